Source: an optimization exercise on an open RTL-to-GDS flow (aim: small area). Production flows keep margins and buffers that such runs may drop.
Where RTL was checked, it was by simulation tests only, not by an equivalence proof against the original.
Runs are listed by start time; runs that overlapped did not see each other's results, and the first one shown may already differ from the original design.
The series may have gaps, and a smaller design here may also do less where the tests do not look.
Only the layout flow was run in runs 1 and 2; the RTL was not checked for function there.
The clock port is modelled as an ideal driver; clocking choices that lean on that would not hold on a real chip.
No activity file was given, so power comes from the tool's default toggle rates.

==> flow/run.sh <==
#!/bin/bash
# Standard ORFS layout, with the port buffers made from the smallest buffer
# cell and a clock tree of small clock buffers without dummy loads.
bash standard.sh "BUFFER_PORTS_ARGS=-buffer_cell sky130_fd_sc_hd__buf_1" \
  "CTS_ARGS=-sink_clustering_enable -repair_clock_nets -root_buf sky130_fd_sc_hd__clkbuf_8 -buf_list sky130_fd_sc_hd__clkbuf_4 -dont_use_dummy_load" \
  finish > flow_make.log 2>&1
==> standard.sh <==
#!/bin/bash
# synth_recipe.tcl (not shown) runs the flow's synth.tcl, then flattens the netlist and writes it again
# the make line also repeats each setting of config.mk as NAME=value (left out here)
make -C /OpenROAD-flow-scripts/flow DESIGN_CONFIG=/design/flow/config.mk WORK_HOME=/design/flow/orfs CLKGATE_MAP_FILE= SYNTH_SCRIPT=/design/flow/synth_recipe.tcl "${@:-finish}"
==> config.mk <==
export PLATFORM = sky130hd
export DESIGN_NAME = spi_verilog
export DESIGN_NICKNAME = spi_verilog
export VERILOG_FILES = /design/flow/design.v
export SDC_FILE = /design/flow/constraint.sdc
export NUM_CORES = 4
export LEC_CHECK = 0
export CAP_MARGIN = 20
export CORE_MARGIN = 2
export CORE_UTILIZATION = 40
export PLACE_DENSITY = 0.6
export SLEW_MARGIN = 20
export SYNTH_HIERARCHICAL = 1
export SYNTH_MINIMUM_KEEP_SIZE = 0
==> constraint.sdc <==
create_clock -name core_clock -period 10.0 [get_ports {clk}]
set_input_delay 2.0000 -clock core_clock [delete_from_list [all_inputs] [get_ports {clk}]]
set_output_delay 2.0000 -clock core_clock [all_outputs]
set_load 0.01 [all_outputs]
==> design.v <==
module spi_verilog
#( parameter CLK_FREQ    = 100000000,
   parameter WORD_LENGTH =        32,
   parameter SPICLK_FREQ =  25000000
)
( input wire clk,
  input wire reset,
  output wire cs,
  output reg  mosi_1,
  input  wire miso_1,
  output reg  mosi_2,
  input  wire miso_2,
  output wire sclk,
  input  wire data_in_v,
  output wire ready_out,
  output wire data_out_v,
  input  wire [WORD_LENGTH-1:0] data_in_1,
  input  wire [WORD_LENGTH-1:0] data_in_2,
  output wire [WORD_LENGTH-1:0] data_out_1,
  output wire [WORD_LENGTH-1:0] data_out_2
);
localparam [5:0] ST_WAIT = 6'd63, ST_LAST = 6'd32, ST_END = 6'd34, ST_IDLE = 6'd35;
reg [1:0] ph;
reg [5:0] st;
wire step   = (ph == 2'd3);
wire st_end = (st == ST_END);
wire ready  = (st_end && ph != 2'd0) || (st == ST_IDLE);
wire bits   = !st[5];                                    
wire load   = ready;                                     
wire shift  = step && (bits || st == ST_WAIT);
wire hold   = !(load || shift);
always @(posedge clk) begin
    if (reset) begin
        ph <= 2'd2;
        st <= ST_END;
    end else begin
        ph <= ph + 2'd1;
        if (ready)
            st <= data_in_v ? ST_WAIT : ST_IDLE;
        else if (step)
            st <= st + 6'd1;
        if (shift && st != 6'd31) begin
            mosi_1 <= sr_1[WORD_LENGTH-1];
            mosi_2 <= sr_2[WORD_LENGTH-1];
        end
    end
end
reg  [WORD_LENGTH-1:0] srn_1, srn_2;
wire [WORD_LENGTH-1:0] sr_1 = ~srn_1;
wire [WORD_LENGTH-1:0] sr_2 = ~srn_2;
wire [WORD_LENGTH-1:0] nxt_1, nxt_2;
spi_lane_sel #(.W(WORD_LENGTH)) u_sel_1 (.load(load), .shift(shift), .hold(hold),
    .d(data_in_1), .p({sr_1[WORD_LENGTH-2:0], miso_1}), .o(sr_1), .yn(nxt_1));
spi_lane_sel #(.W(WORD_LENGTH)) u_sel_2 (.load(load), .shift(shift), .hold(hold),
    .d(data_in_2), .p({sr_2[WORD_LENGTH-2:0], miso_2}), .o(sr_2), .yn(nxt_2));
always @(posedge clk) begin
    srn_1 <= nxt_1;
    srn_2 <= nxt_2;
end
wire cs_low = bits || (st == ST_LAST && !ph[1]);
assign cs         = !cs_low;
assign sclk       = cs_low && ph[1];
assign ready_out  = ready;
assign data_out_v = st_end && (ph[0] ^ ph[1]);
assign data_out_1 = sr_1;
assign data_out_2 = sr_2;
endmodule
module spi_lane_sel #(parameter W = 32)
( input  wire load, shift, hold,
  input  wire [W-1:0] d, p, o,
  output wire [W-1:0] yn
);
assign yn = ~(({W{load}} & d) | ({W{shift}} & p) | ({W{hold}} & o));
endmodule
==> results.txt, run 1 <==
The first-pass GRT wire length came out at 10200 um. In the routed layout, each cell is associated on average with a via count of 5.26. The cts-stage hold buffer count is 0. The cell area that synthesis handed to floorplanning was 0.00290 mm2. For the worst setup path, the data arrival time is 2380 ps. The multiplexer fraction of the synthesized cell area came out at 0%.

The starting density of the core came out at 40.6%. The clock skew after layout is 18.3 ps. Counting every net in the synthesized netlist gives 344. For this run, the number of Yosys warnings is 7. The count of filler cells inserted in the layout is 729. The power per cell area is 371 mW/mm2. Clock tree synthesis selected as its root buffer the cell sky130_fd_sc_hd__clkbuf_8. The smallest clock period supported by the final layout is computed as 4380 ps. The synthesized netlist devotes 4.14% of its cell area to simple gates. The synthesized-area fraction occupied by ao, oa, aoi and oai cells is 24.8%.

After Yosys synthesis, full adders, half adders and majority gates account for 2.16% of the synthesized area. The die extent in y came out at 89.1 um. The cell count after synthesis is 270.

The area used by multi-input combinational logic is 958 um2. In this run, post-CTS repair resized a total of 0 instances. The final max-slew violation count is 0.

The worst setup path category is flop to output pin. The share of the Yosys chip area taken by registers is 51.8%. The level count of the clock H-tree is 3. The floorplan die width is 89.1 um. Setup repair after global routing left no endpoint under its margin. The number of different library cells used by synthesis comes to 29.

The routed design has 7040 um of wire. For the pin with the worst max-slew slack, the measured transition is 1070 ps. Counting along the longest clock path gives a buffer depth of 2.

The global-route usage over all layers is 16.5%. The XOR/XNOR share of the synthesized area came out at 1.51%. The total instance count after detailed placement is 489. In this run the post-CTS setup repair buffer count came out at 0. The repair_antennas step left the layout with diodes totalling 0. The maximum VDD drop is 0.163 mV. The detailed router finished its first iteration with 363 violations. The worst path required time is 8000 ps.

The initial antenna violation count is 0. The leakage power came out at 1.65 nW. In this run the tool buffered the top-level ports with 138 buffer cells. Counting flops and latches in the post-synthesis netlist gives 74.

The number of placement rows came out at 31. The global route total overflow is 0. Dividing the detail-routed wire length by the instance count gives 14.1 um. The number of hold-slack violations in the final timing report was 0. The number of global-route vias before repair is 2266. The via count is 2619. The startpoint type of the worst setup path is a flop. The filler-free cell count of the finished design came out at 498. The core outline area is 0.00714 mm2. The run finished with no timing, DRC or antenna violations. The detail route stage leaves a number of antenna-violating nets equal to 0. The sort of element at the end of the critical path is an output pin. The number of ports placed on the die boundary is 139. The final net count came out at 475. The clock insertion delay at the later pin of the skew report came out at 340 ps. The clock buffer count from CTS is 9. The final critical-path share of the clock period is 43.8%.

The wire-length estimate of the detail-placed layout is 4810 um. The most common cell after layout, fill and taps aside is sky130_fd_sc_hd__buf_1. The layout-stage area growth over the synthesis result came out at 21.8%. The number of detailed-routing iterations run before antenna repair came out at 6. The minimum setup slack among reg-to-reg paths is 7430 ps. The top cell types in the final layout, fill and taps aside, are sky130_fd_sc_hd__buf_1, sky130_fd_sc_hd__dfxtp_1, sky130_fd_sc_hd__inv_1. The setup violation total in the final timing report came out at 0. The maximum number of pins on one net before global-route repair came out at 66. After synthesis, the largest family of logic cells by area is compound AO/OA/AOI/OAI gates. Across the whole layout, storage elements account for 0.00150 mm2.

The class of the tightest hold or removal check is flop to flop. The floorplan step defined a die boundary enclosing 0.00794 mm2. For this run, design rule violations remaining after detail routing come to 0.

The setup total negative slack is 0 ps. The remaining max-slew budget at the tightest pin is 28.9%. The clock tree from TritonCTS is built. The clock net sink count came out at 74. The clock-pin transition on the worst setup and hold timing paths came out at 60 ps. Static timing analysis puts the maximum clock frequency at 228 MHz.

In this run the worst path has a maximum fanout of 65. The layout cell share with drive strength beyond 1 came out at 4.26%. The final weighted congestion of routability-driven global placement came out at 0.815. The number of max-cap violations came out at 0. The average instance in the mapped netlist occupies 10.7 um2.
metrics by stage:
stage | worst slack [ps] | hold slack, ps | instance area, um2 | utilization, % | total power, mW
global placement | 6040 | 435 | 3380 | 47.4 | 1.14
global route | 5380 | 477 | 3530 | 49.5 | 1.42
finish | 5620 | 454 | 3530 | 49.5 | 1.31
detailed placement | 5990 | 444 | 3410 | 47.7 | 1.15
floorplan | 6770 | 415 | 2900 | - | 0.991
CTS | 5620 | 454 | 3530 | 49.5 | 1.32
cells by family after synthesis:
family,after synthesis
flip-flops,74
XOR/XNOR,5
adder cells (fa/ha/maj),5
AND/OR/NAND/NOR,19
AO/OA/AOI/OAI,75
buffers and inverters,92
layer usage:
| layer | vias up | GRT usage (%) | wire, um |
|---|---|---|---|
| li1 | 1276 | - | - |
| met2 | 104 | 26.3 | 3370 |
| met3 | 5 | 5.91 | 522 |
| met1 | 1234 | 20.6 | 3080 |
| met4 | 0 | 6.11 | 70 |
| met5 | - | 0 | 0 |
registers in the layout, summed over array words and instances (netlist names):
signal,cells
srn_1,32
srn_2,32
st,6
ph,2
mosi_1,1
mosi_2,1
synth_stat cells (all sizes together):
library cell | count | area [um2]
o211a | 1 | 10.0
o21ai | 2 | 13.8
ha | 5 | 62.6
and3 | 2 | 12.5
and2 | 1 | 6.26
buf | 20 | 181
a21oi | 2 | 10.0
nor2b | 1 | 6.26
a21boi | 1 | 7.51
nand2 | 3 | 11.3
o211ai | 1 | 7.51
dfxtp | 72 | 1440
nand4 | 4 | 25.0
edfxtp | 2 | 60.1
nor3 | 1 | 5.00
nand3 | 2 | 10.0
a222oi | 64 | 641
xnor2 | 2 | 17.5
a211oi | 2 | 15.0
or3 | 1 | 6.26
or2 | 1 | 6.26
xor2 | 3 | 26.3
o2111ai | 1 | 8.76
nor4b | 1 | 23.8
a31oi | 1 | 6.26
inv | 72 | 270
nor2 | 2 | 7.51
worst max-delay path: stages, from the launching register on:
cell	delay, ps
sky130_fd_sc_hd__dfxtp_1	350
sky130_fd_sc_hd__inv_1	100
sky130_fd_sc_hd__ha_1	160
sky130_fd_sc_hd__nor2b_1	240
sky130_fd_sc_hd__o21ai_2	160
sky130_fd_sc_hd__inv_2	790
sky130_fd_sc_hd__buf_1	220
final timing paths:
check,cells past startpoint,endpoint,from
worst max register to register,7,srn_2[30],st[0]
worst min register to register,1,ph[0],ph[0]
worst max-delay path,6,ready_out,st[0]
worst min-delay path,1,ph[0],ph[0]
power by group:
group	switching, mW	total (mW)	internal, mW
Combinational	0.417	0.652	0.235
Clock	0.0892	0.169	0.0802
Sequential	0.0438	0.490	0.446
Total	0.550	1.31	0.761
layout make-up:
| class | instances | share of cell area (%) |
|---|---|---|
| clock buffers | 9 | 3.51 |
| well taps | 99 | 3.51 |
| multi-input cells | 104 | 27.1 |
| flip-flops and latches | 74 | 42.5 |
| repair buffers | 140 | 15.7 |
| inverters | 72 | 7.65 |
==> run 2, diff against run 1 <==
--- a/config.mk
+++ b/config.mk
@@ -10,5 +10,3 @@
 export CORE_UTILIZATION = 40
 export PLACE_DENSITY = 0.6
 export SLEW_MARGIN = 20
-export SYNTH_HIERARCHICAL = 1
-export SYNTH_MINIMUM_KEEP_SIZE = 0
==> run 2 against run 1 <==
  * Still clean
  * Sequential cell count is the same
  * Via count grew 59%
  * Cell area grew 43%
  * Wire length grew 76%
  * Final cell count grew 49%
  * Non-clock buffer count grew 6
  * Clock skew grew 2.3 ps
  * Highest routed layer unchanged
==> results.txt, run 2 <==
The via density per instance came out at 5.63 (was 5.26). The sequential group share of total power came out at 31.0% (was 37.4%). The via count came to 4166 (was 2619).

The sum of buffers and inverters on the critical path is 2 (was 3). The post-synthesis area per instance came out at 8.81 um2 (was 10.7 um2). Top library cells by usage in the layout, fill and taps aside: sky130_fd_sc_hd__buf_1, sky130_fd_sc_hd__inv_1, sky130_fd_sc_hd__dfxtp_1 (was sky130_fd_sc_hd__buf_1, sky130_fd_sc_hd__dfxtp_1, sky130_fd_sc_hd__inv_1). The post-layout minimum cycle time is 4260 ps (was 4380 ps). The initial antenna violation count was 0 (unchanged). The finished layout cell area came out at 0.00506 mm2 (was 0.00353 mm2). The maximum VDD drop came out at 0.214 mV (was 0.163 mV). The level count of the clock H-tree came to 3 (unchanged). The final max-slew violation count is 0 (unchanged). The flip-flop and latch count after synthesis is 74 (unchanged). The number of synthesized flops with an enable pin is 2 (unchanged). The worst setup slack after layout came out at 5740 ps (was 5620 ps).

The leakage power came out at 3.08 nW (was 1.65 nW). The number of remaining DRC errors came to 0 (unchanged). The synthesized-area fraction occupied by ao, oa, aoi and oai cells came out at 43.6% (was 24.8%). The worst setup path category is flop to output pin (unchanged). The share of the yosys chip area belonging to registers was 33.9% (was 51.8%). The maximum fanout encountered on the critical timing path is 22 (was 65). The clock tree from TritonCTS is built (unchanged). The layout cell share with drive strength beyond 1 came out at 9.50% (was 4.26%). The floorplan die area was 0.0119 mm2 (was 0.00794 mm2). The number of setup buffers added after CTS was 0 (unchanged).

The post-layout total power was 1.57 mW (was 1.31 mW). The number of max-cap violations is 0 (unchanged). The most common cell after layout, fill and taps aside is sky130_fd_sc_hd__buf_1 (unchanged). The clock insertion delay at the later pin of the skew report is 350 ps (was 340 ps). The final weighted congestion of routability-driven global placement came out at 0.803 (was 0.815). Result of the run: finished clean (unchanged). The number of ports placed on the die boundary came out at 139 (unchanged).

The dominant combinational cell family by area after synthesis is compound AO/OA/AOI/OAI gates (unchanged). The power per cell area is 310 mW/mm2 (was 371 mW/mm2). The cell area reported after detailed placement came out at 0.00494 mm2 (was 0.00341 mm2).

The residual antenna-violating net count after detailed routing is 0 (unchanged). The final critical-path share of the clock period came out at 42.6% (was 43.8%). The highest attainable clock frequency came out at 235 MHz (was 228 MHz).

The filler-free cell count of the finished design came out at 740 (was 498). Yosys instantiated no cell more often than sky130_fd_sc_hd__inv_1. The worst path required time was 8000 ps (about the same).

The area share of fa/ha/maj cells after synthesis is 1.41% (was 2.16%). The root buffer cell was sky130_fd_sc_hd__clkbuf_8 (unchanged). Commonest cells in the netlist: sky130_fd_sc_hd__inv_1, sky130_fd_sc_hd__dfxtp_1, sky130_fd_sc_hd__a211oi_1 (was sky130_fd_sc_hd__dfxtp_1, sky130_fd_sc_hd__inv_1, sky130_fd_sc_hd__a222oi_1). The clock buffer count from CTS is 9 (unchanged). The data arrival time at the worst-slack endpoint is 2260 ps (was 2380 ps). The top cell type's share of synthesized area came out at 32.5% (was 49.7%). The async set-or-reset flop fraction in the synthesized netlist came out at 0% (unchanged). The count of synthesis-stage warnings from yosys was 1 (was 7). The final wirelength is 12400 um (was 7040 um).

The most used flip-flop cell after synthesis is sky130_fd_sc_hd__dfxtp_1 (unchanged). The simple-gate share of the synthesized area came out at 2.63% (was 4.14%). The sort of element at the end of the critical path is an output pin (unchanged). The final net count came to 676 (was 475). The number of input and output port buffers inserted is 138 (unchanged). The actual slew at the worst max-slew pin was 1090 ps (was 1070 ps). The starting density of the core came out at 40.9% (was 40.6%). The cell count after synthesis is 503 (was 270). The final routed wire length divided by cell count is 16.8 um (was 14.1 um). The XOR/XNOR share of the synthesized area came out at 0.988% (was 1.51%). The clock skew after layout was 20.7 ps (was 18.3 ps). The multiplexer fraction of the synthesized cell area is 0% (unchanged). The total nets after synthesis is 577 (was 344). The startpoint type of the worst setup path is a flop (unchanged).

The number of detailed-routing iterations run before antenna repair is 6 (unchanged). The total instance count after detailed placement was 731 (was 489). The post-synthesis cell type count is 33 (was 29). The number of violations reported at the end of detailed-routing iteration 0 is 302 (was 363). The global-route usage over all layers came out at 20.5% (was 16.5%). The largest stage delay on the critical path came out at 910 ps (was 790 ps).

The design internal power came out at 0.826 mW (was 0.761 mW). The biggest area consumer among synthesized cells is sky130_fd_sc_hd__dfxtp_1 (unchanged). The start of the worst register-to-register path is st[5] (was st[0]). The number of inserted diodes came out at 0 (unchanged).

The critical-path cell with the highest stage delay is sky130_fd_sc_hd__or4b_2 (was sky130_fd_sc_hd__inv_2). The critical path startpoint is st[5] (was st[0]). Leading registers by flop count: srn_1 (32), srn_2 (32), st (6) (unchanged).

The pre-CTS worst setup slack is 6060 ps (was 5990 ps). The layout-stage area growth over the synthesis result is 14.3% (was 21.8%). The post-cts sizing count came out at 0 (unchanged). The floorplan die width is 109 um (was 89.1 um).

The switching power share of the total came out at 47.5% (was 41.9%). The number of placement rows came out at 38 (was 31). The net switching power is 0.746 mW (was 0.550 mW). The sum of net half-perimeters after detailed placement came out at 7200 um (was 4810 um). The remaining max-slew budget at the tightest pin is 27.2% (was 28.9%). The class of the tightest hold or removal check is flop to flop (unchanged).

The maximum buffer depth of the clock tree came out at 2 (unchanged). The start point of the worst min-delay path is ph[0] (unchanged). The post-synth design cell area came to 0.00443 mm2 (was 0.00290 mm2). The setup violation total in the final timing report came out at 0 (unchanged). The maximum number of pins on one net before global-route repair is 74 (was 66).

The core outline area came out at 0.0108 mm2 (was 0.00714 mm2). Leading post-synthesis cells by cell area: sky130_fd_sc_hd__dfxtp_1, sky130_fd_sc_hd__o211a_1, sky130_fd_sc_hd__inv_1 (was sky130_fd_sc_hd__dfxtp_1, sky130_fd_sc_hd__a222oi_1, sky130_fd_sc_hd__inv_1). The clock-pin transition on the worst setup and hold timing paths is 60 ps (about the same). The number of global-route vias before repair was 3924 (was 2266).

Sequence of cells on the critical path: or4b_2, a21o_2, inv_1, buf_1 (was inv_1, ha_1, nor2b_1, o21ai_2, inv_2, buf_1). The cts-stage hold buffer count is 0 (unchanged). The number of hold-slack violations in the final timing report was 0 (unchanged). The global route total overflow is 0 (unchanged). The combinational group share of total power was 57.4% (was 49.7%). RSZ-0062 raised after global routing: false (unchanged). The die extent in y is 109 um (was 89.1 um). The clock net sink count is 74 (unchanged). The clock share of power came out at 11.6% (was 12.9%). The setup total negative slack is 0 ps (unchanged). The cell type group with the largest total delay on the critical path is simple AND/OR/NAND/NOR gates (was buffers and inverters).

The first-pass GRT wire length came to 19500 um (was 10200 um).
run 2: path summary, 6_finish.rpt:
check,end,depth (start not counted),slack (ps)
setup / recovery,ready_out,4,5740
setup reg to reg,srn_1[8],5,7250
hold / removal,ph[0],1,450
hold reg to reg,ph[0],1,450
run 2: stage by stage:
stage                     util [%]  hold WS [ps]
after floorplan                  -           415
after global placement        45.6           434
after detailed placement      45.6           446
after CTS                     46.7           454
after global routing          46.7           471
final                         46.7           452
run 2: power by group through the flow:
stage | Combinational (mW) | Clock, mW | Sequential, mW
finish | 0.903 | 0.182 | 0.488
global route | 0.985 | 0.197 | 0.503
CTS | 0.901 | 0.188 | 0.487
detailed placement | 0.899 | 0 | 0.494
global placement | 0.886 | 0 | 0.490
floorplan | 0.687 | 0 | 0.482
run 2: layout make-up:
| cell class | instances | area [um2] |
|---|---|---|
| fillers | 1110 | 5780 |
| multi-input cells | 234 | 2170 |
| flip-flops and latches | 74 | 1500 |
| repair buffers | 146 | 578 |
| inverters | 137 | 514 |
| well taps | 140 | 175 |
| clock buffers | 9 | 124 |
run 2: cells by family (layout without fill, tap and decap cells):
group / count (synthesis) / in the layout
simple gates: 21 / 21
compound gates: 203 / 203
flops: 74 / 74
fa+ha+maj: 5 / 5
xor+xnor: 5 / 5
buf+inv: 195 / 292
run 2: layer usage:
layer  track usage (%)  wire length (um)  up-vias
met3              6.10               899        9
met4              4.52               126        0
li1                  -                 -     2006
met5                 0                 0        -
met2              32.9              5630      144
met1              27.1              5770     2007
==> run 3, diff against run 2 <==
--- a/design.v
+++ b/design.v
@@ -22,19 +22,20 @@
 localparam [5:0] ST_WAIT = 6'd63, ST_LAST = 6'd32, ST_END = 6'd34, ST_IDLE = 6'd35;
 reg [1:0] ph;
 reg [5:0] st;
-wire step   = (ph == 2'd3);
-wire st_end = (st == ST_END);
-wire ready  = (st_end && ph != 2'd0) || (st == ST_IDLE);
+wire step   = !ph[1] && ph[0];
+wire tail   = (st[5:1] == 5'b10001);                     
+wire ready  = tail && (st[0] || !ph[0]);
 wire bits   = !st[5];                                    
+wire wait_s = (st == ST_WAIT);
 wire load   = ready;                                     
-wire shift  = step && (bits || st == ST_WAIT);
+wire shift  = step && (bits || wait_s);
 wire hold   = !(load || shift);
 always @(posedge clk) begin
     if (reset) begin
-        ph <= 2'd2;
+        ph <= 2'b00;
         st <= ST_END;
     end else begin
-        ph <= ph + 2'd1;
+        ph <= {ph[0], !ph[1]};
         if (ready)
             st <= data_in_v ? ST_WAIT : ST_IDLE;
         else if (step)
@@ -57,11 +58,11 @@
     srn_1 <= nxt_1;
     srn_2 <= nxt_2;
 end
-wire cs_low = bits || (st == ST_LAST && !ph[1]);
+wire cs_low = bits || (st == ST_LAST && ph[1]);
 assign cs         = !cs_low;
-assign sclk       = cs_low && ph[1];
+assign sclk       = bits && !ph[1];
 assign ready_out  = ready;
-assign data_out_v = st_end && (ph[0] ^ ph[1]);
+assign data_out_v = tail && !st[0] && !ph[0];
 assign data_out_1 = sr_1;
 assign data_out_2 = sr_2;
 endmodule
--- a/config.mk
+++ b/config.mk
@@ -10,3 +10,5 @@
 export CORE_UTILIZATION = 40
 export PLACE_DENSITY = 0.6
 export SLEW_MARGIN = 20
+export SYNTH_HIERARCHICAL = 1
+export SYNTH_MINIMUM_KEEP_SIZE = 0
==> run 3 against run 2 <==
  * Utilization up 4.0 points
  * Fmax increased by 22%
  * Clock skew decreased by 6.8 ps
  * Area after synthesis fell by 36%
  * Still clean
  * Combinational power decreased by 42%
  * Clock power down 7%
  * Cell area is 31% lower
==> results.txt, run 3 <==
The post-cts sizing count is 0 (unchanged). The final routed wire length divided by cell count came out at 14.2 um (was 16.8 um). The clock insertion delay at the later pin of the skew report came out at 330 ps (was 350 ps).

The count of synthesis-stage warnings from yosys came out at 7 (was 1). The worst setup path category is flop to output pin (unchanged). The finished layout cell area was 0.00348 mm2 (was 0.00506 mm2).

The logic depth of the worst register-to-register path is 6 (was 5). The post-synth design cell area is 0.00286 mm2 (was 0.00443 mm2). The maximum buffer depth of the clock tree came out at 2 (unchanged). The die extent in y is 88.5 um (was 109 um). The setup violation total in the final timing report is 0 (unchanged). The storage element area came out at 0.00150 mm2 (unchanged). The flip-flop and latch count after synthesis is 74 (unchanged). The initial antenna violation count is 0 (unchanged). The most common cell after layout, fill and taps aside was sky130_fd_sc_hd__buf_1 (unchanged).

The final wirelength came to 7030 um (was 12400 um). The minimum setup slack among reg-to-reg paths is 7420 ps (was 7250 ps). The post-layout minimum cycle time is 3490 ps (was 4260 ps).

The level count of the clock H-tree came to 3 (unchanged). The starting density of the core came out at 41.6% (was 40.9%). The clock buffer count from CTS is 9 (unchanged). The core utilization of the finished layout was 50.7% (was 46.7%). The final net count was 471 (was 676). The area used by multi-input combinational logic was 932 um2 (was 0.00217 mm2). The global route total overflow came to 0 (unchanged). The most used flip-flop cell after synthesis was sky130_fd_sc_hd__dfxtp_1 (unchanged). The number of ports placed on the die boundary came out at 139 (unchanged).

The final critical-path share of the clock period is 34.9% (was 42.6%). The sink of the worst hold path is mosi_1 (was ph[0]). The number of synthesized flops with an enable pin came out at 2 (unchanged). The core outline area came to 0.00687 mm2 (was 0.0108 mm2). The count of filler cells inserted in the layout came to 706 (was 1110). The maximum VDD drop came out at 0.124 mV (was 0.214 mV).

The maximum number of pins on one net before global-route repair is 69 (was 74). The post-synthesis area per instance came out at 10.7 um2 (was 8.81 um2). The start of the worst register-to-register path is st[2] (was st[5]). The actual slew at the worst max-slew pin came out at 717 ps (was 1090 ps). The maximum fanout encountered on the critical timing path was 6 (was 22). The number of inserted diodes is 0 (unchanged). The number of placement rows came out at 30 (was 38). The clock net sink count came out at 74 (unchanged). The cell count after synthesis is 268 (was 503). The top cell type's share of synthesized area came to 50.5% (was 32.5%). The biggest area consumer among synthesized cells is sky130_fd_sc_hd__dfxtp_1 (unchanged). The startpoint type of the worst setup path is a flop (unchanged). The total instance count after detailed placement came out at 485 (was 731).

The number of setup buffers added after CTS came out at 0 (unchanged). The first-pass GRT wire length came out at 10400 um (was 19500 um). The post-synthesis cell type count came to 30 (was 33). Leading post-synthesis cells by cell area: sky130_fd_sc_hd__dfxtp_1, sky130_fd_sc_hd__a222oi_1, sky130_fd_sc_hd__inv_1 (was sky130_fd_sc_hd__dfxtp_1, sky130_fd_sc_hd__o211a_1, sky130_fd_sc_hd__inv_1).

The global-route usage over all layers came out at 17.0% (was 20.5%). Commonest cells in the netlist: sky130_fd_sc_hd__dfxtp_1, sky130_fd_sc_hd__inv_1, sky130_fd_sc_hd__a222oi_1 (was sky130_fd_sc_hd__inv_1, sky130_fd_sc_hd__dfxtp_1, sky130_fd_sc_hd__a211oi_1). Top library cells by usage in the layout, fill and taps aside: sky130_fd_sc_hd__buf_1, sky130_fd_sc_hd__dfxtp_1, sky130_fd_sc_hd__inv_1 (was sky130_fd_sc_hd__buf_1, sky130_fd_sc_hd__inv_1, sky130_fd_sc_hd__dfxtp_1).

The number of max-cap violations is 0 (unchanged). The sum of net half-perimeters after detailed placement came out at 4760 um (was 7200 um). Result of the run: finished clean (unchanged). The floorplan die width came out at 88.5 um (was 109 um). The floorplan die area is 0.00783 mm2 (was 0.0119 mm2). The clock tree from TritonCTS is built (unchanged). The leakage power is 1.57 nW (was 3.08 nW). The via count is 2619 (was 4166).

The async set-or-reset flop fraction in the synthesized netlist came to 0% (unchanged). The number of detailed-routing iterations run before antenna repair was 8 (was 6). The number of remaining DRC errors came to 0 (unchanged).

The data arrival time at the worst-slack endpoint was 1490 ps (was 2260 ps). The number of hold-slack violations in the final timing report came out at 0 (unchanged). The number of instances on the worst hold path came to 1 (unchanged). The final weighted congestion of routability-driven global placement was 0.772 (was 0.803). The sort of element at the end of the critical path is an output pin (unchanged).

The number of input and output port buffers inserted came out at 138 (unchanged). The number of global-route vias before repair came out at 2220 (was 3924). The root buffer cell was sky130_fd_sc_hd__clkbuf_8 (unchanged). The via density per instance came out at 5.30 (was 5.63).

The power per cell area is 334 mW/mm2 (was 310 mW/mm2). The cts-stage hold buffer count came to 0 (unchanged). The start point of the worst min-delay path is srn_1[31] (was ph[0]). The cell area reported after detailed placement came out at 0.00336 mm2 (was 0.00494 mm2). The remaining max-slew budget at the tightest pin is 52.2% (was 27.2%). The highest attainable clock frequency came out at 286 MHz (was 235 MHz).

The total nets after synthesis is 339 (was 577). The clock skew after layout came out at 13.9 ps (was 20.7 ps). The layout cell share with drive strength beyond 1 came out at 4.52% (was 9.50%). The filler-free cell count of the finished design is 494 (was 740).

The residual antenna-violating net count after detailed routing is 0 (unchanged). RSZ-0062 raised after global routing: false (unchanged). Leading registers by flop count: srn_1 (32), srn_2 (32), st (6) (unchanged).

The clock-pin transition on the worst setup and hold timing paths came out at 70 ps (was 60 ps). The final max-slew violation count came to 0 (unchanged). The dominant cell by count in the synthesized netlist is sky130_fd_sc_hd__dfxtp_1 (was sky130_fd_sc_hd__inv_1). The number of violations reported at the end of detailed-routing iteration 0 was 318 (was 302). The share of the yosys chip area belonging to registers came out at 52.6% (was 33.9%).

The layout-stage area growth over the synthesis result came out at 21.9% (was 14.3%). The worst path required time came out at 8000 ps (about the same). The capturing point of the worst reg2reg path is srn_1[7] (was srn_1[8]). The class of the tightest hold or removal check is flop to flop (unchanged). The setup total negative slack was 0 ps (unchanged).
==> run 3: kinds of logic (layout without fill, tap and decap cells) <==
logic type	count (synthesis)	after routing	share of synthesized area (%)
flip-flops	74	74	52.6
XOR/XNOR	2	2	0.613
buffers and inverters	90	220	15.5
AND/OR/NAND/NOR	24	24	5.08
AO/OA/AOI/OAI	76	76	25.4
adder cells (fa/ha/maj)	2	2	0.876
==> run 3: cell type report <==
type | count | share of cell area, %
Inverter | 70 | 7.55
Timing Repair Buffer | 141 | 15.5
Clock buffer | 9 | 3.56
Sequential cell | 74 | 43.1
Tap cell | 96 | 3.45
Multi-Input combinational cell | 104 | 26.8
==> run 3: how the worst max path moves through the flow <==
stage                       to  slack [ps]  start
floorplan           data_out_v        6990  st[2]
detailed placement  data_out_v        6840  st[2]
global route        data_out_v        6330  st[2]
CTS                 data_out_v        6470  st[2]
global placement    data_out_v        6880  st[2]
finish              data_out_v        6510  st[2]
==> run 3: power breakdown <==
part	total, mW	leakage (nW)	switching, mW	internal, mW
clock network	0.169	0.0647	0.0890	0.0803
registers	0.472	0.623	0.0357	0.436
logic	0.522	0.884	0.342	0.180
total	1.16	1.57	0.467	0.696
==> run 3: worst max-delay path: stages (launching register included) <==
cell	delay, ps
sky130_fd_sc_hd__dfxtp_1	360
sky130_fd_sc_hd__nor3_2	380
sky130_fd_sc_hd__nand2_1	120
sky130_fd_sc_hd__nor3_1	150
sky130_fd_sc_hd__buf_1	170
==> run 3: per-layer routing <==
metal | vias up | share of wire [%] | routed length (um) | GRT usage [%]
met4 | 0 | 0.58 | 41 | 5.79
met5 | - | 0 | 0 | 0
li1 | 1277 | - | - | -
met3 | 5 | 9.5 | 670 | 4.94
met2 | 129 | 45 | 3190 | 26.9
met1 | 1208 | 44 | 3130 | 22.3
==> run 3: stage by stage <==
| step | hold slack (ps) | worst slack (ps) | total power, mW |
|---|---|---|---|
| 2_1_floorplan | 447 | 6990 | 0.853 |
| 3_3_place_gp | 467 | 6880 | 0.994 |
| 3_5_place_dp | 477 | 6840 | 1.00 |
| 4_1_cts | 493 | 6470 | 1.17 |
| 5_1_grt | 511 | 6330 | 1.26 |
| 6_report | 492 | 6510 | 1.16 |
==> run 4, diff against run 3 <==
--- a/config.mk
+++ b/config.mk
@@ -5,10 +5,10 @@
 export SDC_FILE = /design/flow/constraint.sdc
 export NUM_CORES = 4
 export LEC_CHECK = 0
-export CAP_MARGIN = 20
+export CAP_MARGIN = 0
 export CORE_MARGIN = 2
 export CORE_UTILIZATION = 40
 export PLACE_DENSITY = 0.6
-export SLEW_MARGIN = 20
+export SLEW_MARGIN = 0
 export SYNTH_HIERARCHICAL = 1
 export SYNTH_MINIMUM_KEEP_SIZE = 0
==> run 4 against run 3 <==
  * Utilization stayed put
  * Clock-buffer cell count did not move
  * Fmax unchanged
  * First-iteration DRC count did not move
  * Final cell count unchanged
  * Global-route usage unchanged
  * Clock skew unchanged
  * Combinational power about the same
==> results.txt, run 4 <==
Result of the run: finished clean (unchanged). The dominant cell by count in the synthesized netlist is sky130_fd_sc_hd__dfxtp_1 (unchanged). The clock tree from TritonCTS is built (unchanged). The biggest area consumer among synthesized cells is sky130_fd_sc_hd__dfxtp_1 (unchanged).

Commonest cells in the netlist: sky130_fd_sc_hd__dfxtp_1, sky130_fd_sc_hd__inv_1, sky130_fd_sc_hd__a222oi_1 (unchanged). The via count came out at 2619 (unchanged). The post-synthesis area per instance was 10.7 um2 (unchanged). The clock insertion delay at the later pin of the skew report came out at 330 ps (about the same).

The dominant combinational cell family by area after synthesis is compound AO/OA/AOI/OAI gates (unchanged). The number of violations reported at the end of detailed-routing iteration 0 is 318 (unchanged). The cts-stage hold buffer count is 0 (unchanged).

The number of input and output port buffers inserted is 138 (unchanged). The worst path required time is 8000 ps (about the same). The final max-slew violation count is 0 (unchanged).

The setup violation total in the final timing report came out at 0 (unchanged). The number of hold-slack violations in the final timing report is 0 (unchanged). The most used flip-flop cell after synthesis is sky130_fd_sc_hd__dfxtp_1 (unchanged).

The number of inserted diodes came to 0 (unchanged). The final net count came out at 471 (unchanged). The final routed wire length divided by cell count is 14.2 um (unchanged). The post-layout minimum cycle time came out at 3490 ps (unchanged).

The cell count after synthesis came out at 268 (unchanged). The maximum VDD drop came to 0.124 mV (unchanged). The final hold slack is 492 ps (unchanged). The top cell type's share of synthesized area came to 50.5% (unchanged). The floorplan die width came out at 88.5 um (unchanged). The post-layout total power is 1.16 mW (unchanged). The leakage power came out at 1.57 nW (unchanged). The global-route usage over all layers came to 17.0% (unchanged). The finished layout cell area came out at 0.00348 mm2 (unchanged).

RSZ-0062 raised after global routing: false (unchanged). The data arrival time at the worst-slack endpoint was 1490 ps (about the same). The synthesized-area fraction occupied by ao, oa, aoi and oai cells was 25.4% (unchanged). The initial antenna violation count came out at 0 (unchanged). The critical-path cell with the highest stage delay was sky130_fd_sc_hd__nor3_2 (unchanged). The maximum buffer depth of the clock tree is 2 (unchanged). The worst setup slack after layout came to 6510 ps (unchanged). The multiplexer fraction of the synthesized cell area came to 0% (unchanged).

The number of ports placed on the die boundary came out at 139 (unchanged). The post-synth design cell area came out at 0.00286 mm2 (unchanged). The layout-stage area growth over the synthesis result came to 21.9% (unchanged).

The global route total overflow is 0 (unchanged). The cell area reported after detailed placement was 0.00336 mm2 (unchanged). The filler-free cell count of the finished design came out at 494 (unchanged). The post-cts sizing count came out at 0 (unchanged). The core utilization of the finished layout is 50.7% (unchanged). The number of global-route vias before repair was 2220 (unchanged). The number of synthesized flops with an enable pin came to 2 (unchanged).

The setup total negative slack came out at 0 ps (unchanged). The via density per instance is 5.30 (unchanged). The XOR/XNOR share of the synthesized area was 0.613% (unchanged). The clock skew after layout came to 13.9 ps (unchanged). Leading registers by flop count: srn_1 (32), srn_2 (32), st (6) (unchanged). The total instance count after detailed placement is 485 (unchanged). Leading post-synthesis cells by cell area: sky130_fd_sc_hd__dfxtp_1, sky130_fd_sc_hd__a222oi_1, sky130_fd_sc_hd__inv_1 (unchanged).

The actual slew at the worst max-slew pin is 717 ps (unchanged). The number of remaining DRC errors came out at 0 (unchanged). The most common cell after layout, fill and taps aside is sky130_fd_sc_hd__buf_1 (unchanged). The sort of element at the end of the critical path is an output pin (unchanged).

The worst setup path category was flop to output pin (unchanged). The maximum number of pins on one net before global-route repair is 69 (unchanged). The layout cell share with drive strength beyond 1 is 4.52% (unchanged). The final weighted congestion of routability-driven global placement came out at 0.772 (unchanged). The area share of fa/ha/maj cells after synthesis came out at 0.876% (unchanged). The startpoint type of the worst setup path is a flop (unchanged).

The core outline area came out at 0.00687 mm2 (unchanged). The remaining max-slew budget at the tightest pin came to 52.2% (unchanged). The final critical-path share of the clock period was 34.9% (unchanged). The largest stage delay on the critical path is 380 ps (about the same).

The async set-or-reset flop fraction in the synthesized netlist is 0% (unchanged). The first-pass GRT wire length came out at 10400 um (unchanged). The pre-CTS worst setup slack was 6840 ps (unchanged).

The post-synthesis cell type count came out at 30 (unchanged). The final wirelength came to 7030 um (unchanged). The highest attainable clock frequency was 286 MHz (unchanged). The simple-gate share of the synthesized area is 5.08% (unchanged). The die extent in y is 88.5 um (unchanged). The level count of the clock H-tree is 3 (unchanged). The number of detailed-routing iterations run before antenna repair was 8 (unchanged). The power per cell area is 334 mW/mm2 (unchanged). The floorplan die area is 0.00783 mm2 (unchanged). Top library cells by usage in the layout, fill and taps aside: sky130_fd_sc_hd__buf_1, sky130_fd_sc_hd__dfxtp_1, sky130_fd_sc_hd__inv_1 (unchanged). Sequence of cells on the critical path: nor3_2, nand2_1, nor3_1, buf_1 (unchanged). The flip-flop and latch count after synthesis is 74 (unchanged). The number of placement rows came out at 30 (unchanged). The count of synthesis-stage warnings from yosys came out at 7 (unchanged). The root buffer cell is sky130_fd_sc_hd__clkbuf_8 (unchanged). The class of the tightest hold or removal check is flop to flop (unchanged). The maximum fanout encountered on the critical timing path is 6 (unchanged). The clock buffer count from CTS came out at 9 (unchanged). The number of max-cap violations is 0 (unchanged). The starting density of the core is 41.6% (unchanged). The share of the yosys chip area belonging to registers came to 52.6% (unchanged). The clock net sink count was 74 (unchanged).

The clock-pin transition on the worst setup and hold timing paths was 70 ps (about the same). The total nets after synthesis came out at 339 (unchanged). The sum of net half-perimeters after detailed placement is 4760 um (unchanged). The residual antenna-violating net count after detailed routing came to 0 (unchanged). The number of setup buffers added after CTS came to 0 (unchanged).
==> run 4: layout make-up <==
| cell class | count | area [um2] |
|---|---|---|
| well taps | 96 | 120 |
| multi-input cells | 104 | 932 |
| repair buffers | 141 | 541 |
| clock buffers | 9 | 124 |
| fillers | 706 | 3390 |
| inverters | 70 | 263 |
| flip-flops and latches | 74 | 1500 |
==> run 4: worst max-delay path, delay by kind of cell (launching register included) <==
| family | cells | cell delay (ps) |
|---|---|---|
| and+or+nand+nor | 3 | 650 |
| DFF | 1 | 360 |
| buffers and inverters | 1 | 170 |
==> run 4: kinds of logic after synthesis <==
logic type      Yosys count
compound gates           76
xor+xnor                  2
buf+inv                  90
simple gates             24
fa+ha+maj                 2
flops                    74
==> run 4: path summary, 6_finish.rpt <==
kind	slack, ps	to	cells after the start	from
setup / recovery	6510	data_out_v	4	st[2]
hold / removal	490	mosi_1	1	srn_1[31]
setup reg to reg	7420	srn_1[7]	6	st[2]
hold reg to reg	490	mosi_1	1	srn_1[31]
==> run 4: report_power, final <==
group          switching (mW)  internal [mW]  total [mW]
clock                  0.0890         0.0803       0.169
combinational           0.342          0.180       0.522
sequential             0.0357          0.436       0.472
==> run 4: layer usage <==
layer / track usage [%] / share of wire (%) / vias up
met5: 0 / 0 / -
met4: 5.79 / 0.58 / 0
met3: 4.94 / 9.5 / 5
met2: 26.9 / 45 / 129
met1: 22.3 / 44 / 1208
li1: - / - / 1277
==> run 5, diff against run 4 <==
==> flow/run.sh (replaced) <==
#!/bin/bash
# Layout flow: the standard ORFS flow (standard.sh, unchanged synthesis),
# with two placement/CTS choices passed to make:
#  - port buffers use the smallest buffer cell (buf_1) instead of the default;
#  - the clock tree uses clkbuf_8 at the root, clkbuf_4 below, no dummy loads.
# make's full output goes to flow_make.log; ORFS writes each step's own log
# under orfs/logs/.
set -euo pipefail
bash standard.sh \
  "BUFFER_PORTS_ARGS=-buffer_cell sky130_fd_sc_hd__buf_1" \
  "CTS_ARGS=-sink_clustering_enable -repair_clock_nets -root_buf sky130_fd_sc_hd__clkbuf_8 -buf_list sky130_fd_sc_hd__clkbuf_4 -dont_use_dummy_load" \
  finish > flow_make.log 2>&1
--- a/config.mk
+++ b/config.mk
@@ -5,10 +5,10 @@
 export SDC_FILE = /design/flow/constraint.sdc
 export NUM_CORES = 4
 export LEC_CHECK = 0
-export CAP_MARGIN = 0
+export CAP_MARGIN = 20
 export CORE_MARGIN = 2
 export CORE_UTILIZATION = 40
 export PLACE_DENSITY = 0.6
-export SLEW_MARGIN = 0
+export SLEW_MARGIN = 20
 export SYNTH_HIERARCHICAL = 1
 export SYNTH_MINIMUM_KEEP_SIZE = 0
==> run 5 against run 4 <==
  * Hold slack did not move
  * Global-route usage did not move
  * Critical path type unchanged
  * Cell area did not move
  * Total power did not move
  * Area after synthesis did not move
  * Wire length did not move
  * Clock skew did not move
  * Highest routed layer unchanged
  * Sequential share of layout area did not move
  * Sequential cell count did not move
==> results.txt, run 5 <==
Result of the run: finished clean (unchanged). The root buffer cell is sky130_fd_sc_hd__clkbuf_8 (unchanged). The level count of the clock H-tree came out at 3 (unchanged).

The simple-gate share of the synthesized area is 5.08% (unchanged). The most common cell after layout, fill and taps aside was sky130_fd_sc_hd__buf_1 (unchanged). The number of detailed-routing iterations run before antenna repair came out at 8 (unchanged). The core outline area is 0.00687 mm2 (unchanged). The actual slew at the worst max-slew pin is 717 ps (unchanged). The XOR/XNOR share of the synthesized area came to 0.613% (unchanged). The maximum fanout encountered on the critical timing path is 6 (unchanged). The number of input and output port buffers inserted was 138 (unchanged). The maximum VDD drop is 0.124 mV (unchanged). Sequence of cells on the critical path: nor3_2, nand2_1, nor3_1, buf_1 (unchanged).

The floorplan die area came out at 0.00783 mm2 (unchanged). RSZ-0062 raised after global routing: false (unchanged). The async set-or-reset flop fraction in the synthesized netlist was 0% (unchanged). The final max-slew violation count came out at 0 (unchanged). The final weighted congestion of routability-driven global placement came out at 0.772 (unchanged). The final net count is 471 (unchanged).

The highest attainable clock frequency was 286 MHz (unchanged). The total instance count after detailed placement is 485 (unchanged). The area share of fa/ha/maj cells after synthesis is 0.876% (unchanged).

The worst path required time was 8000 ps (about the same). The number of setup buffers added after CTS came out at 0 (unchanged). The critical-path cell with the highest stage delay is sky130_fd_sc_hd__nor3_2 (unchanged). The number of violations reported at the end of detailed-routing iteration 0 is 318 (unchanged). The largest stage delay on the critical path came out at 380 ps (about the same). The post-cts sizing count came to 0 (unchanged). The cts-stage hold buffer count came out at 0 (unchanged). The number of ports placed on the die boundary is 139 (unchanged). The number of hold-slack violations in the final timing report came to 0 (unchanged).

The layout-stage area growth over the synthesis result came out at 21.9% (unchanged). The multiplexer fraction of the synthesized cell area was 0% (unchanged). The post-synth design cell area is 0.00286 mm2 (unchanged). The worst setup path category is flop to output pin (unchanged). The logic depth of the worst register-to-register path was 6 (unchanged). The startpoint type of the worst setup path is a flop (unchanged). The clock skew after layout came out at 13.9 ps (unchanged). The clock net sink count was 74 (unchanged).

The sum of net half-perimeters after detailed placement was 4760 um (unchanged). The number of max-cap violations is 0 (unchanged). The clock buffer count from CTS is 9 (unchanged).

The top cell type's share of synthesized area came out at 50.5% (unchanged). The total nets after synthesis was 339 (unchanged). The layout cell share with drive strength beyond 1 is 4.52% (unchanged). The setup violation total in the final timing report is 0 (unchanged). The global-route usage over all layers came out at 17.0% (unchanged).

The starting density of the core was 41.6% (unchanged). The remaining max-slew budget at the tightest pin came to 52.2% (unchanged). The setup total negative slack is 0 ps (unchanged). The post-synthesis cell type count came out at 30 (unchanged). The clock-pin transition on the worst setup and hold timing paths is 70 ps (about the same).

The die extent in y came to 88.5 um (unchanged). The number of instances on the worst hold path is 1 (unchanged). The power per cell area came out at 334 mW/mm2 (unchanged). The count of synthesis-stage warnings from yosys came out at 7 (unchanged). The biggest area consumer among synthesized cells is sky130_fd_sc_hd__dfxtp_1 (unchanged).

The filler-free cell count of the finished design came to 494 (unchanged). The final wirelength is 7030 um (unchanged). The class of the tightest hold or removal check is flop to flop (unchanged).

The residual antenna-violating net count after detailed routing is 0 (unchanged). The number of placement rows is 30 (unchanged). The worst setup slack after layout is 6510 ps (unchanged). The clock insertion delay at the later pin of the skew report is 330 ps (about the same). Top library cells by usage in the layout, fill and taps aside: sky130_fd_sc_hd__buf_1, sky130_fd_sc_hd__dfxtp_1, sky130_fd_sc_hd__inv_1 (unchanged). The cell count after synthesis came to 268 (unchanged).

The share of the yosys chip area belonging to registers was 52.6% (unchanged). The global route total overflow is 0 (unchanged). Commonest cells in the netlist: sky130_fd_sc_hd__dfxtp_1, sky130_fd_sc_hd__inv_1, sky130_fd_sc_hd__a222oi_1 (unchanged). The leakage power is 1.57 nW (unchanged). The synthesized-area fraction occupied by ao, oa, aoi and oai cells is 25.4% (unchanged). The final critical-path share of the clock period is 34.9% (unchanged). The most used flip-flop cell after synthesis was sky130_fd_sc_hd__dfxtp_1 (unchanged). The sort of element at the end of the critical path is an output pin (unchanged). The via density per instance came out at 5.30 (unchanged). The first-pass GRT wire length came out at 10400 um (unchanged). The clock tree from TritonCTS is built (unchanged). The dominant combinational cell family by area after synthesis is compound AO/OA/AOI/OAI gates (unchanged). The post-synthesis area per instance came to 10.7 um2 (unchanged). The number of global-route vias before repair came out at 2220 (unchanged). The post-layout minimum cycle time came out at 3490 ps (unchanged). Leading post-synthesis cells by cell area: sky130_fd_sc_hd__dfxtp_1, sky130_fd_sc_hd__a222oi_1, sky130_fd_sc_hd__inv_1 (unchanged). The pre-CTS worst setup slack was 6840 ps (unchanged). The final routed wire length divided by cell count is 14.2 um (unchanged). The flip-flop and latch count after synthesis is 74 (unchanged). The count of filler cells inserted in the layout came out at 706 (unchanged). The floorplan die width is 88.5 um (unchanged). The number of inserted diodes was 0 (unchanged). The maximum number of pins on one net before global-route repair came out at 69 (unchanged). The number of synthesized flops with an enable pin is 2 (unchanged). Leading registers by flop count: srn_1 (32), srn_2 (32), st (6) (unchanged). The maximum buffer depth of the clock tree was 2 (unchanged). The initial antenna violation count is 0 (unchanged).

The data arrival time at the worst-slack endpoint was 1490 ps (about the same). The dominant cell by count in the synthesized netlist is sky130_fd_sc_hd__dfxtp_1 (unchanged). The via count came out at 2619 (unchanged).

The number of remaining DRC errors is 0 (unchanged).
==> run 5: path summary, 6_finish.rpt <==
path              slack, ps      start    endpoint
setup reg to reg       7420      st[2]    srn_1[7]
setup / recovery       6510      st[2]  data_out_v
hold / removal          490  srn_1[31]      mosi_1
hold reg to reg         490  srn_1[31]      mosi_1
==> run 5: through the flow <==
| step | utilization [%] | hold WS (ps) | instance area, um2 | total power [mW] |
|---|---|---|---|---|
| final | 50.7 | 492 | 3480 | 1.16 |
| after global routing | 50.7 | 511 | 3480 | 1.26 |
| after CTS | 50.7 | 493 | 3480 | 1.17 |
| after detailed placement | 48.9 | 477 | 3360 | 1.00 |
| after global placement | 48.9 | 467 | 3360 | 0.994 |
| after floorplan | - | 447 | 2860 | 0.853 |
==> run 5: kinds of logic (layout without fill, tap and decap cells) <==
logic type | count (synthesis) | count (layout)
buf+inv | 90 | 220
compound gates | 76 | 76
fa+ha+maj | 2 | 2
simple gates | 24 | 24
xor+xnor | 2 | 2
flops | 74 | 74
==> run 5: layout make-up <==
cell class / instances / area, um2 / share of cell area, %
Clock buffer: 9 / 124 / 3.56
Sequential cell: 74 / 1500 / 43.1
Timing Repair Buffer: 141 / 541 / 15.5
Tap cell: 96 / 120 / 3.45
Multi-Input combinational cell: 104 / 932 / 26.8
Inverter: 70 / 263 / 7.55
==> run 5: power breakdown <==
| group | internal (mW) | total [mW] | leakage [nW] | switching, mW |
|---|---|---|---|---|
| Combinational | 0.180 | 0.522 | 0.884 | 0.342 |
| Sequential | 0.436 | 0.472 | 0.623 | 0.0357 |
| Clock | 0.0803 | 0.169 | 0.0647 | 0.0890 |
==> run 5: worst max-delay path: cells and delay by family (launching register included) <==
family | cells | cell delay (ps)
and+or+nand+nor | 3 | 650
buffers and inverters | 1 | 170
DFF | 1 | 360
==> run 5: per-layer routing <==
metal	wire [um]	vias to the layer above	global-route usage, %
li1	-	1277	-
met1	3130	1208	22.3
met2	3190	129	26.9
met3	670	5	4.94
met4	41	0	5.79
met5	0	-	0
==> run 6, diff against run 5 <==
--- a/flow/run.sh
+++ b/flow/run.sh
@@ -8,5 +8,5 @@
 set -euo pipefail
 bash standard.sh \
   "BUFFER_PORTS_ARGS=-buffer_cell sky130_fd_sc_hd__buf_1" \
-  "CTS_ARGS=-sink_clustering_enable -repair_clock_nets -root_buf sky130_fd_sc_hd__clkbuf_8 -buf_list sky130_fd_sc_hd__clkbuf_4 -dont_use_dummy_load" \
+  "CTS_ARGS=-sink_clustering_enable -repair_clock_nets -root_buf sky130_fd_sc_hd__clkbuf_4 -buf_list sky130_fd_sc_hd__clkbuf_4 -dont_use_dummy_load -sink_clustering_size 8 -sink_clustering_max_diameter 60" \
   finish > flow_make.log 2>&1
==> run 6 against run 5 <==
  * Fmax down 1.8%
  * Non-clock buffer count unchanged
  * Wire length up 1.4%
  * Largest cell class unchanged
  * Area after synthesis unchanged
==> results.txt, run 6 <==
The cell area reported after detailed placement is 0.00336 mm2 (unchanged). The async set-or-reset flop fraction in the synthesized netlist is 0% (unchanged). The most common cell after layout, fill and taps aside is sky130_fd_sc_hd__buf_1 (unchanged). The highest metal layer with signal wires was met4 (unchanged). The final routed wire length divided by cell count came out at 14.4 um (was 14.2 um). The maximum VDD drop came out at 0.127 mV (was 0.124 mV).

The clock skew after layout came out at 30.1 ps (was 13.9 ps). The floorplan die area was 0.00783 mm2 (unchanged). The level count of the clock H-tree is 3 (unchanged).

The final hold slack is 484 ps (was 492 ps). The number of hold-slack violations in the final timing report was 0 (unchanged). The sum of net half-perimeters after detailed placement is 4760 um (unchanged). The number of ports placed on the die boundary is 139 (unchanged). The sum of routed wire segments on met1 came out at 3210 um (was 3130 um).

The number of violations reported at the end of detailed-routing iteration 0 was 367 (was 318). The wire length on met3 was 603 um (was 670 um). The final max-slew violation count came out at 0 (unchanged). The pre-CTS worst setup slack came out at 6840 ps (unchanged).

The worst setup slack after layout is 6440 ps (was 6510 ps). The cts-stage hold buffer count came out at 0 (unchanged). The minimum setup slack among reg-to-reg paths came out at 7400 ps (was 7420 ps). The number of max-cap violations is 0 (unchanged). The starting density of the core came to 41.6% (unchanged).

The clock tree from TritonCTS is built (unchanged). The sort of element at the end of the critical path is an output pin (unchanged). The clock-pin transition on the worst setup and hold timing paths came out at 120 ps (was 70 ps). The via count came out at 2656 (was 2619). The startpoint type of the worst setup path is a flop (unchanged). The count of synthesis-stage warnings from yosys is 7 (unchanged). The floorplan die width came to 88.5 um (unchanged). Result of the run: finished clean (unchanged). The number of remaining DRC errors was 0 (unchanged).

The root buffer cell is sky130_fd_sc_hd__clkbuf_4 (was sky130_fd_sc_hd__clkbuf_8). The worst path required time is 8000 ps (about the same). The post-synthesis cell type count is 30 (unchanged). The initial antenna violation count is 0 (unchanged). The biggest area consumer among synthesized cells is sky130_fd_sc_hd__dfxtp_1 (unchanged).

The dominant cell by count in the synthesized netlist is sky130_fd_sc_hd__dfxtp_1 (unchanged). Leading post-synthesis cells by cell area: sky130_fd_sc_hd__dfxtp_1, sky130_fd_sc_hd__a222oi_1, sky130_fd_sc_hd__inv_1 (unchanged). The critical-path cell with the highest stage delay is sky130_fd_sc_hd__nor3_2 (unchanged). The number of detailed-routing iterations run before antenna repair came out at 9 (was 8). The final net count came out at 471 (unchanged). The number of inserted diodes came out at 0 (unchanged).

The highest attainable clock frequency is 281 MHz (was 286 MHz). Top library cells by usage in the layout, fill and taps aside: sky130_fd_sc_hd__buf_1, sky130_fd_sc_hd__dfxtp_1, sky130_fd_sc_hd__inv_1 (unchanged). Sequence of cells on the critical path: nor3_2, nand2_1, nor3_1, buf_1 (unchanged). The most used flip-flop cell after synthesis was sky130_fd_sc_hd__dfxtp_1 (unchanged). The layout-stage area growth over the synthesis result came out at 19.9% (was 21.9%). The number of input and output port buffers inserted was 138 (unchanged). The post-synth design cell area is 0.00286 mm2 (unchanged). The number of placement rows is 30 (unchanged). The final critical-path share of the clock period came out at 35.6% (was 34.9%). The clock insertion delay at the later pin of the skew report came out at 400 ps (was 330 ps). The final wirelength is 7130 um (was 7030 um). The finished layout cell area is 0.00342 mm2 (was 0.00348 mm2). The largest stage delay on the critical path is 380 ps (about the same). The maximum fanout encountered on the critical timing path came out at 6 (unchanged). The setup violation total in the final timing report is 0 (unchanged).

The number of global-route vias before repair came out at 2239 (was 2220). The first-pass GRT wire length is 10400 um (about the same). The maximum number of pins on one net before global-route repair is 69 (unchanged).

The post-layout minimum cycle time came to 3560 ps (was 3490 ps). The flip-flop and latch count after synthesis is 74 (unchanged). The clock buffer count from CTS came out at 9 (unchanged). The core outline area is 0.00687 mm2 (unchanged). Commonest cells in the netlist: sky130_fd_sc_hd__dfxtp_1, sky130_fd_sc_hd__inv_1, sky130_fd_sc_hd__a222oi_1 (unchanged). The cell count after synthesis came to 268 (unchanged). The clock net sink count came out at 74 (unchanged).

The top cell type's share of synthesized area came out at 50.5% (unchanged). The post-cts sizing count is 0 (unchanged). The die extent in y is 88.5 um (unchanged). The maximum buffer depth of the clock tree came out at 2 (unchanged).

The worst setup path category is flop to output pin (unchanged). The global route total overflow is 0 (unchanged). The post-synthesis area per instance is 10.7 um2 (unchanged). The cell type group with the largest total delay on the critical path is simple AND/OR/NAND/NOR gates (unchanged). The via density per instance came out at 5.38 (was 5.30). The leakage power was 1.55 nW (was 1.57 nW). The global-route usage over all layers came out at 16.9% (was 17.0%).

The power per cell area is 328 mW/mm2 (was 334 mW/mm2). The class of the tightest hold or removal check is flop to flop (unchanged). The actual slew at the worst max-slew pin came out at 734 ps (was 717 ps).

The setup total negative slack is 0 ps (unchanged). The final weighted congestion of routability-driven global placement is 0.772 (unchanged). The data arrival time at the worst-slack endpoint is 1560 ps (was 1490 ps). Leading registers by flop count: srn_1 (32), srn_2 (32), st (6) (unchanged). The number of setup buffers added after CTS came out at 0 (unchanged). The number of synthesized flops with an enable pin is 2 (unchanged). RSZ-0062 raised after global routing: false (unchanged). The detailed route wirelength on metal2 is 3210 um (was 3190 um). The total nets after synthesis came out at 339 (unchanged). The layout cell share with drive strength beyond 1 is 4.52% (unchanged). The share of the yosys chip area belonging to registers came out at 52.6% (unchanged). The sum of buffers and inverters on the critical path is 1 (unchanged). The remaining max-slew budget at the tightest pin came out at 51.1% (was 52.2%).

The residual antenna-violating net count after detailed routing is 0 (unchanged).
==> run 6: path summary, 6_finish.rpt <==
| check | from | depth (start not counted) | endpoint |
|---|---|---|---|
| max | st[2] | 4 | data_out_v |
| min | srn_1[12] | 2 | srn_1[13] |
| max reg2reg | st[2] | 6 | srn_1[9] |
| min reg2reg | srn_1[12] | 2 | srn_1[13] |
==> run 6: routing by layer <==
metal	track usage, %	vias to the layer above
li1	-	1283
met1	22.4	1244
met2	26.8	119
met3	3.82	10
met4	7.02	0
met5	0	-
==> run 6: through the flow <==
step                utilization [%]  power, mW  instances
detailed placement             48.9       1.00        485
global route                   49.9       1.22        494
CTS                            49.9       1.13        494
finish                         49.9       1.12        494
global placement               48.9      0.994        485
floorplan                         -      0.853        268
==> run 6: where the power goes <==
part	switching (mW)	internal [mW]	leakage, nW
clock	0.0860	0.0419	0.0414
combinational	0.345	0.180	0.884
sequential	0.0357	0.435	0.623
==> run 6: worst reg2reg max path, cell delays in order (launching register included) <==
cell                       delay [ps]
sky130_fd_sc_hd__dfxtp_1          370
sky130_fd_sc_hd__nor3_2           380
sky130_fd_sc_hd__and3_2           260
sky130_fd_sc_hd__buf_4            560
sky130_fd_sc_hd__nor2_4           240
sky130_fd_sc_hd__buf_4            340
sky130_fd_sc_hd__a222oi_1         340
==> run 6: final cells by class <==
cell class / count / area (um2)
fillers: 712 / 3440
flip-flops and latches: 74 / 1500
multi-input cells: 104 / 932
repair buffers: 141 / 541
inverters: 70 / 263
well taps: 96 / 120
clock buffers: 9 / 67.6
==> run 6: cells by family (layout without fill, tap and decap cells) <==
group	after synthesis	count (layout)	synth area share, %
AO/OA/AOI/OAI	76	76	25.4
XOR/XNOR	2	2	0.613
adder cells (fa/ha/maj)	2	2	0.876
buffers and inverters	90	220	15.5
flip-flops	74	74	52.6
AND/OR/NAND/NOR	24	24	5.08
==> run 7, diff against run 6 <==
--- a/design.v
+++ b/design.v
@@ -23,23 +23,23 @@
 reg [1:0] ph;
 reg [5:0] st;
 wire step   = !ph[1] && ph[0];
-wire tail   = (st[5:1] == 5'b10001);                     
+wire tail   = st[5] && !st[4] && st[1];                  
 wire ready  = tail && (st[0] || !ph[0]);
 wire bits   = !st[5];                                    
-wire wait_s = (st == ST_WAIT);
+wire wait_s = st[5] && st[4];                           
 wire load   = ready;                                     
 wire shift  = step && (bits || wait_s);
 wire hold   = !(load || shift);
+wire       capture = ready && data_in_v;
+wire       st_inc  = (step && !ready) || (tail && !st[0] && !ph[0]);
+wire [5:0] st_nxt  = (st + {5'd0, st_inc}) | {6{capture}};
 always @(posedge clk) begin
     if (reset) begin
         ph <= 2'b00;
         st <= ST_END;
     end else begin
         ph <= {ph[0], !ph[1]};
-        if (ready)
-            st <= data_in_v ? ST_WAIT : ST_IDLE;
-        else if (step)
-            st <= st + 6'd1;
+        st <= st_nxt;
         if (shift && st != 6'd31) begin
             mosi_1 <= sr_1[WORD_LENGTH-1];
             mosi_2 <= sr_2[WORD_LENGTH-1];
@@ -58,7 +58,8 @@
     srn_1 <= nxt_1;
     srn_2 <= nxt_2;
 end
-wire cs_low = bits || (st == ST_LAST && ph[1]);
+wire last   = st[5] && !st[1] && !st[0];                 
+wire cs_low = bits || (last && ph[1]);
 assign cs         = !cs_low;
 assign sclk       = bits && !ph[1];
 assign ready_out  = ready;
--- a/flow/run.sh
+++ b/flow/run.sh
@@ -8,5 +8,5 @@
 set -euo pipefail
 bash standard.sh \
   "BUFFER_PORTS_ARGS=-buffer_cell sky130_fd_sc_hd__buf_1" \
-  "CTS_ARGS=-sink_clustering_enable -repair_clock_nets -root_buf sky130_fd_sc_hd__clkbuf_4 -buf_list sky130_fd_sc_hd__clkbuf_4 -dont_use_dummy_load -sink_clustering_size 8 -sink_clustering_max_diameter 60" \
+  "CTS_ARGS=-sink_clustering_enable -repair_clock_nets -root_buf sky130_fd_sc_hd__clkbuf_8 -buf_list sky130_fd_sc_hd__clkbuf_4 -dont_use_dummy_load" \
   finish > flow_make.log 2>&1
==> run 7 against run 6 <==
  * Non-clock buffer count unchanged
  * Sequential cell count unchanged
  * Fmax down 11%
  * Synthesized cell count down 4.1%
  * Hold slack better by 5.8 ps
  * Critical path type unchanged
  * Largest cell class unchanged
==> results.txt, run 7 <==
The maximum fanout encountered on the critical timing path came to 67 (was 6). The total nets after synthesis came out at 328 (was 339). The filler-free cell count of the finished design came to 484 (was 494). The power per cell area came out at 322 mW/mm2 (was 328 mW/mm2). The clock tree from TritonCTS is built (unchanged). The flip-flop and latch count after synthesis is 74 (unchanged). Result of the run: finished clean (unchanged). The final wirelength was 6710 um (was 7130 um). The data arrival time at the worst-slack endpoint is 1990 ps (was 1560 ps). Leading post-synthesis cells by cell area: sky130_fd_sc_hd__dfxtp_1, sky130_fd_sc_hd__a222oi_1, sky130_fd_sc_hd__inv_1 (unchanged). The most used flip-flop cell after synthesis is sky130_fd_sc_hd__dfxtp_1 (unchanged). The wire length on met3 came out at 559 um (was 603 um). The final net count is 461 (was 471).

The total instance count after detailed placement is 475 (was 485). The post-synthesis cell type count is 30 (unchanged). The initial antenna violation count is 0 (unchanged). Top library cells by usage in the layout, fill and taps aside: sky130_fd_sc_hd__buf_1, sky130_fd_sc_hd__dfxtp_1, sky130_fd_sc_hd__inv_1, sky130_fd_sc_hd__a222oi_1, sky130_fd_sc_hd__clkbuf_8 (was sky130_fd_sc_hd__buf_1, sky130_fd_sc_hd__dfxtp_1, sky130_fd_sc_hd__inv_1).

The actual slew at the worst max-slew pin came out at 678 ps (was 734 ps). The residual antenna-violating net count after detailed routing is 0 (unchanged). The highest metal layer with signal wires is met4 (unchanged). The cell count after synthesis came out at 257 (was 268). The clock-pin transition on the worst setup and hold timing paths came out at 60 ps (was 120 ps). The post-synthesis area per instance is 10.9 um2 (was 10.7 um2). The maximum number of pins on one net before global-route repair is 68 (was 69). The number of global-route vias before repair is 2195 (was 2239).

The final critical-path share of the clock period came out at 39.9% (was 35.6%). The via density per instance is 5.35 (was 5.38). The global-route usage over all layers was 16.5% (was 16.9%). The clock buffer count from CTS came to 9 (unchanged). The final max-slew violation count is 0 (unchanged).

The startpoint type of the worst setup path is a flop (unchanged). The logic depth of the worst register-to-register path is 9 (was 6). The worst setup path category is flop to output pin (unchanged).

The maximum VDD drop came out at 0.120 mV (was 0.127 mV). The sum of routed wire segments on met1 came to 2860 um (was 3210 um). The sum of net half-perimeters after detailed placement came out at 4500 um (was 4760 um).

The first-pass GRT wire length is 9900 um (was 10400 um). The floorplan die area came out at 0.00771 mm2 (was 0.00783 mm2). The die extent in y came out at 87.8 um (was 88.5 um). The number of instances on the worst hold path is 1 (was 2). The minimum setup slack among reg-to-reg paths came out at 7440 ps (was 7400 ps). The clock skew after layout is 18.4 ps (was 30.1 ps). The number of ports placed on the die boundary is 139 (unchanged).

The level count of the clock H-tree is 3 (unchanged). The setup violation total in the final timing report is 0 (unchanged). The count of synthesis-stage warnings from yosys came out at 7 (unchanged). Commonest cells in the netlist: sky130_fd_sc_hd__dfxtp_1, sky130_fd_sc_hd__a222oi_1, sky130_fd_sc_hd__inv_1 (was sky130_fd_sc_hd__dfxtp_1, sky130_fd_sc_hd__inv_1, sky130_fd_sc_hd__a222oi_1).

The core outline area came out at 0.00679 mm2 (was 0.00687 mm2). The number of setup buffers added after CTS is 0 (unchanged). The number of hold-slack violations in the final timing report came out at 0 (unchanged). The layout-stage area growth over the synthesis result came out at 22.4% (was 19.9%).

The number of violations reported at the end of detailed-routing iteration 0 came out at 358 (was 367). The post-synth design cell area was 0.00281 mm2 (was 0.00286 mm2). The remaining max-slew budget at the tightest pin is 54.8% (was 51.1%). The global route total overflow is 0 (unchanged). The setup total negative slack is 0 ps (unchanged). The number of input and output port buffers inserted is 138 (unchanged).

The clock net sink count came out at 74 (unchanged). The layout cell share with drive strength beyond 1 is 6.19% (was 4.52%). The post-layout total power is 1.11 mW (was 1.12 mW). The cts-stage hold buffer count came out at 0 (unchanged). The final hold slack is 490 ps (was 484 ps). The detailed route wirelength on metal2 came out at 3120 um (was 3210 um). The clock insertion delay at the later pin of the skew report was 340 ps (was 400 ps). The via count was 2587 (was 2656). The maximum buffer depth of the clock tree is 2 (unchanged). The top cell type's share of synthesized area was 51.3% (was 50.5%). The final routed wire length divided by cell count came out at 13.9 um (was 14.4 um). The number of synthesized flops with an enable pin was 2 (unchanged). The class of the tightest hold or removal check is flop to flop (unchanged). The worst path required time is 8000 ps (about the same). The number of remaining DRC errors came to 0 (unchanged).

The highest attainable clock frequency is 251 MHz (was 281 MHz). The post-layout minimum cycle time came out at 3990 ps (was 3560 ps). The leakage power is 1.50 nW (was 1.55 nW). The number of max-cap violations came out at 0 (unchanged). The final weighted congestion of routability-driven global placement came out at 0.783 (was 0.772). The root buffer cell is sky130_fd_sc_hd__clkbuf_8 (was sky130_fd_sc_hd__clkbuf_4).

The number of placement rows is 30 (unchanged). The dominant cell by count in the synthesized netlist is sky130_fd_sc_hd__dfxtp_1 (unchanged). The count of filler cells inserted in the layout is 675 (was 712). The most common cell after layout, fill and taps aside is sky130_fd_sc_hd__buf_1 (unchanged).

The async set-or-reset flop fraction in the synthesized netlist is 0% (unchanged). The cell area reported after detailed placement is 0.00332 mm2 (was 0.00336 mm2). RSZ-0062 raised after global routing: false (unchanged). The sort of element at the end of the critical path was an output pin (unchanged).

The post-cts sizing count is 0 (unchanged). The share of the yosys chip area belonging to registers came out at 53.4% (was 52.6%). The biggest area consumer among synthesized cells is sky130_fd_sc_hd__dfxtp_1 (unchanged).

The number of inserted diodes is 0 (unchanged). Leading registers by flop count: srn_1 (32), srn_2 (32), st (6) (unchanged). The starting density of the core came to 41.4% (was 41.6%). The floorplan die width was 87.8 um (was 88.5 um). The number of detailed-routing iterations run before antenna repair was 7 (was 9). The finished layout cell area came out at 0.00344 mm2 (was 0.00342 mm2).
## run 7: logic make-up (layout without fill, tap and decap cells)
| logic type | after synthesis | in the layout | share of synthesized area [%] |
|---|---|---|---|
| and+or+nand+nor | 23 | 23 | 5.30 |
| DFF | 74 | 74 | 53.4 |
| xor gates and xnor gates | 3 | 3 | 0.935 |
| AOI/OAI and AO/OA | 72 | 72 | 24.9 |
| buffers and inverters | 83 | 214 | 14.6 |
| adders and majority gates | 2 | 2 | 0.890 |
## run 7: layout make-up
cell class | instances | area (um2) | area share (%)
clock buffer | 9 | 124 | 3.60
inverter | 64 | 240 | 6.98
multi-input combinational | 100 | 916 | 26.6
sequential | 74 | 1500 | 43.6
tap | 96 | 120 | 3.49
timing repair buffer | 141 | 541 | 15.7
## run 7: per-stage QoR
stage	worst slack, ps	util [%]
CTS	6000	50.7
detailed placement	6380	48.8
finish	6010	50.7
global placement	6380	48.8
global route	5890	50.7
floorplan	7080	-
## run 7: per-layer routing
layer,GRT usage [%],vias up
li1,-,1237
met1,20.6,1212
met2,26.6,124
met3,3.39,14
met4,9.09,0
met5,0,-
## run 7: final timing paths
path / startpoint / endpoint
max: st[5] / ready_out
min: ph[1] / ph[0]
max reg2reg: st[5] / st[4]
min reg2reg: ph[1] / ph[0]
## run 7: power breakdown
| group | switching (mW) | leakage [nW] | internal (mW) | total, mW |
|---|---|---|---|---|
| sequential | 0.0361 | 0.624 | 0.428 | 0.464 |
| clock | 0.0887 | 0.0647 | 0.0802 | 0.169 |
| combinational | 0.311 | 0.808 | 0.165 | 0.475 |
| total | 0.436 | 1.50 | 0.673 | 1.11 |
## run 7: worst max-delay path, cell delays in order, from the launching register on
cell and delay (ps):
sky130_fd_sc_hd__dfxtp_1 400, sky130_fd_sc_hd__nor2b_2 290, sky130_fd_sc_hd__and3_2 220, sky130_fd_sc_hd__buf_4 540, sky130_fd_sc_hd__buf_1 210
==> run 8, diff against run 7 <==
==> flow/run.sh (replaced) <==
#!/bin/bash
# Layout flow: the standard ORFS flow (standard.sh, unchanged synthesis),
# with these choices passed to make:
#  - port buffers use the smallest buffer cell (buf_1) instead of the default;
#  - the clock tree is built from clkbuf_4 without dummy loads, and a
#    POST_CTS hook (flow/post_cts.tcl) upsizes to clkbuf_8 the leaf buffers
#    whose flip-flop clock pins would see more than 100 ps of slew.
# make's full output goes to flow_make.log; ORFS writes each step's own log
# under orfs/logs/.
set -euo pipefail
here=$(pwd)
bash standard.sh \
  "BUFFER_PORTS_ARGS=-buffer_cell sky130_fd_sc_hd__buf_1" \
  "CTS_ARGS=-sink_clustering_enable -repair_clock_nets -root_buf sky130_fd_sc_hd__clkbuf_4 -buf_list sky130_fd_sc_hd__clkbuf_4 -dont_use_dummy_load" \
  "POST_CTS_TCL=$here/flow/post_cts.tcl" \
  finish > flow_make.log 2>&1
==> flow/post_cts.tcl (new file) <==
# POST_CTS hook: upsize the clock tree's leaf buffers (clkbuf_4 from CTS)
# whose flip-flop clock pins see a slew above a threshold to clkbuf_8, then
# legalize the placement again.
set thr [expr {[info exists ::env(CLK_UPSIZE_PS)] ? $::env(CLK_UPSIZE_PS) : 100}]
set block [ord::get_db_block]
set big [[ord::get_db] findMaster sky130_fd_sc_hd__clkbuf_8]
estimate_parasitics -placement
set n 0
foreach inst [$block getInsts] {
  if {[[$inst getMaster] getName] ne "sky130_fd_sc_hd__clkbuf_4"} { continue }
  set out [[$inst findITerm X] getNet]
  set worst 0
  foreach it [$out getITerms] {
    if {[$it getInst] == $inst} { continue }
    if {[[$it getMTerm] getName] ne "CLK"} { continue }
    set pin [get_pins [[$it getInst] getName]/CLK]
    foreach p {slew_max_rise slew_max_fall} {
      set s [expr {1000.0 * [get_property $pin $p]}]
      if {$s > $worst} { set worst $s }
    }
  }
  puts "clock leaf [$inst getName]: worst flip-flop clock slew $worst ps"
  if {$worst > $thr} {
    $inst swapMaster $big
    incr n
  }
}
puts "upsized $n clock buffers to clkbuf_8"
if {$n > 0} {
  detailed_placement
  check_placement -verbose
  estimate_parasitics -placement
}
==> run 8 against run 7 <==
  * Clock skew increased by 3.7 ps
  * Non-clock buffer count unchanged
  * Sequential cell count unchanged
  * Hold slack improved by 4.8 ps
  * Sequential share of layout area increased by 0.56 points
  * Highest routed layer unchanged
==> results.txt, run 8 <==
Result of the run: finished clean (unchanged). The finished layout cell area came out at 0.00340 mm2 (was 0.00344 mm2). The initial antenna violation count came to 0 (unchanged). The worst setup slack after layout is 5920 ps (was 6010 ps). The sum of net half-perimeters after detailed placement came to 4500 um (unchanged). The final routed wire length divided by cell count came out at 13.9 um (about the same).

The maximum VDD drop came out at 0.128 mV (was 0.120 mV). The layout cell share with drive strength beyond 1 came out at 6.19% (unchanged). The number of detailed-routing iterations run before antenna repair is 9 (was 7). The most common cell after layout, fill and taps aside was sky130_fd_sc_hd__buf_1 (unchanged). The number of instances on the worst hold path was 2 (was 1). The clock tree from TritonCTS was built (unchanged). The sink of the worst hold path is srn_1[9] (was ph[0]).

The pre-CTS worst setup slack came out at 6380 ps (unchanged). The clock skew after layout came to 22.0 ps (was 18.4 ps). The floorplan die area was 0.00771 mm2 (unchanged). The layout-stage area growth over the synthesis result came out at 20.9% (was 22.4%). The post-layout minimum cycle time came to 4080 ps (was 3990 ps). The number of input and output port buffers inserted is 138 (unchanged). Leading registers by flop count: srn_1 (32), srn_2 (32), st (6) (unchanged). The cell area reported after detailed placement is 0.00332 mm2 (unchanged). The logic depth of the worst register-to-register path is 9 (unchanged). The count of filler cells inserted in the layout came out at 688 (was 675). The number of synthesized flops with an enable pin came out at 2 (unchanged).

The worst path required time was 8000 ps (about the same). The post-synthesis cell type count came to 30 (unchanged). The most used flip-flop cell after synthesis is sky130_fd_sc_hd__dfxtp_1 (unchanged). The async set-or-reset flop fraction in the synthesized netlist came to 0% (unchanged). The starting density of the core came out at 41.4% (unchanged).

The number of hold-slack violations in the final timing report was 0 (unchanged). Top library cells by usage in the layout, fill and taps aside: sky130_fd_sc_hd__buf_1, sky130_fd_sc_hd__dfxtp_1, sky130_fd_sc_hd__inv_1, sky130_fd_sc_hd__a222oi_1, sky130_fd_sc_hd__clkbuf_4 (was sky130_fd_sc_hd__buf_1, sky130_fd_sc_hd__dfxtp_1, sky130_fd_sc_hd__inv_1, sky130_fd_sc_hd__a222oi_1, sky130_fd_sc_hd__clkbuf_8). The data arrival time at the worst-slack endpoint came out at 2080 ps (was 1990 ps). The dominant cell by count in the synthesized netlist is sky130_fd_sc_hd__dfxtp_1 (unchanged). The minimum setup slack among reg-to-reg paths is 7460 ps (was 7440 ps). The share of the yosys chip area belonging to registers is 53.4% (unchanged). The final critical-path share of the clock period is 40.8% (was 39.9%).

The remaining max-slew budget at the tightest pin was 55.0% (was 54.8%). The setup total negative slack is 0 ps (unchanged). The flip-flop and latch count after synthesis came out at 74 (unchanged).

The highest attainable clock frequency is 245 MHz (was 251 MHz). The final net count came out at 461 (unchanged). The number of remaining DRC errors is 0 (unchanged). The biggest area consumer among synthesized cells was sky130_fd_sc_hd__dfxtp_1 (unchanged). The final weighted congestion of routability-driven global placement came to 0.783 (unchanged). The core utilization of the finished layout came to 50.0% (was 50.7%).

The power per cell area was 316 mW/mm2 (was 322 mW/mm2). The count of synthesis-stage warnings from yosys is 7 (unchanged). The post-synthesis area per instance came out at 10.9 um2 (unchanged). The global route total overflow came out at 0 (unchanged).

The cell count after synthesis came to 257 (unchanged). The post-synth design cell area came out at 0.00281 mm2 (unchanged). The class of the tightest hold or removal check is flop to flop (unchanged). The area used by multi-input combinational logic is 916 um2 (unchanged).

The start point of the worst min-delay path is srn_1[8] (was ph[1]). The number of max-cap violations was 0 (unchanged). The storage element area is 0.00150 mm2 (unchanged).

The number of ports placed on the die boundary was 139 (unchanged). The sort of element at the end of the critical path is an output pin (unchanged). The core outline area came out at 0.00679 mm2 (unchanged). The top cell type's share of synthesized area is 51.3% (unchanged).

Leading post-synthesis cells by cell area: sky130_fd_sc_hd__dfxtp_1, sky130_fd_sc_hd__a222oi_1, sky130_fd_sc_hd__inv_1 (unchanged). The residual antenna-violating net count after detailed routing came out at 0 (unchanged). The clock insertion delay at the later pin of the skew report is 380 ps (was 340 ps). The number of violations reported at the end of detailed-routing iteration 0 came to 361 (was 358). The startpoint type of the worst setup path is a flop (unchanged). The actual slew at the worst max-slew pin came out at 675 ps (was 678 ps). Commonest cells in the netlist: sky130_fd_sc_hd__dfxtp_1, sky130_fd_sc_hd__a222oi_1, sky130_fd_sc_hd__inv_1 (unchanged). The clock-pin transition on the worst setup and hold timing paths is 90 ps (was 60 ps). The die extent in y is 87.8 um (unchanged). The number of placement rows came out at 30 (unchanged). The final max-slew violation count came out at 0 (unchanged). The leakage power came out at 1.48 nW (was 1.50 nW). The final wirelength came out at 6730 um (was 6710 um). The setup violation total in the final timing report is 0 (unchanged). The number of inserted diodes was 0 (unchanged). The global-route usage over all layers came out at 16.5% (unchanged). The clock net sink count came out at 74 (unchanged).

The maximum number of pins on one net before global-route repair came out at 68 (unchanged). The maximum fanout encountered on the critical timing path is 67 (unchanged). The worst setup path category is flop to output pin (unchanged).

The via density per instance came out at 5.34 (was 5.35). The first-pass GRT wire length came out at 9890 um (was 9900 um). The total nets after synthesis is 328 (unchanged). RSZ-0062 raised after global routing: false (unchanged). The via count is 2585 (was 2587).

The floorplan die width came out at 87.8 um (unchanged). The number of global-route vias before repair is 2188 (was 2195). The start of the worst register-to-register path is st[5] (unchanged).

The capturing point of the worst reg2reg path is st[4] (unchanged).
-- run 8: cell types whose count changed in the layout (fill, tap and decap cells not counted) --
cell and delta:
sky130_fd_sc_hd__clkbuf_4 +7, sky130_fd_sc_hd__clkbuf_8 -7
-- run 8: power by group --
part           leakage (nW)  switching, mW  internal (mW)  total, mW
clock network        0.0466         0.0834         0.0503      0.134
logic                 0.808          0.311          0.165      0.476
registers             0.624         0.0364          0.427      0.464
-- run 8: layout make-up --
type	count	area share (%)
clock buffer	9	2.36
inverter	64	7.07
multi-input combinational	100	27.0
sequential	74	44.2
tap	96	3.53
timing repair buffer	141	15.9
-- run 8: kinds of logic after synthesis --
| logic type | count (synthesis) | synth area share, % |
|---|---|---|
| DFF | 74 | 53.4 |
| xor gates and xnor gates | 3 | 0.935 |
| AOI/OAI and AO/OA | 72 | 24.9 |
| adders and majority gates | 2 | 0.890 |
| and+or+nand+nor | 23 | 5.30 |
| buffers and inverters | 83 | 14.6 |
-- run 8: worst max-delay path: stages (launching register included) --
cell and delay (ps):
sky130_fd_sc_hd__dfxtp_1 410, sky130_fd_sc_hd__nor2b_2 280, sky130_fd_sc_hd__and3_2 210, sky130_fd_sc_hd__buf_4 520, sky130_fd_sc_hd__buf_1 210
-- run 8: worst max path at each step --
stage / slack [ps] / to / cells past startpoint / start
after floorplan: 7080 / mosi_1 / 2 / reset
after global placement: 6380 / ready_out / 4 / st[5]
after detailed placement: 6380 / ready_out / 4 / st[5]
after global routing: 5800 / ready_out / 4 / st[5]
final: 5920 / ready_out / 4 / st[5]
-- run 8: metrics by stage --
stage	std cells	hold WS [ps]	total power, mW
floorplan	257	421	0.805
global placement	475	464	0.940
detailed placement	475	475	0.946
global route	484	511	1.16
finish	484	494	1.07
-- run 8: layer usage --
metal,wire [um],up-vias,track usage [%]
met2,3120,116,26.3
li1,-,1242,-
met5,0,-,0
met1,2950,1214,20.6
met4,155,0,9.09
met3,497,13,3.68
==> run 9, diff against run 8 <==
--- a/config.mk
+++ b/config.mk
@@ -7,8 +7,8 @@
 export LEC_CHECK = 0
 export CAP_MARGIN = 20
 export CORE_MARGIN = 2
-export CORE_UTILIZATION = 40
-export PLACE_DENSITY = 0.6
+export CORE_UTILIZATION = 55
+export PLACE_DENSITY = 0.7
 export SLEW_MARGIN = 20
 export SYNTH_HIERARCHICAL = 1
 export SYNTH_MINIMUM_KEEP_SIZE = 0
==> run 9 against run 8 <==
  * Non-clock buffer count stayed put
  * Still clean on timing, DRC and antenna
  * Synthesized cell count stayed put
  * Area after synthesis stayed put
  * First-iteration DRC count is 6.1% higher
  * Clock power is 7% higher
==> results.txt, run 9 <==
The global route total overflow came out at 0 (unchanged). The floorplan die area came out at 0.00570 mm2 (was 0.00771 mm2). The post-synthesis area per instance is 10.9 um2 (unchanged).

The first-pass GRT wire length came out at 9090 um (was 9890 um). The via density per instance came to 5.66 (was 5.34). The number of max-cap violations came out at 0 (unchanged).

The highest attainable clock frequency is 246 MHz (was 245 MHz). The via count is 2591 (was 2585). The count of filler cells inserted in the layout came out at 434 (was 688). The number of violations reported at the end of detailed-routing iteration 0 came out at 383 (was 361). The core outline area came to 0.00501 mm2 (was 0.00679 mm2). The number of inserted diodes is 0 (unchanged). The final net count was 461 (unchanged). The clock skew after layout came to 26.8 ps (was 22.0 ps). The final weighted congestion of routability-driven global placement came out at 0.824 (was 0.783).

The clock insertion delay at the later pin of the skew report came out at 400 ps (was 380 ps). The clock tree from TritonCTS was built (unchanged). The number of placement rows is 26 (was 30). The critical-path cell with the highest stage delay is sky130_fd_sc_hd__buf_4 (unchanged). The async set-or-reset flop fraction in the synthesized netlist came out at 0% (unchanged). The number of global-route vias before repair came to 2047 (was 2188). The total nets after synthesis came out at 328 (unchanged). The maximum VDD drop is 0.171 mV (was 0.128 mV). The worst setup path category is flop to output pin (unchanged). The residual antenna-violating net count after detailed routing was 0 (unchanged). The post-layout minimum cycle time came to 4070 ps (was 4080 ps). The data arrival time at the worst-slack endpoint is 2070 ps (was 2080 ps).

The sort of element at the end of the critical path was an output pin (unchanged). The maximum number of pins on one net before global-route repair is 68 (unchanged). Leading registers by flop count: srn_1 (32), srn_2 (32), st (6) (unchanged).

The share of the yosys chip area belonging to registers is 53.4% (unchanged). The final max-slew violation count came out at 0 (unchanged). The area share of fa/ha/maj cells after synthesis is 0.890% (unchanged). The number of synthesized flops with an enable pin is 2 (unchanged). The sum of net half-perimeters after detailed placement came out at 4410 um (was 4500 um). The top cell type's share of synthesized area came to 51.3% (unchanged). The count of synthesis-stage warnings from yosys came to 7 (unchanged). The clock-pin transition on the worst setup and hold timing paths is 90 ps (about the same). The most common cell after layout, fill and taps aside is sky130_fd_sc_hd__buf_1 (unchanged). The number of ports placed on the die boundary came out at 139 (unchanged). The largest stage delay on the critical path came out at 520 ps (about the same). Leading post-synthesis cells by cell area: sky130_fd_sc_hd__dfxtp_1, sky130_fd_sc_hd__a222oi_1, sky130_fd_sc_hd__inv_1 (unchanged).

The floorplan die width is 75.5 um (was 87.8 um). The startpoint type of the worst setup path was a flop (unchanged). The flip-flop and latch count after synthesis came out at 74 (unchanged). The number of remaining DRC errors came to 0 (unchanged).

Sequence of cells on the critical path: nor2b_2, and3_2, buf_4, buf_1 (unchanged). Commonest cells in the netlist: sky130_fd_sc_hd__dfxtp_1, sky130_fd_sc_hd__a222oi_1, sky130_fd_sc_hd__inv_1 (unchanged). Result of the run: finished clean (unchanged). The multiplexer fraction of the synthesized cell area is 0% (unchanged). The minimum setup slack among reg-to-reg paths is 7380 ps (was 7460 ps).

The post-synth design cell area is 0.00281 mm2 (unchanged). The leakage power is 1.48 nW (about the same). The clock net sink count came out at 74 (unchanged).

The power per cell area came out at 321 mW/mm2 (was 316 mW/mm2). RSZ-0062 raised after global routing: false (unchanged). The biggest area consumer among synthesized cells is sky130_fd_sc_hd__dfxtp_1 (unchanged). The initial antenna violation count came out at 0 (unchanged). The layout cell share with drive strength beyond 1 is 6.19% (unchanged). The XOR/XNOR share of the synthesized area is 0.935% (unchanged). The global-route usage over all layers is 21.1% (was 16.5%). The cell count after synthesis is 257 (unchanged). The final routed wire length divided by cell count came to 14.5 um (was 13.9 um). The worst path required time is 8000 ps (about the same). The maximum fanout encountered on the critical timing path is 67 (unchanged). The pre-CTS worst setup slack came to 6380 ps (about the same). The layout-stage area growth over the synthesis result was 19.9% (was 20.9%).

The simple-gate share of the synthesized area is 5.30% (unchanged). The setup violation total in the final timing report is 0 (unchanged). The sum of buffers and inverters on the critical path is 2 (unchanged). The number of input and output port buffers inserted is 138 (unchanged). The cell count along the critical path is 4 (unchanged). The number of hold-slack violations in the final timing report came out at 0 (unchanged). The class of the tightest hold or removal check is flop to flop (unchanged). The dominant combinational cell family by area after synthesis is compound AO/OA/AOI/OAI gates (unchanged). Top library cells by usage in the layout, fill and taps aside: sky130_fd_sc_hd__buf_1, sky130_fd_sc_hd__dfxtp_1, sky130_fd_sc_hd__inv_1, sky130_fd_sc_hd__a222oi_1 (was sky130_fd_sc_hd__buf_1, sky130_fd_sc_hd__dfxtp_1, sky130_fd_sc_hd__inv_1, sky130_fd_sc_hd__a222oi_1, sky130_fd_sc_hd__clkbuf_4). The worst setup slack after layout is 5930 ps (was 5920 ps). The starting density of the core is 56.1% (was 41.4%).

The number of instances on the worst hold path was 1 (was 2). The setup total negative slack is 0 ps (unchanged). The final wirelength was 6630 um (was 6730 um). The remaining max-slew budget at the tightest pin came to 36.8% (was 55.0%).

The die extent in y is 75.5 um (was 87.8 um). The actual slew at the worst max-slew pin is 946 ps (was 675 ps). The most used flip-flop cell after synthesis is sky130_fd_sc_hd__dfxtp_1 (unchanged). The dominant cell by count in the synthesized netlist is sky130_fd_sc_hd__dfxtp_1 (unchanged).

The logic depth of the worst register-to-register path was 6 (was 9). The cell type group with the largest total delay on the critical path is buffers and inverters (unchanged). The post-synthesis cell type count is 30 (unchanged). The synthesized-area fraction occupied by ao, oa, aoi and oai cells is 24.9% (unchanged). The final critical-path share of the clock period is 40.7% (was 40.8%). The number of detailed-routing iterations run before antenna repair came out at 9 (unchanged).
## run 9: routing by layer
layer,up-vias,global-route usage (%),wire [um]
li1,1242,-,-
met1,1211,25.8,2870
met2,131,34.3,3110
met4,0,7.02,61
met3,7,8.20,580
met5,-,0,0
## run 9: report_power, final
group	total, mW	leakage, nW	switching, mW	internal (mW)
Sequential	0.463	0.624	0.0361	0.427
Combinational	0.477	0.808	0.312	0.165
Clock	0.143	0.0492	0.0884	0.0545
## run 9: cell families after synthesis
family                   count (synthesis)
XOR/XNOR                                 3
flip-flops                              74
AO/OA/AOI/OAI                           72
buffers and inverters                   83
adder cells (fa/ha/maj)                  2
AND/OR/NAND/NOR                         23
## run 9: worst paths after layout
check                            from        end
worst min register to register  ph[1]      ph[0]
worst max register to register  st[5]   srn_1[2]
worst max-delay path            st[5]  ready_out
worst min-delay path            ph[1]      ph[0]
## run 9: through the flow
stage	hold WS [ps]	area (um2)	util [%]	power (mW)	std cells
3_3_place_gp	457	3290	65.6	0.934	449
2_1_floorplan	421	2810	-	0.805	257
6_report	467	3370	67.3	1.08	458
3_5_place_dp	455	3290	65.6	0.944	449
5_1_grt	513	3370	67.3	1.16	458
## run 9: cell type report
cell class,instances,area [um2],share of cell area (%)
clock buffers,9,86.3,2.56
inverters,64,240,7.12
repair buffers,141,541,16.0
flip-flops and latches,74,1500,44.5
multi-input cells,100,916,27.2
well taps,70,87.6,2.60
==> run 10, diff against run 9 <==
--- a/config.mk
+++ b/config.mk
@@ -7,8 +7,8 @@
 export LEC_CHECK = 0
 export CAP_MARGIN = 20
 export CORE_MARGIN = 2
-export CORE_UTILIZATION = 55
-export PLACE_DENSITY = 0.7
+export CORE_UTILIZATION = 70
+export PLACE_DENSITY = 0.85
 export SLEW_MARGIN = 20
 export SYNTH_HIERARCHICAL = 1
 export SYNTH_MINIMUM_KEEP_SIZE = 0
==> run 10 against run 9 <==
  * Clock power about the same
  * Setup slack better by 550 ps
  * Register-to-register slack worse by 30 ps
  * Total power up 0.76%
  * Via count up 1.0%
  * Critical path type unchanged
  * Utilization up 18 points
  * Still clean
  * Highest routed layer unchanged
  * Wire length up 2.1%
  * Largest power group unchanged
  * Non-clock buffer count unchanged
  * Clock-buffer cell count unchanged
==> results.txt, run 10 <==
Result of the run: finished clean (unchanged). Leading registers by flop count: srn_1 (32), srn_2 (32), st (6) (unchanged). The number of ports placed on the die boundary is 139 (unchanged). The class of the tightest hold or removal check is flop to flop (unchanged). The number of placement rows is 23 (was 26). The most common cell after layout, fill and taps aside is sky130_fd_sc_hd__buf_1 (unchanged). The finished layout cell area is 0.00335 mm2 (was 0.00337 mm2). The floorplan die width is 67.4 um (was 75.5 um). The cell area reported after detailed placement is 0.00326 mm2 (was 0.00329 mm2).

The final net count is 461 (unchanged). The via density per instance was 5.97 (was 5.66). The layout-stage area growth over the synthesis result was 19.3% (was 19.9%). The post-synthesis cell type count came out at 30 (unchanged).

The sum of net half-perimeters after detailed placement is 4570 um (was 4410 um). The setup violation total in the final timing report is 0 (unchanged). The startpoint type of the worst setup path is a flop (unchanged). The maximum fanout encountered on the critical timing path is 7 (was 67). The die extent in y came out at 67.4 um (was 75.5 um).

The number of inserted diodes came out at 0 (unchanged). The post-synth design cell area came out at 0.00281 mm2 (unchanged). The clock insertion delay at the later pin of the skew report came out at 410 ps (was 400 ps). The post-layout minimum cycle time is 3510 ps (was 4070 ps). The clock skew after layout came to 22.4 ps (was 26.8 ps). Leading post-synthesis cells by cell area: sky130_fd_sc_hd__dfxtp_1, sky130_fd_sc_hd__a222oi_1, sky130_fd_sc_hd__inv_1 (unchanged). The count of filler cells inserted in the layout is 247 (was 434). The initial antenna violation count came out at 0 (unchanged). The dominant cell by count in the synthesized netlist is sky130_fd_sc_hd__dfxtp_1 (unchanged). The worst path required time was 8000 ps (about the same). The clock tree from TritonCTS was built (unchanged). The biggest area consumer among synthesized cells is sky130_fd_sc_hd__dfxtp_1 (unchanged). The remaining max-slew budget at the tightest pin came to 56.9% (was 36.8%). The net switching power is 0.440 mW (was 0.437 mW). The number of remaining DRC errors is 0 (unchanged). The floorplan die area is 0.00454 mm2 (was 0.00570 mm2).

The via count came out at 2617 (was 2591). The number of detailed-routing iterations run before antenna repair came out at 11 (was 9). The clock share of power is 13.2% (about the same).

The number of violations reported at the end of detailed-routing iteration 0 came to 478 (was 383). The total nets after synthesis came to 328 (unchanged). The final critical-path share of the clock period came to 35.1% (was 40.7%).

The worst setup path category is flop to output pin (unchanged). The power per cell area is 326 mW/mm2 (was 321 mW/mm2). The final routed wire length divided by cell count is 15.4 um (was 14.5 um). The number of hold-slack violations in the final timing report is 0 (unchanged). The async set-or-reset flop fraction in the synthesized netlist came out at 0% (unchanged).

The core outline area is 0.00394 mm2 (was 0.00501 mm2). The actual slew at the worst max-slew pin is 647 ps (was 946 ps). The final weighted congestion of routability-driven global placement is 0.761 (was 0.824).

The layout cell share with drive strength beyond 1 is 6.19% (unchanged). The number of input and output port buffers inserted came out at 138 (unchanged). The global route total overflow came to 0 (unchanged).

The maximum number of pins on one net before global-route repair is 67 (was 68). The first-pass GRT wire length is 9910 um (was 9090 um). The data arrival time at the worst-slack endpoint came out at 1510 ps (was 2070 ps). The combinational group share of total power is 44.1% (was 44.0%). The maximum VDD drop came out at 0.197 mV (was 0.171 mV).

The number of global-route vias before repair is 2280 (was 2047). The number of synthesized flops with an enable pin is 2 (unchanged). RSZ-0062 raised after global routing: false (unchanged). The design internal power is 0.651 mW (was 0.647 mW).

The post-synthesis area per instance was 10.9 um2 (unchanged). The clock-pin transition on the worst setup and hold timing paths came out at 80 ps (was 90 ps). The starting density of the core came out at 71.3% (was 56.1%). The final max-slew violation count is 0 (unchanged). The most used flip-flop cell after synthesis was sky130_fd_sc_hd__dfxtp_1 (unchanged).

The global-route usage over all layers came out at 29.1% (was 21.1%). The number of max-cap violations is 0 (unchanged). The residual antenna-violating net count after detailed routing was 0 (unchanged). The sort of element at the end of the critical path is an output pin (unchanged). The highest attainable clock frequency is 285 MHz (was 246 MHz). Commonest cells in the netlist: sky130_fd_sc_hd__dfxtp_1, sky130_fd_sc_hd__a222oi_1, sky130_fd_sc_hd__inv_1 (unchanged). The flip-flop and latch count after synthesis came out at 74 (unchanged). The clock net sink count came out at 74 (unchanged). The final wirelength is 6770 um (was 6630 um).

The switching power share of the total came out at 40.4% (was 40.3%). The share of the yosys chip area belonging to registers was 53.4% (unchanged). The cell count after synthesis came out at 257 (unchanged). Top library cells by usage in the layout, fill and taps aside: sky130_fd_sc_hd__buf_1, sky130_fd_sc_hd__dfxtp_1, sky130_fd_sc_hd__inv_1, sky130_fd_sc_hd__a222oi_1, sky130_fd_sc_hd__nor2_1 (was sky130_fd_sc_hd__buf_1, sky130_fd_sc_hd__dfxtp_1, sky130_fd_sc_hd__inv_1, sky130_fd_sc_hd__a222oi_1). The leakage power is 1.48 nW (about the same). The top cell type's share of synthesized area came out at 51.3% (unchanged). The count of synthesis-stage warnings from yosys is 7 (unchanged). The sequential group share of total power was 42.7% (was 42.8%). The setup total negative slack was 0 ps (unchanged).
[run 10: cell counts after synthesis]
Identical to the previous run, type by type.
[run 10: stage by stage]
step | hold slack (ps) | cells | setup slack (ps) | total power, mW | util [%]
after floorplan | 421 | 257 | 7080 | 0.805 | -
after global placement | 433 | 429 | 6950 | 0.927 | 82.7
after detailed placement | 442 | 429 | 6920 | 0.945 | 82.7
after global routing | 502 | 438 | 6380 | 1.17 | 85.1
final | 463 | 438 | 6490 | 1.09 | 85.1
[run 10: logic make-up (layout without fill, tap and decap cells)]
logic type,count (synthesis),in the layout,share of synthesized area (%)
AO/OA/AOI/OAI,72,72,24.9
XOR/XNOR,3,3,0.935
adder cells (fa/ha/maj),2,2,0.890
buffers and inverters,83,214,14.6
flip-flops,74,74,53.4
AND/OR/NAND/NOR,23,23,5.30
[run 10: area by class of cell]
type	instances	area [um2]	share of cell area [%]
well taps	50	62.6	1.87
clock buffers	9	92.6	2.76
inverters	64	240	7.16
repair buffers	141	541	16.1
multi-input cells	100	916	27.3
flip-flops and latches	74	1500	44.8
[run 10: worst max-delay path, stage by stage, from the launching register on]
cell,delay [ps]
sky130_fd_sc_hd__dfxtp_1,420
sky130_fd_sc_hd__nor2b_2,290
sky130_fd_sc_hd__and3_2,250
sky130_fd_sc_hd__buf_1,160
[run 10: path summary, 6_finish.rpt]
path,from,endpoint,slack [ps],cells after the start
worst max-delay path,st[5],ready_out,6490,3
worst min-delay path,ph[1],ph[0],460,1
worst max register to register,st[5],st[4],7350,9
worst min register to register,ph[1],ph[0],460,1
[run 10: metal layers]
layer	GRT usage, %	share of wire (%)	vias up
li1	-	-	1240
met1	35.3	39	1217
met2	48.0	50	146
met3	9.00	9.0	14
met4	12.2	1.5	0
met5	0	0	-
[run 10: power groups by stage]
stage          combinational, mW  sequential (mW)  clock (mW)
2_1_floorplan              0.344            0.462           0
3_3_place_gp               0.461            0.466           0
3_5_place_dp               0.474            0.471           0
5_1_grt                    0.530            0.477       0.159
6_report                   0.481            0.466       0.144
==> run 11, diff against run 10 <==
--- a/config.mk
+++ b/config.mk
@@ -7,8 +7,10 @@
 export LEC_CHECK = 0
 export CAP_MARGIN = 20
 export CORE_MARGIN = 2
-export CORE_UTILIZATION = 70
-export PLACE_DENSITY = 0.85
+export CORE_UTILIZATION = 40
+export GPL_ROUTABILITY_DRIVEN = 0
+export GPL_TIMING_DRIVEN = 0
+export PLACE_DENSITY = 0.6
 export SLEW_MARGIN = 20
 export SYNTH_HIERARCHICAL = 1
 export SYNTH_MINIMUM_KEEP_SIZE = 0
==> run 11 against run 10 <==
  * Largest power group unchanged
  * Still clean on timing, DRC and antenna
  * Critical path depth stayed put
  * Global-route usage is 12 points lower
  * Synthesized cell count unchanged
  * Critical path type unchanged
  * Setup slack worse by 240 ps
==> results.txt, run 11 <==
The initial antenna violation count is 0 (unchanged). The top cell type's share of synthesized area came out at 51.3% (unchanged). The share of the yosys chip area belonging to registers came out at 53.4% (unchanged). The most used flip-flop cell after synthesis is sky130_fd_sc_hd__dfxtp_1 (unchanged). The number of placement rows was 30 (was 23). Sequence of cells on the critical path: nor2b_2, and3_2, buf_1 (unchanged). The met2 usage in global routing is 25.9% (was 48.0%).

The sum of net half-perimeters after detailed placement was 5010 um (was 4570 um). The die extent in y is 87.8 um (was 67.4 um). The class of the tightest hold or removal check is flop to flop (unchanged).

The setup violation total in the final timing report is 0 (unchanged). The global route total overflow came out at 0 (unchanged). The biggest area consumer among synthesized cells is sky130_fd_sc_hd__dfxtp_1 (unchanged). The starting density of the core came out at 41.4% (was 71.3%). The clock skew after layout was 24.0 ps (was 22.4 ps). The worst path required time is 8000 ps (about the same). The remaining max-slew budget at the tightest pin came to 52.6% (was 56.9%). Commonest cells in the netlist: sky130_fd_sc_hd__dfxtp_1, sky130_fd_sc_hd__a222oi_1, sky130_fd_sc_hd__inv_1 (unchanged). The floorplan die area is 0.00771 mm2 (was 0.00454 mm2).

The data arrival time at the worst-slack endpoint is 1750 ps (was 1510 ps). The post-synthesis area per instance is 10.9 um2 (unchanged). The post-synthesis cell type count came out at 30 (unchanged). The worst setup path category is flop to output pin (unchanged). The actual slew at the worst max-slew pin came to 711 ps (was 647 ps). The finished layout cell area is 0.00354 mm2 (was 0.00335 mm2). The XOR/XNOR share of the synthesized area is 0.935% (unchanged).

The maximum VDD drop is 0.116 mV (was 0.197 mV). The power per cell area is 313 mW/mm2 (was 326 mW/mm2). The synthesized-area fraction occupied by ao, oa, aoi and oai cells came out at 24.9% (unchanged). The simple-gate share of the synthesized area is 5.30% (unchanged). The final routed wire length divided by cell count came to 13.9 um (was 15.4 um). The clock net sink count is 74 (unchanged).

The layout-stage area growth over the synthesis result is 25.9% (was 19.3%). The number of ports placed on the die boundary is 139 (unchanged). The setup total negative slack is 0 ps (unchanged). The number of detailed-routing iterations run before antenna repair is 8 (was 11). The number of hold-slack violations in the final timing report is 0 (unchanged). The number of remaining DRC errors came out at 0 (unchanged). The final wirelength is 6930 um (was 6770 um). The met1 capacity usage during global routing came out at 22.8% (was 35.3%).

The via count was 2593 (was 2617). The layout cell share with drive strength beyond 1 is 9.43% (was 6.19%). The clock tree from TritonCTS is built (unchanged). The final critical-path share of the clock period is 37.5% (was 35.1%).

The core utilization of the finished layout came out at 52.1% (was 85.1%). The flip-flop and latch count after synthesis came out at 74 (unchanged). The floorplan die width came to 87.8 um (was 67.4 um). The residual antenna-violating net count after detailed routing is 0 (unchanged).

The startpoint type of the worst setup path is a flop (unchanged). The number of synthesized flops with an enable pin is 2 (unchanged). Leading registers by flop count: srn_1 (32), srn_2 (32), st (6) (unchanged). The total nets after synthesis is 328 (unchanged). The post-layout minimum cycle time was 3750 ps (was 3510 ps). The number of max-cap violations is 0 (unchanged).

The busiest layer in global routing is met2 (unchanged). The leakage power was 1.56 nW (was 1.48 nW). The async set-or-reset flop fraction in the synthesized netlist was 0% (unchanged). The clock-pin transition on the worst setup and hold timing paths is 90 ps (was 80 ps). The sort of element at the end of the critical path is an output pin (unchanged).

The critical-path cell with the highest stage delay is sky130_fd_sc_hd__and3_2 (was sky130_fd_sc_hd__dfxtp_1). RSZ-0062 raised after global routing: false (unchanged). The maximum fanout encountered on the critical timing path is 13 (was 7). The most common cell after layout, fill and taps aside was sky130_fd_sc_hd__buf_1 (unchanged). Top library cells by usage in the layout, fill and taps aside: sky130_fd_sc_hd__buf_1, sky130_fd_sc_hd__dfxtp_1, sky130_fd_sc_hd__inv_1, sky130_fd_sc_hd__a222oi_1, sky130_fd_sc_hd__buf_6 (was sky130_fd_sc_hd__buf_1, sky130_fd_sc_hd__dfxtp_1, sky130_fd_sc_hd__inv_1, sky130_fd_sc_hd__a222oi_1, sky130_fd_sc_hd__nor2_1).

The number of violations reported at the end of detailed-routing iteration 0 came out at 406 (was 478). The post-synth design cell area is 0.00281 mm2 (unchanged). Result of the run: finished clean (unchanged).

The post-layout total power is 1.11 mW (was 1.09 mW). The number of global-route vias before repair is 2193 (was 2280). The number of inserted diodes is 0 (unchanged). The dominant cell by count in the synthesized netlist was sky130_fd_sc_hd__dfxtp_1 (unchanged). Leading post-synthesis cells by cell area: sky130_fd_sc_hd__dfxtp_1, sky130_fd_sc_hd__a222oi_1, sky130_fd_sc_hd__inv_1 (unchanged). The cell area reported after detailed placement is 0.00345 mm2 (was 0.00326 mm2). The count of synthesis-stage warnings from yosys came out at 7 (unchanged). The number of input and output port buffers inserted came out at 137 (was 138). The highest attainable clock frequency is 266 MHz (was 285 MHz). The clock insertion delay at the later pin of the skew report is 390 ps (was 410 ps). The first-pass GRT wire length came out at 10200 um (was 9910 um). The dominant combinational cell family by area after synthesis is compound AO/OA/AOI/OAI gates (unchanged). The area share of fa/ha/maj cells after synthesis came out at 0.890% (unchanged).

The global-route usage over all layers came out at 16.9% (was 29.1%). The cell count after synthesis came out at 257 (unchanged). The core outline area came out at 0.00679 mm2 (was 0.00394 mm2). The met3 track demand over resource is 3.58% (was 9.00%). The final max-slew violation count is 0 (unchanged).

The final net count is 476 (was 461). The via density per instance is 5.20 (was 5.97). The maximum number of pins on one net before global-route repair is 14 (was 67). The multiplexer fraction of the synthesized cell area came out at 0% (unchanged). The largest stage delay on the critical path is 450 ps (was 420 ps).
-- run 11: cell counts after synthesis --
No cell type changed its count.
-- run 11: cell type report --
| type | instances | area, um2 |
|---|---|---|
| fillers | 698 | 3250 |
| flip-flops and latches | 74 | 1500 |
| multi-input cells | 100 | 903 |
| repair buffers | 137 | 514 |
| inverters | 64 | 240 |
| plain buffers | 19 | 169 |
| well taps | 96 | 120 |
| clock buffers | 9 | 92.6 |
-- run 11: worst max-delay path, delay by kind of cell, from the launching register on --
kind | cells | cell delay, ps
and+or+nand+nor | 2 | 720
DFF | 1 | 440
buffers and inverters | 1 | 200
-- run 11: worst paths after layout --
kind,start,to,slack (ps),cells after the start
setup / recovery,st[5],ready_out,6250,3
hold / removal,ph[1],ph[0],470,1
setup reg to reg,st[5],st[4],7770,8
hold reg to reg,ph[1],ph[0],470,1
-- run 11: layer usage --
layer	share of wire, %	wire (um)	up-vias
met3	6.5	453	9
met5	0	0	-
met4	1.8	127	0
met2	46	3210	104
met1	45	3140	1213
li1	-	-	1267
-- run 11: logic make-up (layout without fill, tap and decap cells) --
logic type,after synthesis,after routing
flip-flops,74,74
AO/OA/AOI/OAI,72,72
XOR/XNOR,3,3
adder cells (fa/ha/maj),2,2
AND/OR/NAND/NOR,23,23
buffers and inverters,83,229
-- run 11: stage by stage --
stage	cells	hold slack (ps)	worst slack [ps]
2_1_floorplan	257	421	7080
3_3_place_gp	490	445	6720
3_5_place_dp	490	457	6690
5_1_grt	499	506	6110
6_report	499	470	6250
-- run 11: power by group --
part / internal, mW / leakage [nW] / switching [mW]
sequential: 0.427 / 0.624 / 0.0351
clock: 0.0588 / 0.0518 / 0.0878
combinational: 0.186 / 0.889 / 0.315

## afterwards: timing with drivers on the ports
In the flow no input, the clock included, has a driving cell. The finished layouts below were timed again as built, in two steps.
Step 1 sets driving cells, clkbuf_16 on the clock port and buf_2 on the other inputs (assumed; they add their load-dependent delay and slew).
Step 2 also shifts input and output timing later by t, the mid clock arrival at the registers, as if the neighbouring blocks saw the same clock.
Three values: no drivers, after step 1, after step 2; two values: the first two.
| run | t (ns) | setup WS [ns] | worst setup path after step 2 | clock arrival spread, ns | slew at the worst register clock pin (ns) |
|---|---|---|---|---|---|
| run 1 | 0.358 | 5.623 / 5.593 / 5.951 | register to output | 0.018 / 0.018 | 0.07 / 0.07 |
| run 2 | 0.370 | 5.738 / 5.704 / 6.075 | register to output | 0.020 / 0.021 | 0.08 / 0.08 |
| run 3 | 0.352 | 6.506 / 6.477 / 6.829 | register to output | 0.014 / 0.014 | 0.07 / 0.07 |
| run 4 | 0.352 | 6.506 / 6.477 / 6.829 | register to output | 0.014 / 0.014 | 0.07 / 0.07 |
| run 5 | 0.352 | 6.506 / 6.477 / 6.829 | register to output | 0.014 / 0.014 | 0.07 / 0.07 |
| run 6 | 0.413 | 6.441 / 6.415 / 6.828 | register to output | 0.030 / 0.030 | 0.12 / 0.12 |
| run 7 | 0.355 | 6.012 / 5.983 / 6.339 | register to output | 0.023 / 0.023 | 0.08 / 0.08 |
| run 8 | 0.399 | 5.921 / 5.893 / 6.293 | register to output | 0.026 / 0.025 | 0.09 / 0.09 |
| run 9 | 0.413 | 5.932 / 5.906 / 6.319 | register to output | 0.027 / 0.027 | 0.09 / 0.09 |
| run 10 | 0.422 | 6.487 / 6.461 / 6.883 | register to output | 0.023 / 0.023 | 0.09 / 0.09 |
| run 11 | 0.405 | 6.246 / 6.219 / 6.624 | register to output | 0.027 / 0.028 | 0.09 / 0.09 |
After both steps setup and hold are still met in every run listed.
